This is an optimization exercise on Yosys and OpenROAD, whose aim is small area, a short achievable clock period and few clock cycles, not a production implementation.
Only simulation tests tie the RTL to the original design; equivalence was not proved.
Runs are listed by start time; runs that overlapped did not see each other's results, and the first one shown may already differ from the original design.
The series may have gaps, and a smaller design here may also do less where the tests do not look.

==> flow/design.v <==
module alu (
    input logic [2:0] ALUOp,
    input logic [31:0] a,b,
    output logic [31:0] out,
    output logic zero
);
logic [31:0] res;
always_comb begin : ALU
    case (ALUOp)
        3'b000 : res = a & b;
        3'b001 : res = a | b;
        3'b010 : res = a + b;
        3'b110 : res = a - b;
        3'b111 : res = (a < b) ? 32'h0000_0001 : 32'h0000_0000;
        default: res = 32'h0000_0000;
    endcase
end
always_comb begin
    zero = (res == '0) ? 1'b1 : 1'b0;
    out = res;
end
endmodule
module ALUcontrol (
    input   logic [5:0] func,
    input   logic [1:0] ALUCtrl,
    output  logic [2:0] ALUOp
);
always_comb begin : FunctionControl
    case (ALUCtrl)
        2'b00 : begin 
				case (func)
					6'b100000: ALUOp = 3'b010;  
                    6'b100010: ALUOp = 3'b110;  
                    6'b100100: ALUOp = 3'b000;  
                    6'b100101: ALUOp = 3'b001;  
                    6'b101010: ALUOp = 3'b111;  
					default : ALUOp = 3'b000;
				endcase
				end
        2'b01 : ALUOp = 3'b010;  
        2'b10 : ALUOp = 3'b110;  
        2'b11 : ALUOp = 3'b000;  
        default : ALUOp = 3'b000;
    endcase
end
endmodule
module pc (
	input logic clk, rst, PCSrc, Branch,
    input logic [31:0] pc_offset,pc_jmp,
	output logic [31:0] pc
);
logic [31:0] pc_d,pc_inc;
logic [9:0] pc_q;  
logic [31:0] offshift;
always_comb begin : PCoffset
    offshift = pc_offset;  
end
always_comb begin : ADD
    pc_inc  = {22'b0, pc_q} + 1;  
end
always_comb begin : mux
    case ({PCSrc,Branch})
        2'b00: pc_d = pc_inc;
        2'b01: pc_d = offshift + pc_inc;
        2'b10: pc_d = pc_jmp;
        default: pc_d = pc_inc;
    endcase
end
always_ff @( posedge clk ) begin : PC
    if (rst) begin
        pc_q <= 0;
    end else begin
        pc_q <= pc_d[9:0];
    end
end
always_comb pc = {22'b0, pc_q};
endmodule
module instmem (
   input logic clk,rst,
   input logic [31:0] read_addr,
   input logic [31:0] mem_data,
   output logic [31:0] inst
);
   always_ff @(posedge clk ) begin : InstructionMemory
      if (rst) begin
         inst <= 0;
      end 
      else begin
         inst <= mem_data;
      end
   end
endmodule
module regmem 
#(parameter SIZE = 31)  
(
		input  logic 		clk,
		input  logic   		rst,
		input  logic [4:0]  R_reg1,R_reg2,W_reg,
		input  logic 		regWrite,
		input  logic [31:0]	W_data,
		output logic [31:0]	R_data1,R_data2
		);
	logic [32*(SIZE+1)-1:0] mem_array;
	genvar g;
	generate
		for (g = 0; g <= SIZE; g = g+1) begin : regs
			always_ff @(posedge clk) begin : RegMem
				if (rst)
					mem_array[32*g +: 32] <= 0;
				else if (regWrite && (W_reg == g))
					mem_array[32*g +: 32] <= W_data;
			end
		end
	endgenerate
      always_comb begin : RegRead
         if (rst) begin
            R_data1 = 0;
            R_data2 = 0;
         end else begin
            R_data1 = mem_array[32*R_reg1 +: 32];
            R_data2 = mem_array[32*R_reg2 +: 32];
         end
      end
endmodule
module datapath (
    input logic clk,rst,
    input logic RegWrite,RegDst,MemRead,MemWrite,ALUSrc,MemToReg,PCSrc,Branch,
	 input logic [2:0] ALUOp,
	output logic zero,
	output logic [5:0] func, opcode,
    output logic [9:0]  imem_addr,
    input  logic [31:0] imem_data,
    output logic [9:0]  d_addr,
    output logic        d_wr,
    output logic [31:0] d_wdata,
    input  logic [31:0] d_rdata
);
logic [31:0] instruction,sign_extend;
logic [25:0] pc_jmp;
logic [31:0] pc_fetch;
logic [31:0] toW_data,toA,toB,r_data2,alu_out,toMemMux;
logic [4:0] toW_reg;
pc InstructionFetch(
	.clk(clk),
	.rst(rst), 
	.PCSrc(PCSrc),
	.Branch(Branch),
    .pc_offset(sign_extend),
	.pc_jmp(pc_jmp),
	.pc(pc_fetch)
);
instmem InstructionMemory(
	.clk(clk),
	.rst(rst),
	.read_addr(pc_fetch), 
	.mem_data(imem_data),
    .inst(instruction)
); 
always_comb begin : muxW_reg
    toW_reg = (RegDst) ? instruction[15:11] : instruction[20:16];
end
regmem Registers(
		.clk(clk),
		.rst(rst),
		.R_reg1(instruction[25:21]),
        .R_reg2(instruction[20:16]),
        .W_reg(toW_reg),
		.regWrite(RegWrite),  
		.W_data(toW_data),
		.R_data1(toA),
        .R_data2(r_data2)
		);
always_comb begin : signExtend
	sign_extend = (instruction[15]==0) ? {16'h0000,instruction[15:0]} : {16'hFFFF,instruction[15:0]};
end
always_comb begin : muxtoALU
    toB = (ALUSrc) ? sign_extend : r_data2;
end
alu ALU(
    .ALUOp(ALUOp),  
    .a(toA),
    .b(toB),
    .out(alu_out),
	.zero(zero)
);
always_comb begin : DataMemory
    d_addr   = alu_out[9:0];
    d_wr     = MemWrite;
    d_wdata  = r_data2;
    toMemMux = d_rdata;
end
always_comb imem_addr = pc_fetch[9:0];
always_comb begin : muxMemToReg
    toW_data = (MemToReg) ? toMemMux : alu_out;
end
always_comb begin : assignations
	opcode = instruction[31:26];
	func = instruction[5:0];
	pc_jmp = instruction[25:0];
end
endmodule
module controlunit (
    input logic clk,rst,
    input logic [5:0] opcode,
    input logic zero,
    output logic RegDst,
    output logic Branch,
    output logic MemRead,
    output logic MemToReg,
    output logic [1:0]ALUCtrl,
    output logic MemWrite,
    output logic ALUSrc,
    output logic RegWrite,
    output logic PCSrc
);
localparam logic [5:0] RType = 6'h00;
localparam logic [5:0] ADDI  = 6'h08;
localparam logic [5:0] LW    = 6'h23;
localparam logic [5:0] SW    = 6'h2B;
localparam logic [5:0] BEQ   = 6'h04;
localparam logic [5:0] JMP   = 6'h02;
		always_comb begin
		Branch      = '0;  
		RegDst      = '0;
		RegWrite    = '0;
		ALUSrc      = '0;
		ALUCtrl     = 2'b00;
		MemWrite    = '0;
		MemRead     = '0;
		MemToReg    = '0;
		PCSrc       = '0;
			case (opcode)
					RType: begin
                        Branch    = 1'b0;
                        RegDst    = 1'b1;
                        RegWrite  = 1'b1;
                        ALUSrc    = 1'b0;
                        ALUCtrl   = 2'b00;
                        MemWrite  = 1'b0;
                        MemRead   = 1'b0;
                        MemToReg  = 1'b0;
					end
                    ADDI: begin
                        Branch  = 1'b0;
                        RegDst  = 1'b0;
                        RegWrite = 1'b1;
                        ALUSrc = 1'b1;
                        ALUCtrl = 2'b01;
                        MemWrite = 1'b0;
                        MemRead = 1'b0;
                        MemToReg = 1'b0;
                    end
                    LW: begin
                        Branch = 1'b0;
                        RegDst = 1'b0;
                        RegWrite = 1'b1;
                        ALUSrc = 1'b1;
                        ALUCtrl = 2'b01;
                        MemWrite = 1'b0;
                        MemRead = 1'b1;
                        MemToReg = 1'b1;
                    end
                    SW: begin
                        Branch = 1'b0;
                        RegDst = 1'b0;
                        RegWrite = 1'b0;
                        ALUSrc = 1'b1;
                        ALUCtrl = 2'b01;
                        MemWrite = 1'b1;
                        MemRead = 1'b0;
                        MemToReg = 1'b0;
                    end
                    BEQ: begin
                        RegDst = 1'b0;
                        RegWrite = 1'b0;
                        ALUSrc = 1'b0;
                        ALUCtrl = 2'b10;
                        MemWrite = 1'b0;
                        MemRead = 1'b0;
                        MemToReg = 1'b0;
                        PCSrc = 1'b0;
                        Branch = (zero=='1);
                    end
                    JMP: begin
                        PCSrc = 1'b1;
                        RegDst = 1'b0;
                        RegWrite = 1'b0;
                        ALUSrc = 1'b1;
                        ALUCtrl = 2'b10;
                        MemWrite = 1'b0;
                        MemRead = 1'b0;
                        MemToReg = 1'b0;
                    end
                    default: begin
                        Branch = 1'b0;
                        RegDst = 1'b0;
                        RegWrite = 1'b0;
                        ALUSrc = 1'b0;
                        ALUCtrl = 2'b00;
                        MemWrite = 1'b0;
                        MemRead = 1'b0;
                        MemToReg = 1'b0;
                        PCSrc = 1'b0;
                    end
			endcase
		end
endmodule
module mips (
    input  logic        clk,rst,
    output logic [9:0]  imem_addr,
    input  logic [31:0] imem_data,
    output logic [9:0]  d_addr,
    output logic        d_wr,
    output logic [31:0] d_wdata,
    input  logic [31:0] d_rdata
);
logic RegWrite,RegDst,MemRead,MemWrite,ALUSrc,MemToReg,PCSrc,zero,Branch;
logic [2:0] ALUOp;
logic [1:0] ALUCtrl;
logic [5:0] func, opcode;
datapath Datapath(.*);
controlunit ControlUnit(.*);
ALUcontrol ALUControl(.*);
endmodule
==> flow/run.sh <==
#!/bin/bash
# synth_recipe.tcl (not shown) runs the flow's synth.tcl, then flattens the netlist and writes it again
# the make line also repeats each setting of config.mk as NAME=value (left out here)
make -C /OpenROAD-flow-scripts/flow DESIGN_CONFIG=/design/flow/config.mk WORK_HOME=/design/flow/orfs CLKGATE_MAP_FILE= SYNTH_SCRIPT=/design/flow/synth_recipe.tcl finish
==> flow/config.mk <==
export PLATFORM = sky130hd
export DESIGN_NAME = mips
export DESIGN_NICKNAME = mips
export VERILOG_FILES = /design/flow/design.v
export SDC_FILE = /design/flow/constraint.sdc
export NUM_CORES = 4
export LEC_CHECK = 0
export CAP_MARGIN = 20
export CORE_MARGIN = 2
export CORE_UTILIZATION = 40
export PLACE_DENSITY = 0.6
export SLEW_MARGIN = 20
==> flow/constraint.sdc <==
create_clock -name core_clock -period 10.0 [get_ports {clk}]
set_input_delay 2.0000 -clock core_clock [delete_from_list [all_inputs] [get_ports {clk}]]
set_output_delay 2.0000 -clock core_clock [all_outputs]
set_load 0.01 [all_outputs]
==> summary.txt, run 1 <==
detailed-route DRC error count 0; WP data required ~8 ns; Max Clk Rate ~110 MHz; clock latency on the worst-skew pair just under 0.8 ns; Post-CTS Setup Bufs 0; Clock transition at path regs 0.06 ns; Critical R2R Launch Datapath.InstructionMemory.inst[17]; # nets final approximately 6400; met2 Usage GRT 45.31%; crit start category flip-flop; starting density of the core around 40%; CTS tree built; Slew Viols, Final 0; DR WL/cell approximately 27 um; Reg-to-Reg End Datapath.InstructionFetch.pc_q[9]; vias in the first global route a little under 50000; Hold/Removal Path Class reg2reg; gpl congestion ~0.98; dpl ws about 1.6 ns; IO Pins roughly 120; minimum clock period after layout 9.065 ns; worst-case reg-to-reg path depth 25; initial antenna violation count 4; Post-synth EDFFs 0; first-pass GRT wire length 329.0 mm; root buffer cell clkbuf_16; FP Rows 140; syn_nets roughly 6700; final setup margin between 0.9 and 1 ns; critical path launch point Datapath.InstructionMemory.inst[17]; most used cell, CP nand2_1; ratio of final minimum period to clock period 90.65%; most used flip-flop cell after synthesis dfxtp_1; Rel. slew slack around a quarter; area delta synth->final 11.94%; gr busiest metal met2; status finished clean; placed instance count 8024; Syn. warnings 8; Seq cells post-synth approximately 1100; met1 GRT Util 39.39%; Tightest Pin Transition ~1.1 ns; Setup Viol. Count Final 0; Num CTS Buffers ~120; CTS resizes 0; TritonRoute pass-1 iters 6; total gr overflow 0; R2R setup slack about 1.7 ns; RSZ-0062 raised after global routing false; htree depth 3; CORE AREA between 100000 and 150000 um2; Worst path slowest cell dfxtp_4; Hold-fix buffers, CTS 0; Synth cell types slightly below 80; crit-path max FO 47; Die W roughly 390 um; Critical Path Max Stage Delay 0.93 ns; vias per cell between 6 and 7; CTS Sinks between 1000 and 1500; Die Y roughly 390 um; CP Capture Type output port; DP HPWL approximately 140 mm; non-filler cells, final ~8200; largest net degree at the start of global routing 97; Worst Path Class, Setup reg2out; # diodes 0; crit path to d_addr[0]; cell count after synthesis 6463; share of cells above drive strength 1 about 18%; syn_area_per_cell a little over 9 um2; GRT Resource Usage Total between 20% and 30%; Fin. Hold Viols 0; setup TNS 0 ns; mapped cell area approximately 59000 um2; Port Buf Inserts around 120; total number of vias between 50000 and 60000; Worst EP arrival 7.07 ns; First DRT Iteration DRCs between 6000 and 7000; Routed Antenna Nets 0; ys async rst share 0%; total die area ~150000 um2; met3 GRT Util approximately 6.7%; Max Buffers Root-to-Sink 3; MaxCap Viol Count 0; Seq/Total Area, Yosys 36.43%; routed wire length between 200 and 250 mm; crit-path cells buf_4, buf_4, mux4_2, mux4_2, nand2_1, a21oi_1, nand2_1, nand2_1, ha_1, nor2b_1, nand2_1, a21oi_1, o31ai_1, a21boi_0, a31oi_1, clkdlybuf4s50_1; setup skew after layout approximately 0.06 ns
[metrics by stage]
| step | hold WS [ns] | utilization (%) | area [um2] |
|---|---|---|---|
| 2_1_floorplan | 0.4385 | - | 58580 |
| 3_3_place_gp | 0.4452 | 42.27 | 61530 |
| 3_5_place_dp | 0.4558 | 42.27 | 61530 |
| 4_1_cts | 0.4628 | 45.04 | 65570 |
| 5_1_grt | 0.4804 | 45.05 | 65570 |
| 6_report | 0.4595 | 45.05 | 65570 |
[cell usage after synthesis (10+ instances only)]
master    instances  area [um2]
nand2_1        1261        4733
dfxtp_1        1066       21340
a21oi_1         882        4414
mux4_2          640       14410
nor2_1          604        2267
clkbuf_1        514        1929
o21ai_0         295        1476
nand3_1         284        1421
ha_1            118        1476
inv_1           115       431.7
buf_1            97       364.1
a211oi_1         80       600.6
nor2b_1          53       331.6
nand2b_1         50       312.8
nor3_1           31       155.2
xnor2_1          27       236.5
mux2i_1          23       230.2
o21ai_1          22       110.1
a21o_1           18       135.1
a221oi_1         18       157.7
buf_2            18       90.09
o211ai_1         18       135.1
o21a_1           15       112.6
o21bai_1         14       105.1
nand4_1          13       81.33
nor4_1           13       81.33
o31ai_1          13       97.59
a211o_1          11       96.34
or2_2            10       62.56
[logic make-up after synthesis]
family	share of synthesized area [%]
AND/OR/NAND/NOR	16.71
AO/OA/AOI/OAI	13.88
flip-flops	36.43
buffers and inverters	4.851
multiplexers	25.04
adder cells (fa/ha/maj)	2.623
XOR/XNOR	0.4635
[layout make-up]
type	count	area, um2
fill	13800	79990
sequential	1066	21370
clock buffer	170	3437
clock inverter	46	601.8
timing repair buffer	275	2490
multi-input combinational	4650	34830
tap	1917	2399
inverter	116	447.9
[critical path: cells and delay by family (launching register included)]
family | cells | cell delay, ns
compound gates | 5 | 1.36
fa+ha+maj | 1 | 0.59
flops | 1 | 0.93
mux | 2 | 0.87
simple gates | 5 | 0.64
buf+inv | 3 | 1.82
[registers in the layout, indices dropped and copies added (netlist names)]
register	cells
Datapath.InstructionMemory.inst	32
Datapath.InstructionFetch.pc_q	10
Datapath.Registers.mem_array	1024
[metal layers]
| metal | part of all wire [%] | wire (um) |
|---|---|---|
| met1 | 40 | 90350 |
| met2 | 45 | 100700 |
| met3 | 11 | 24590 |
| met4 | 4.4 | 9964 |
| met5 | 0.0044 | 10 |
[worst min-delay path by stage]
| stage | cells after the start | slack (ns) | from | endpoint |
|---|---|---|---|---|
| floorplan | 2 | 0.44 | Datapath.Registers.mem_array[207] | Datapath.Registers.mem_array[207] |
| global placement | 2 | 0.45 | Datapath.Registers.mem_array[655] | Datapath.Registers.mem_array[655] |
| detailed placement | 2 | 0.46 | Datapath.Registers.mem_array[463] | Datapath.Registers.mem_array[463] |
| CTS | 2 | 0.46 | Datapath.Registers.mem_array[463] | Datapath.Registers.mem_array[463] |
| global route | 2 | 0.48 | Datapath.Registers.mem_array[209] | Datapath.Registers.mem_array[209] |
| finish | 2 | 0.46 | Datapath.Registers.mem_array[463] | Datapath.Registers.mem_array[463] |
[cells in the final DEF (no fill, tap or decap), types with 117 or more instances in the layout]
cell type        Yosys  layout
nand2_1           1261    1229
dfxtp_1           1066    1057
a21oi_1            882     870
mux4_2             640     640
nor2_1             604     565
o21ai_0            295     294
nand3_1            284     284
buf_4                0     147
ha_1               118     118
clkbuf_16            0     117
clkdlybuf4s50_1      0     117
Testbench counts, summed over its fixed seeds: cycles 101,700.
Power of run 1 is not shown: the default activity estimate is doubtful for this run.
==> run 2, diff against run 1 <==
==> flow/design.v (replaced) <==
module alu (
    input  logic [3:0]  alusel,    
    input  logic        sub,
    input  logic [31:0] a, b,
    output logic [31:0] out,
    output logic        eq
);
logic [32:0] sum;
always_comb begin
    sum = {1'b0, a} + {1'b0, b ^ {32{sub}}} + {32'b0, sub};
    out = ({32{alusel[0]}} & sum[31:0])
        | ({32{alusel[1]}} & (a & b))
        | ({32{alusel[2]}} & (a | b))
        | ({32{alusel[3]}} & {31'b0, ~sum[32]});
    eq  = (a == b);
end
endmodule
module ALUcontrol (
    input  logic [31:0] instr,
    output logic [3:0]  alusel,
    output logic        sub
);
wire [5:0] op = instr[31:26];
wire [5:0] fn = instr[5:0];
always_comb begin
    alusel = 4'b0001;                
    sub    = 1'b0;
    if (op == 6'h00) begin
        case (fn)
            6'h20: alusel = 4'b0001;               
            6'h22: begin alusel = 4'b0001; sub = 1'b1; end  
            6'h25: alusel = 4'b0100;               
            6'h2A: begin alusel = 4'b1000; sub = 1'b1; end  
            default: alusel = 4'b0010;             
        endcase
    end
end
endmodule
module pc (
    input  logic [9:0] F,
    input  logic [9:0] offset,
    output logic [9:0] inc,
    output logic [9:0] tgt
);
always_comb begin
    inc = F + 10'd1;
    tgt = F + 10'd1 + offset;
end
endmodule
module instmem (
    input  logic        clk, rst,
    input  logic        load,       
    input  logic        squash,     
    input  logic [31:0] mem_data,
    output logic [31:0] inst,
    output logic        valid
);
always_ff @(posedge clk) begin
    if (rst)          valid <= 1'b0;
    else if (squash)  valid <= valid & ~load;
    else if (load)    valid <= 1'b1;
end
always_ff @(posedge clk) begin
    if (load) inst <= mem_data;
end
endmodule
module regmem (
    input  logic        clk, rst,
    input  logic [4:0]  R_reg1, R_reg2, W_reg,
    input  logic        regWrite,
    input  logic [31:0] W_data,
    output logic [31:0] R_data1, R_data2
);
logic [32*32-1:0] mem_array;
wire  [31:0] wd = rst ? 32'd0 : W_data;
genvar g;
generate
    for (g = 0; g < 32; g = g + 1) begin : regs
        wire en = rst | (regWrite && (W_reg == g));
        always_ff @(posedge clk) begin : RegMem
            if (en)
                mem_array[32*g +: 32] <= wd;
        end
    end
endgenerate
logic [31:0] sel1, sel2;
always_comb begin : RegRead
    sel1 = (32'd1 << R_reg1);
    sel2 = (32'd1 << R_reg2);
    R_data1 = 32'd0;
    R_data2 = 32'd0;
    for (int i = 0; i < 32; i++) begin
        R_data1 = R_data1 | ({32{sel1[i]}} & mem_array[32*i +: 32]);
        R_data2 = R_data2 | ({32{sel2[i]}} & mem_array[32*i +: 32]);
    end
end
endmodule
module datapath (
    input  logic        clk,rst,
    output logic [9:0]  imem_addr,
    input  logic [31:0] imem_data,
    output logic [9:0]  d_addr,
    output logic        d_wr,
    output logic [31:0] d_wdata,
    input  logic [31:0] d_rdata
);
logic [9:0]  F;
assign imem_addr = F;
logic [31:0] IR;
logic        id_v;
logic        id_we, id_lw, id_sw, id_beq, id_j, id_use_rs, id_use_rt, id_imm_b;
logic [3:0]  id_alusel;
logic        id_sub;
logic [4:0]  id_wa;
controlunit ControlUnit (
    .instr(IR),
    .we(id_we), .lw(id_lw), .sw(id_sw), .beq(id_beq), .j(id_j),
    .use_rs(id_use_rs), .use_rt(id_use_rt), .imm_b(id_imm_b),
    .wa(id_wa)
);
ALUcontrol ALUControl (
    .instr(IR),
    .alusel(id_alusel),
    .sub(id_sub)
);
wire [4:0]  rs = IR[25:21];
wire [4:0]  rt = IR[20:16];
wire [31:0] imm = {{16{IR[15]}}, IR[15:0]};
logic        m_we, m_lw;
logic [4:0]  m_wa;
logic [31:0] m_res;
wire  [31:0] m_wdata = m_lw ? d_rdata : m_res;
logic [31:0] rf_a, rf_b;
regmem Registers (
    .clk(clk), .rst(rst),
    .R_reg1(rs), .R_reg2(rt),
    .W_reg(m_wa), .regWrite(m_we), .W_data(m_wdata),
    .R_data1(rf_a), .R_data2(rf_b)
);
logic        ex_v, ex_we, ex_lw, ex_sw, ex_beq, ex_pred, ex_sub, ex_fa, ex_fb;
logic [3:0]  ex_alusel;
logic [4:0]  ex_wa;
logic [31:0] ex_a, ex_b;
logic [9:0]  ex_imm, ex_alt;
wire ex_wr  = ex_v & ex_we;
wire load_use = id_v & ex_v & ex_lw &
                ((id_use_rs & (ex_wa == rs)) | (id_use_rt & (ex_wa == rt)));
logic redirect;
logic [9:0] redirect_pc;
wire hold_id  = redirect & id_v & (id_beq | id_j);
wire stall    = load_use | hold_id;
wire        pred = id_beq & (IR[15] | (rs == rt));
logic [9:0] f_inc, f_tgt;
pc InstructionFetch (
    .F(F), .offset(IR[9:0]), .inc(f_inc), .tgt(f_tgt)
);
always_ff @(posedge clk) begin
    if (rst) F <= 10'd0;
    else if (redirect) F <= redirect_pc;
    else if (!stall) begin
        if (id_v & id_j)         F <= IR[9:0];
        else if (id_v & pred)    F <= f_tgt;
        else                     F <= f_inc;
    end
end
instmem InstructionMemory (
    .clk(clk), .rst(rst),
    .load(!stall), .squash(redirect),
    .mem_data(imem_data),
    .inst(IR), .valid(id_v)
);
always_ff @(posedge clk) begin
    if (rst) ex_v <= 1'b0;
    else     ex_v <= id_v & ~stall;
end
always_ff @(posedge clk) begin
    begin
        ex_we     <= id_we;
        ex_lw     <= id_lw;
        ex_sw     <= id_sw;
        ex_beq    <= id_beq;
        ex_pred   <= pred;
        ex_sub    <= id_sub;
        ex_alusel <= id_alusel;
        ex_wa     <= id_wa;
        ex_imm    <= IR[9:0];
        ex_alt    <= pred ? f_inc : f_tgt;
        ex_fa     <= ex_wr & (ex_wa == rs);
        ex_fb     <= ex_wr & (ex_wa == rt) & ~id_imm_b;
        ex_a      <= (m_we & (m_wa == rs)) ? m_wdata : rf_a;
        ex_b      <= id_imm_b ? imm : ((m_we & (m_wa == rt)) ? m_wdata : rf_b);
    end
end
wire [31:0] opa = ex_fa ? m_res : ex_a;
wire [31:0] opb = ex_fb ? m_res : ex_b;
logic [31:0] alu_out;
logic        eq;
alu ALU (
    .alusel(ex_alusel), .sub(ex_sub),
    .a(opa), .b(opb),
    .out(alu_out), .eq(eq)
);
always_comb begin
    redirect    = ex_v & ex_beq & (eq ^ ex_pred);
    redirect_pc = ex_alt;
end
always_ff @(posedge clk) begin
    if (rst) begin
        m_we <= 1'b0;
        d_wr <= 1'b0;
    end else begin
        m_we <= ex_v & ex_we;
        d_wr <= ex_v & ex_sw;
    end
end
always_ff @(posedge clk) begin
    m_lw    <= ex_lw;
    m_wa    <= ex_wa;
    m_res   <= alu_out;
    d_addr  <= opa[9:0] + ex_imm;
    d_wdata <= opb;
end
endmodule
module controlunit (
    input  logic [31:0] instr,
    output logic        we,       
    output logic        lw, sw, beq, j,
    output logic        use_rs, use_rt,
    output logic        imm_b,    
    output logic [4:0]  wa
);
localparam logic [5:0] RType = 6'h00;
localparam logic [5:0] ADDI  = 6'h08;
localparam logic [5:0] LW    = 6'h23;
localparam logic [5:0] SW    = 6'h2B;
localparam logic [5:0] BEQ   = 6'h04;
localparam logic [5:0] JMP   = 6'h02;
wire [5:0] op = instr[31:26];
wire rtype = (op == RType);
wire addi  = (op == ADDI);
always_comb begin
    lw     = (op == LW);
    sw     = (op == SW);
    beq    = (op == BEQ);
    j      = (op == JMP);
    we     = rtype | addi | lw;
    use_rs = rtype | addi | lw | sw | beq;
    use_rt = rtype | sw | beq;
    imm_b  = addi;
    wa     = rtype ? instr[15:11] : instr[20:16];
end
endmodule
module mips (
    input  logic        clk,rst,
    output logic [9:0]  imem_addr,
    input  logic [31:0] imem_data,
    output logic [9:0]  d_addr,
    output logic        d_wr,
    output logic [31:0] d_wdata,
    input  logic [31:0] d_rdata
);
datapath Datapath(.*);
endmodule
--- a/flow/config.mk
+++ b/flow/config.mk
@@ -7,2 +7,3 @@
 export LEC_CHECK = 0
+export ABC_CLOCK_PERIOD_IN_PS = 3000
 export CAP_MARGIN = 20
@@ -11,2 +12,3 @@
 export PLACE_DENSITY = 0.6
+export SETUP_SLACK_MARGIN = 5
 export SLEW_MARGIN = 20
==> run 2 against run 1 <==
Final cell count shrank 28%. First-iteration DRC count grew 48%. Die area shrank 6.7%. Core utilization grew 1.6 points. Wire length grew 11%. Fmax grew 110%. Count of clock-buffer cells in the layout shrank 18. Sequential share of layout area grew 24 points. Critical path depth shrank 5.
==> summary.txt, run 2 <==
Clock transition at path regs 0.07 ns (about the same); Port Buf Inserts 118 (unchanged); CP Capture Type flip-flop; CTS Sinks 1251 (+17%); Post-synth EDFFs 1056 (+1056); IO Pins 119 (unchanged); starting density of the core 40.31% (+0.065 points); crit-path max FO 36 (-23%); Die W 373.5 um (-3.4%); MaxCap Viol Count 0 (unchanged); Seq cells post-synth 1251 (+17%); Rel. slew slack 15.03% (-9.2 points); vias in the first global route 41770 (-14%); Fin. Hold Viols 0 (unchanged); setup TNS 0 ns (unchanged); largest net degree at the start of global routing 42 (-57%); commonest non-fill, non-tap cells in the layout 1056 x edfxtp_1, 410 x a22o_1, 410 x a221oi_1; Seq/Total Area, Yosys 65.23% (+29 points); Commonest cells post-synth 1056 x edfxtp_1, 410 x a221oi_1, 410 x a22o_1; syn_nets 4125 (-38%); Worst Path Class, Setup reg2reg; # nets final 4249 (-34%); mapped cell area 54600 um2 (-6.8%); First DRT Iteration DRCs 9679 (+48%); Hold/Removal Path Class reg2reg; detailed-route DRC error count 0 (unchanged); clock latency on the worst-skew pair 0.78 ns (about the same); filler cell count 11860 (-14%); met3 wire length 45.26 mm (+84%); cell count after synthesis 3942 (-39%); htree depth 3 (unchanged); area delta synth->final 15.63%; Top reg by flops Datapath.Registers.mem_array; Setup Viol. Count Final 0 (unchanged); met1 WL 82.34 mm (-8.9%); CTS resizes 0 (unchanged); DP HPWL 133.8 mm (-5.6%); root buffer cell clkbuf_16; RSZ-0062 raised after global routing false; setup skew after layout 0.05147 ns (-0.008813 ns); share of cells above drive strength 1 11.89% (-5.8 points); max reg flops 1024 (unchanged); vias per cell 7.452 (+19%); Max Clk Rate 231.8 MHz (+110%); Routed Antenna Nets 0 (unchanged); TritonRoute pass-1 iters 11 (+5); Sequential Area 35620 um2 (+67%); post-synth top area share 58.08% (+22 points); Syn. warnings 7 (-1); total gr overflow 0 (unchanged); ratio of final minimum period to clock period 43.14% (-48 points); leading area contributor after synthesis edfxtp_1; count leader, synth edfxtp_1; total die area 139500 um2 (-6.7%); Synth cell types 66 (-14%); crit start category flip-flop; routed wire length 250.0 mm (+11%); Slew Viols, Final 0 (unchanged); CTS tree built; Post-CTS Setup Bufs 0 (unchanged); GRT Resource Usage Total 34.62% (+5.4 points); Max Buffers Root-to-Sink 3 (unchanged); CORE AREA 135500 um2 (-6.9%); gpl congestion 0.9536 (-2.3%); initial antenna violation count 7 (+3); total number of vias 44410 (-14%); ys async rst share 0% (unchanged); Die Y 373.5 um (-3.4%); minimum clock period after layout 4.314 ns (-4.751 ns); met2 wire length 100.9 mm (+0.18%); FP Rows 135 (-3.6%); Worst EP arrival 4.76 ns (-2.31 ns); DR top layer met5; area of the multi-input gates 18380 um2 (-47%); DR WL/cell 41.95 um (+53%); Tightest Pin Transition 1.272 ns (+0.1343 ns); first-pass GRT wire length 337.7 mm (+2.6%); most used flip-flop cell after synthesis edfxtp_1; syn_area_per_cell 13.85 um2 (+53%); status finished clean; commonest non-fill, non-tap cell in the layout edfxtp_1; Hold-fix buffers, CTS 0 (unchanged); Synth area leaders edfxtp_1 58%, dfxtp_1 7.1%, a221oi_1 6.6%; Num CTS Buffers 120 (+4.3%); WP data required 10.45 ns (+2.45 ns)
-- run 2: cell type report --
type	count	area share, %
Antenna cell	6	0.02378
Clock buffer	152	5.127
Clock inverter	76	1.358
Inverter	94	0.5589
Multi-Input combinational cell	2314	29.11
Sequential cell	1251	56.42
Tap cell	1781	3.530
Timing Repair Buffer	285	3.880
-- run 2: final timing paths --
| kind | start | endpoint | slack, ns | depth (start not counted) |
|---|---|---|---|---|
| setup / recovery | Datapath.ex_fb | Datapath.InstructionMemory.inst[25] | 5.69 | 11 |
| setup reg to reg | Datapath.ex_fb | Datapath.InstructionMemory.inst[25] | 5.69 | 11 |
| hold reg to reg | Datapath.ex_lw | Datapath.m_lw | 0.36 | 0 |
| hold / removal | Datapath.ex_lw | Datapath.m_lw | 0.36 | 0 |
-- run 2: metrics by stage --
stage	hold WS, ns	utilization [%]	cells	setup slack (ns)	instance area (um2)
floorplan	0.3314	-	3942	5.216	54600
global placement	0.3538	43.50	5724	5.388	58920
detailed placement	0.3500	43.51	5724	5.402	58940
CTS	0.3604	46.53	5952	5.383	63030
global route	0.3664	46.59	5953	5.487	63120
finish	0.3626	46.61	5959	5.686	63140
-- run 2: cell families (layout without fill, tap and decap cells) --
logic type,count (synthesis),count (layout),share of synthesized area [%]
compound gates,1333,1333,19.66
other cells,0,6,0
xor+xnor,110,110,1.764
fa+ha+maj,117,117,2.722
buf+inv,377,607,2.651
flops,1251,1251,65.23
mux,110,110,2.044
simple gates,644,644,5.930
-- run 2: critical path, stage by stage (launching register included) --
cell	delay (ns)
dfxtp_2	0.32
buf_4	0.53
mux2i_1	0.41
ha_1	0.31
nor4_1	0.45
nand4_1	0.31
nor2_1	0.40
xnor2_1	0.18
nor2_1	0.06
buf_4	0.20
a31oi_4	0.54
buf_16	0.23
-- run 2: routing by layer --
metal	vias to the layer above	track usage, %
li1	16640	-
met1	21320	41.74
met2	4926	49.33
met3	1509	17.02
met4	14	21.32
met5	-	1.201
Testbench counts for the RTL of run 2, summed over its fixed seeds: cycles 106,156.
Power of run 2 is not shown: the default activity estimate is doubtful for this run.
==> run 3, diff against run 2 <==
==> flow/flow/run.sh (new file) <==
#!/bin/bash
set -euo pipefail
bash standard.sh SETUP_SLACK_MARGIN=6.5 finish > standard_flow.log 2>&1
==> flow/standard.sh (new file) <==
#!/bin/bash
# synth_recipe.tcl (not shown) runs the flow's synth.tcl, then flattens the netlist and writes it again
# the make line also repeats each setting of config.mk as NAME=value (left out here)
make -C /OpenROAD-flow-scripts/flow DESIGN_CONFIG=/design/flow/config.mk WORK_HOME=/design/flow/orfs CLKGATE_MAP_FILE= SYNTH_SCRIPT=/design/flow/synth_recipe.tcl "${@:-finish}"
--- a/flow/config.mk
+++ b/flow/config.mk
@@ -12,3 +12,2 @@
 export PLACE_DENSITY = 0.6
-export SETUP_SLACK_MARGIN = 5
 export SLEW_MARGIN = 20
removed: flow/run.sh
==> run 3 against run 2 <==
Global-route usage is 1.1 points higher. Flip-flop and latch count unchanged. Wire length is 3.6% higher. Synthesized area stayed put. Critical path depth shrank 4. First-iteration DRC count fell by 3.7%. Setup slack better by 0.59 ns. Synthesized cell count is the same. Critical path type unchanged. Largest cell class unchanged.
==> summary.txt, run 3 <==
status finished clean; total die area 139500 um2 (unchanged); Worst path slowest cell and3_4; MaxCap Viol Count 0 (unchanged); TritonRoute pass-1 iters 11 (unchanged); GRT Resource Usage Total 35.74% (+1.1 points); ratio of final minimum period to clock period 37.19% (-5.9 points); post-synthesis xor/xnor area fraction 1.764% (unchanged); mux cell area share after synthesis 2.044% (unchanged); Synth Area in Compound Gates 19.66% (unchanged); Die W 373.5 um (unchanged); CTS tree built; Clock transition at path regs 0.06 ns (about the same); Synth area leaders edfxtp_1 58%, dfxtp_1 7.1%, a221oi_1 6.6%; ys async rst share 0% (unchanged); Setup Viol. Count Final 0 (unchanged); post-synth top area share 58.08% (unchanged); Num CTS Buffers 131 (+9.2%); gpl congestion 0.9644 (+1.1%); initial antenna violation count 8 (+1); Synth Area in Adders 2.722% (unchanged); DP HPWL 133.7 mm (about the same); Post-synth EDFFs 1056 (unchanged); minimum clock period after layout 3.719 ns (-0.5950 ns); syn_nets 4125 (unchanged); Hold/Removal Path Class reg2reg; First DRT Iteration DRCs 9323 (-3.7%); FP Rows 135 (unchanged); Syn. warnings 7 (unchanged); most used flip-flop cell after synthesis edfxtp_1; largest net degree at the start of global routing 41 (-2.4%); total number of vias 45150 (+1.7%); Worst path top cell family by delay simple AND/OR/NAND/NOR gates; Crit path buffers/inverters 2 (-1); final setup margin 6.281 ns (+0.5950 ns); most used cell, CP buf_4; Synth cell types 66 (unchanged); routed wire length 258.9 mm (+3.6%); RSZ-0062 raised after global routing true; Top reg by flops Datapath.Registers.mem_array; Hold-fix buffers, CTS 0 (unchanged); # nets final 4335 (+2.0%); leading area contributor after synthesis edfxtp_1; Tightest Pin Transition 1.154 ns (-0.1174 ns); clock latency on the worst-skew pair 0.80 ns (+0.02 ns); Synth Area in Simple Gates 5.930% (unchanged); DR WL/cell 42.86 um (+2.2%); Seq cells post-synth 1251 (unchanged); vias per cell 7.473 (+0.28%); commonest non-fill, non-tap cells in the layout 1056 x edfxtp_1, 410 x a22o_1, 410 x a221oi_1; CTS Sinks 1251 (unchanged); WP data required 10.62 ns (+0.17 ns); htree depth 4 (+1); IO Pins 119 (unchanged); Seq/Total Area, Yosys 65.23% (unchanged); Max Buffers Root-to-Sink 3 (unchanged); commonest non-fill, non-tap cell in the layout edfxtp_1; root buffer cell clkbuf_16; crit start category flip-flop; Worst EP arrival 4.34 ns (-0.42 ns); setup TNS 0 ns (unchanged); Die Y 373.5 um (unchanged); Rel. slew slack 20.86% (+5.8 points); area delta synth->final 19.35%; Critical Path Max Stage Delay 0.81 ns (+0.27 ns); placed instance count 5692 (-0.56%); cell count after synthesis 3942 (unchanged); detailed-route DRC error count 0 (unchanged); crit-path max FO 33 (-8.3%); total gr overflow 0 (unchanged); mapped cell area 54600 um2 (unchanged); filler cell count 11640 (-1.9%); Routed Antenna Nets 0 (unchanged); starting density of the core 40.31% (unchanged); max reg flops 1024 (unchanged); count leader, synth edfxtp_1; Fin. Hold Viols 0 (unchanged); vias in the first global route 42060 (+0.70%); CP Capture Type flip-flop; syn_area_per_cell 13.85 um2 (unchanged); dpl ws 5.318 ns (-0.08426 ns); Max Clk Rate 268.9 MHz (+16%); non-filler cells, final 6041 (+1.4%); Port Buf Inserts 118 (unchanged); main combinational cell family by area after synthesis compound AO/OA/AOI/OAI gates; first-pass GRT wire length 347.0 mm (+2.8%); crit-path cells buf_4, xor2_1, nor4_1, and3_4, buf_4, nor3_2, a21oi_1; share of cells above drive strength 1 17.24% (+5.4 points); Commonest cells post-synth 1056 x edfxtp_1, 410 x a221oi_1, 410 x a22o_1; CORE AREA 135500 um2 (unchanged); Worst Path Class, Setup reg2reg; setup skew after layout 0.04180 ns (-0.009669 ns); Slew Viols, Final 0 (unchanged)
[run 3: layer usage]
metal | global-route usage, % | routed length, um | share of wire, %
met4 | 24.64 | 26330 | 10
met1 | 42.87 | 84270 | 33
met3 | 16.52 | 44960 | 17
met5 | 0.3774 | 327 | 0.13
met2 | 50.88 | 103100 | 40
[run 3: path summary, 6_finish.rpt]
path | from | end | slack, ns | cells after the start
worst max-delay path | Datapath.InstructionMemory.inst[23] | Datapath.ex_a[17] | 6.28 | 7
worst min-delay path | Datapath.ex_lw | Datapath.m_lw | 0.37 | 0
worst max register to register | Datapath.InstructionMemory.inst[23] | Datapath.ex_a[17] | 6.28 | 7
worst min register to register | Datapath.ex_lw | Datapath.m_lw | 0.37 | 0
[run 3: logic make-up after synthesis]
group / after synthesis
buffers and inverters: 377
muxes: 110
and+or+nand+nor: 644
AOI/OAI and AO/OA: 1333
xor gates and xnor gates: 110
adders and majority gates: 117
DFF: 1251
[run 3: stage by stage]
step,hold WS [ns],instance area (um2),util (%)
floorplan,0.3314,54750,-
global placement,0.3697,58780,43.39
detailed placement,0.3662,58810,43.41
CTS,0.3691,63910,47.18
global route,0.3698,65160,48.10
finish,0.3654,65170,48.10
[run 3: timing repair]
item	4_1_cts	5_1_grt
resized for setup	150	120
endpoints found under the hold margin	0	0
buffers inserted	46	54
endpoints found under the setup margin	162	216
pin swaps	29	39
cloned	3	1
[run 3: final cells by class]
type / instances / area [um2] / area share [%]
well taps: 1781 / 2228 / 3.420
clock buffers: 162 / 3477 / 5.336
multi-input cells: 2315 / 19400 / 29.77
clock inverters: 76 / 817.0 / 1.254
inverters: 94 / 352.8 / 0.5415
flip-flops and latches: 1251 / 35640 / 54.69
repair buffers: 359 / 3246 / 4.981
diodes: 3 / 7.507 / 0.01152
Power of run 3 is not shown: the default activity estimate is doubtful for this run.
==> run 4, diff against run 3 <==
--- a/flow/design.v
+++ b/flow/design.v
@@ -74,3 +74,5 @@
 logic [32*32-1:0] mem_array;
-wire  [31:0] wd = rst ? 32'd0 : W_data;
+logic rst_q;
+always_ff @(posedge clk) rst_q <= rst;
+wire  [31:0] wd = rst_q ? 32'd0 : W_data;
 genvar g;
@@ -78,3 +80,3 @@
     for (g = 0; g < 32; g = g + 1) begin : regs
-        wire en = rst | (regWrite && (W_reg == g));
+        wire en = rst_q | (regWrite && (W_reg == g));
         always_ff @(posedge clk) begin : RegMem
@@ -148,2 +150,3 @@
 logic redirect;
+logic id_fma, id_fmb;
 logic [9:0] redirect_pc;
@@ -189,5 +192,11 @@
         ex_fb     <= ex_wr & (ex_wa == rt) & ~id_imm_b;
-        ex_a      <= (m_we & (m_wa == rs)) ? m_wdata : rf_a;
-        ex_b      <= id_imm_b ? imm : ((m_we & (m_wa == rt)) ? m_wdata : rf_b);
-    end
+        ex_a      <= id_fma ? m_wdata : rf_a;
+        ex_b      <= id_imm_b ? imm : (id_fmb ? m_wdata : rf_b);
+    end
+end
+wire [4:0] nx_rs = imem_data[25:21];
+wire [4:0] nx_rt = imem_data[20:16];
+always_ff @(posedge clk) begin
+    id_fma <= ex_wr & (stall ? (ex_wa == rs) : (ex_wa == nx_rs));
+    id_fmb <= ex_wr & (stall ? (ex_wa == rt) : (ex_wa == nx_rt));
 end
--- a/flow/config.mk
+++ b/flow/config.mk
@@ -11,2 +11,4 @@
 export CORE_UTILIZATION = 40
+export CTS_CLUSTER_DIAMETER = 100
+export CTS_CLUSTER_SIZE = 20
 export PLACE_DENSITY = 0.6
==> run 4 against run 3 <==
Still clean on timing, DRC and antenna. Count of clock-buffer cells in the layout fell by 66. Final area fell by 4.2%. Flip-flop and latch count grew 3. Die area increased by 0.17%. Worst hold slack worse by 0.014 ns. Fmax increased by 2.9%. Final cell count is 1.3% lower. Largest cell class unchanged.
==> summary.txt, run 4 <==
status finished clean; Reg-to-Reg End Datapath.m_res[31]; routed wire length 250.3 mm (-3.3%); Max Buffers Root-to-Sink 3 (unchanged); area delta synth->final 14.11%; Top reg by flops Datapath.Registers.mem_array; total die area 139700 um2 (+0.17%); Slew Viols, Final 0 (unchanged); First DRT Iteration DRCs 9404 (+0.87%); count leader, synth edfxtp_1; syn_area_per_cell 13.69 um2 (-1.1%); setup TNS 0 ns (unchanged); vias in the first global route 41680 (-0.92%); area of the multi-input gates 19080 um2 (-1.7%); Critical R2R Launch Datapath.ex_fb; ys async rst share 0% (unchanged); Hold/Removal Path Class reg2reg; Commonest cells post-synth 1056 x edfxtp_1, 316 x a221oi_1, 298 x a22oi_1; R2R setup slack 6.39 ns (+0.11 ns); Routed Antenna Nets 0 (unchanged); Worst EP arrival 4.20 ns (-0.14 ns); non-filler cells, final 5962 (-1.3%); WP data required 10.59 ns (-0.03 ns); IO Pins 119 (unchanged); Worst Hold Depth 0 (unchanged); Synth cell types 73 (+11%); first-pass GRT wire length 335.8 mm (-3.2%); crit-path max FO 8 (-76%); most used flip-flop cell after synthesis edfxtp_1; critical path launch point Datapath.ex_fb; CP Capture Type flip-flop; starting density of the core 40.32% (about the same); Synth area leaders edfxtp_1 58%, dfxtp_1 7.2%, a221oi_1 5.1%; largest net degree at the start of global routing 41 (unchanged); commonest non-fill, non-tap cells in the layout 1056 x edfxtp_1, 316 x a221oi_1, 298 x a22oi_1; vias per cell 7.451 (-0.30%); DR WL/cell 41.99 um (-2.0%); Seq/Total Area, Yosys 65.23% (about the same); setup skew after layout 0.03682 ns (-0.004982 ns); # nets final 4325 (-0.23%); met3 wire length 42.53 mm (-5.4%); FP Rows 135 (unchanged); clock latency on the worst-skew pair 0.74 ns (-0.06 ns); Die Y 373.8 um (about the same); CTS tree built; crit-path cells buf_12, buf_16, mux2i_4, xnor2_1, ha_1, and4_4, and2_4, and2_4, a221o_1, o211ai_2, or4b_4, a311oi_4, xor2_1, o221ai_2; Critical Path Max Stage Delay 0.51 ns (-0.30 ns); crit path to Datapath.m_res[31]; TritonRoute pass-1 iters 11 (unchanged); Worst path slowest cell or4b_4; ratio of final minimum period to clock period 36.14% (-1.1 points); placed instance count 5779 (+1.5%); post-synth top area share 57.98% (-0.098 points); syn_nets 4177 (+1.3%); share of cells above drive strength 1 13.20% (-4.0 points); Post-synth EDFFs 1056 (unchanged); DR top layer met5; CTS Sinks 1254 (+0.24%); Worst Path Class, Setup reg2reg; most used cell, CP and2_4; RSZ-0062 raised after global routing true; Hold-fix buffers, CTS 0 (unchanged); htree depth 3 (-1); Rel. slew slack 20.59% (-0.27 points); Fin. Hold Viols 0 (unchanged); cell count after synthesis 3994 (+1.3%); max reg flops 1024 (unchanged); minimum clock period after layout 3.614 ns (-0.1053 ns); mapped cell area 54690 um2 (+0.17%); Num CTS Buffers 72 (-45%); Tightest Pin Transition 1.191 ns (+0.03699 ns); met1 WL 82.52 mm (-2.1%); GRT Resource Usage Total 34.46% (-1.3 points); Sequential Area 35710 um2 (+0.19%); Seq cells post-synth 1254 (+0.24%); total number of vias 44420 (-1.6%); worst-case reg-to-reg path depth 14 (+7); Setup Viol. Count Final 0 (unchanged); Max Clk Rate 276.7 MHz (+2.9%); CORE AREA 135600 um2 (+0.12%); MaxCap Viol Count 0 (unchanged); initial antenna violation count 10 (+2); met2 wire length 102.5 mm (-0.51%); leading area contributor after synthesis edfxtp_1; Die W 373.8 um (about the same); crit start category flip-flop; Port Buf Inserts 118 (unchanged); detailed-route DRC error count 0 (unchanged); commonest non-fill, non-tap cell in the layout edfxtp_1; filler cell count 11900 (+2.3%); Clock transition at path regs 0.09 ns (+0.03 ns); gpl congestion 0.9480 (-1.7%); DP HPWL 132.2 mm (-1.1%); total gr overflow 0 (unchanged); Syn. warnings 7 (unchanged); root buffer cell clkbuf_16
[run 4: worst min-delay path by stage]
stage / startpoint / endpoint / slack (ns)
4_1_cts: Datapath.ex_lw / Datapath.m_lw / 0.35
3_5_place_dp: Datapath.ex_lw / Datapath.m_lw / 0.34
6_report: Datapath.ex_lw / Datapath.m_lw / 0.35
2_1_floorplan: Datapath.ex_wa[1] / Datapath.m_wa[1] / 0.33
3_3_place_gp: Datapath.ex_lw / Datapath.m_lw / 0.34
5_1_grt: Datapath.ex_lw / Datapath.m_lw / 0.38
[run 4: per-stage QoR]
stage	hold slack (ns)	utilization, %	area (um2)	worst slack [ns]
3_5_place_dp	0.3389	43.50	59010	5.352
2_1_floorplan	0.3290	-	54790	6.189
3_3_place_gp	0.3427	43.50	59010	5.359
4_1_cts	0.3517	45.59	61840	6.306
5_1_grt	0.3782	46.00	62390	6.274
6_report	0.3516	46.01	62410	6.386
[run 4: cell families after synthesis]
group	share of synthesized area, %
buffers and inverters	2.539
adder cells (fa/ha/maj)	2.718
AND/OR/NAND/NOR	6.076
flip-flops	65.23
multiplexers	2.720
AO/OA/AOI/OAI	19.06
XOR/XNOR	1.665
[run 4: worst max-delay path: cells and delay by family (launching register included)]
kind            cells  cell delay, ns
simple gates        4            0.98
fa+ha+maj           1            0.35
mux                 1            0.26
buf+inv             2            0.32
flops               1            0.38
compound gates      4            0.90
xor+xnor            2            0.30
[run 4: what timing repair did]
item / 4_1_cts / 5_1_grt
resized for setup: 153 / 70
cloned: 4 / 1
setup endpoints to repair: 159 / 93
pin swaps: 28 / 34
hold endpoints to repair: 0 / 0
setup buffers: 44 / 21
[run 4: final cells by class]
cell class / count / area share [%]
flip-flops and latches: 1254 / 57.21
multi-input cells: 2379 / 30.57
repair buffers: 340 / 4.827
well taps: 1781 / 3.570
clock buffers: 96 / 3.031
inverters: 95 / 0.5774
clock inverters: 9 / 0.1824
diodes: 8 / 0.03208
[run 4: per-layer routing]
metal	track usage (%)	up-vias
li1	-	16660
met1	40.95	21430
met2	49.91	4802
met3	15.71	1524
met4	23.27	12
met5	0	-
Testbench counts for the RTL of run 4, summed over its fixed seeds: cycles 106,156.
Power of run 4 is not shown: the default activity estimate is doubtful for this run.
==> run 5, diff against run 4 <==
--- a/flow/design.v
+++ b/flow/design.v
@@ -3,3 +3,3 @@
     input  logic        sub,
-    input  logic [31:0] a, b,
+    input  logic [31:0] a, b,      
     output logic [31:0] out,
@@ -7,9 +7,9 @@
 );
-logic [32:0] sum;
-always_comb begin
-    sum = {1'b0, a} + {1'b0, b ^ {32{sub}}} + {32'b0, sub};
-    out = ({32{alusel[0]}} & sum[31:0])
+logic [33:0] sum;
+always_comb begin
+    sum = {1'b0, a, 1'b1} + {1'b0, b, sub};
+    out = ({32{alusel[0]}} & sum[32:1])
         | ({32{alusel[1]}} & (a & b))
         | ({32{alusel[2]}} & (a | b))
-        | ({32{alusel[3]}} & {31'b0, ~sum[32]});
+        | ({32{alusel[3]}} & {31'b0, ~sum[33]});
     eq  = (a == b);
@@ -68,3 +68,4 @@
     input  logic        clk, rst,
-    input  logic [4:0]  R_reg1, R_reg2, W_reg,
+    input  logic [31:0] R_sel1, R_sel2,    
+    input  logic [4:0]  W_reg,
     input  logic        regWrite,
@@ -87,6 +88,3 @@
 endgenerate
-logic [31:0] sel1, sel2;
 always_comb begin : RegRead
-    sel1 = (32'd1 << R_reg1);
-    sel2 = (32'd1 << R_reg2);
     R_data1 = 32'd0;
@@ -94,4 +92,4 @@
     for (int i = 0; i < 32; i++) begin
-        R_data1 = R_data1 | ({32{sel1[i]}} & mem_array[32*i +: 32]);
-        R_data2 = R_data2 | ({32{sel2[i]}} & mem_array[32*i +: 32]);
+        R_data1 = R_data1 | ({32{R_sel1[i]}} & mem_array[32*i +: 32]);
+        R_data2 = R_data2 | ({32{R_sel2[i]}} & mem_array[32*i +: 32]);
     end
@@ -109,3 +107,4 @@
 logic [9:0]  F;
-assign imem_addr = F;
+logic [9:0]  F_n;
+assign imem_addr = ~F_n;
 logic [31:0] IR;
@@ -135,5 +134,6 @@
 logic [31:0] rf_a, rf_b;
+logic [31:0] rsel_a, rsel_b;    
 regmem Registers (
     .clk(clk), .rst(rst),
-    .R_reg1(rs), .R_reg2(rt),
+    .R_sel1(rsel_a), .R_sel2(rsel_b),
     .W_reg(m_wa), .regWrite(m_we), .W_data(m_wdata),
@@ -141,3 +141,4 @@
 );
-logic        ex_v, ex_we, ex_lw, ex_sw, ex_beq, ex_pred, ex_sub, ex_fa, ex_fb;
+logic        ex_v, ex_we, ex_lw, ex_sw, ex_beq, ex_pred, ex_sub;
+logic [31:0] alu_out;
 logic [3:0]  ex_alusel;
@@ -146,12 +147,12 @@
 logic [9:0]  ex_imm, ex_alt;
-wire ex_wr  = ex_v & ex_we;
-wire load_use = id_v & ex_v & ex_lw &
-                ((id_use_rs & (ex_wa == rs)) | (id_use_rt & (ex_wa == rt)));
-logic redirect;
+wire ex_wr = ex_v & ex_we;
+wire stall = id_v & ex_v & ex_lw &
+             ((id_use_rs & (ex_wa == rs)) | (id_use_rt & (ex_wa == rt)));
+wire fwd_ex_a = ex_wr & ~ex_lw & (ex_wa == rs);
+wire fwd_ex_b = ex_wr & ~ex_lw & (ex_wa == rt);
 logic id_fma, id_fmb;
-logic [9:0] redirect_pc;
-wire hold_id  = redirect & id_v & (id_beq | id_j);
-wire stall    = load_use | hold_id;
+logic ex_j, ex_lost;
+logic mis, lost_beq, lost_j, eq;
 wire        pred = id_beq & (IR[15] | (rs == rt));
-logic [9:0] f_inc, f_tgt;
+logic [9:0] f_inc, f_tgt, f_tgt_ex;
 pc InstructionFetch (
@@ -159,9 +160,22 @@
 );
-always_ff @(posedge clk) begin
-    if (rst) F <= 10'd0;
-    else if (redirect) F <= redirect_pc;
-    else if (!stall) begin
-        if (id_v & id_j)         F <= IR[9:0];
-        else if (id_v & pred)    F <= f_tgt;
-        else                     F <= f_inc;
+pc LostTarget (
+    .F(F), .offset(ex_imm), .inc(), .tgt(f_tgt_ex)
+);
+logic [9:0] F_d;
+always_comb begin
+    if (mis)           F_d = ex_alt;
+    else if (lost_beq) F_d = eq ? f_tgt_ex : f_inc;
+    else if (lost_j)   F_d = ex_alt;
+    else if (stall)    F_d = F;
+    else if (id_v & id_j)  F_d = IR[9:0];
+    else if (id_v & pred)  F_d = f_tgt;
+    else                   F_d = f_inc;
+end
+always_ff @(posedge clk) begin
+    if (rst) begin
+        F   <= 10'd0;
+        F_n <= 10'h3FF;
+    end else begin
+        F   <= F_d;
+        F_n <= ~F_d;
     end
@@ -170,3 +184,3 @@
     .clk(clk), .rst(rst),
-    .load(!stall), .squash(redirect),
+    .load(!stall), .squash(mis),
     .mem_data(imem_data),
@@ -189,7 +203,7 @@
         ex_imm    <= IR[9:0];
-        ex_alt    <= pred ? f_inc : f_tgt;
-        ex_fa     <= ex_wr & (ex_wa == rs);
-        ex_fb     <= ex_wr & (ex_wa == rt) & ~id_imm_b;
-        ex_a      <= id_fma ? m_wdata : rf_a;
-        ex_b      <= id_imm_b ? imm : (id_fmb ? m_wdata : rf_b);
+        ex_j      <= id_j;
+        ex_lost   <= mis;
+        ex_alt    <= id_j ? IR[9:0] : (pred ? f_inc : f_tgt);
+        ex_a      <= fwd_ex_a ? alu_out : (id_fma ? m_wdata : rf_a);
+        ex_b      <= id_imm_b ? imm : ((fwd_ex_b ? alu_out : (id_fmb ? m_wdata : rf_b)) ^ {32{id_sub}});
     end
@@ -202,9 +216,11 @@
 end
-wire [31:0] opa = ex_fa ? m_res : ex_a;
-wire [31:0] opb = ex_fb ? m_res : ex_b;
-logic [31:0] alu_out;
-logic        eq;
+wire [4:0] sel_rs = stall ? rs : nx_rs;
+wire [4:0] sel_rt = stall ? rt : nx_rt;
+always_ff @(posedge clk) begin
+    rsel_a <= 32'd1 << sel_rs;
+    rsel_b <= 32'd1 << sel_rt;
+end
 alu ALU (
     .alusel(ex_alusel), .sub(ex_sub),
-    .a(opa), .b(opb),
+    .a(ex_a), .b(ex_b),
     .out(alu_out), .eq(eq)
@@ -212,4 +228,5 @@
 always_comb begin
-    redirect    = ex_v & ex_beq & (eq ^ ex_pred);
-    redirect_pc = ex_alt;
+    mis      = ex_v & ex_beq & ~ex_lost & (eq ^ ex_pred);
+    lost_beq = ex_v & ex_beq &  ex_lost;
+    lost_j   = ex_v & ex_j   &  ex_lost;
 end
@@ -228,4 +245,4 @@
     m_res   <= alu_out;
-    d_addr  <= opa[9:0] + ex_imm;
-    d_wdata <= opb;
+    d_addr  <= ex_a[9:0] + ex_imm;
+    d_wdata <= ex_b;
 end
==> flow/flow/run.sh (replaced) <==
#!/bin/bash
set -euo pipefail
bash standard.sh SETUP_SLACK_MARGIN=6.85 "BUFFER_PORTS_ARGS=-buffer_cell sky130_fd_sc_hd__buf_2" finish > standard_flow.log 2>&1
==> run 5 against run 4 <==
Critical path depth down 2. Still clean. First-iteration DRC count rose by 9.1%. Synthesized area increased by 4.0%. Via count grew 6.2%. Register-to-register slack improved by 0.22 ns. Wire length rose by 5.4%. Critical path type unchanged.
==> summary.txt, run 5 <==
Worst Path Class, Setup reg2reg; GRT Resource Usage Total 34.92% (+0.46 points); ys async rst share 0% (unchanged); IO Pins 119 (unchanged); DP HPWL 142.3 mm (+7.6%); WP data required 10.57 ns (-0.02 ns); crit start category flip-flop; Commonest cells post-synth 1056 x edfxtp_1, 322 x a22o_1, 321 x a221oi_1; DR WL/cell 41.85 um (-0.31%); Fin. Hold Viols 0 (unchanged); root buffer cell clkbuf_16; share of cells above drive strength 1 17.58% (+4.4 points); Routed Antenna Nets 0 (unchanged); most used flip-flop cell after synthesis edfxtp_1; area of the multi-input gates 19440 um2 (+1.9%); Setup Viol. Count Final 0 (unchanged); vias per cell 7.485 (+0.45%); CTS Sinks 1328 (+5.9%); CORE AREA 141400 um2 (+4.3%); minimum clock period after layout 3.396 ns (-0.2176 ns); Num CTS Buffers 76 (+5.6%); initial antenna violation count 16 (+6); Seq cells post-synth 1328 (+5.9%); Worst EP arrival 3.97 ns (-0.23 ns); RSZ-0062 raised after global routing true; crit path to Datapath.ex_b[31]; Max Buffers Root-to-Sink 3 (unchanged); Seq/Total Area, Yosys 65.30% (+0.072 points); Reg-to-Reg End Datapath.ex_b[31]; Critical R2R Launch Datapath.ex_a[8]; met2 wire length 108.0 mm (+5.3%); MaxCap Viol Count 0 (unchanged); DR top layer met5; fin util 45.38% (-0.64 points); Max Clk Rate 294.4 MHz (+6.4%); # nets final 4524 (+4.6%); Clock transition at path regs 0.09 ns (about the same); first-pass GRT wire length 354.7 mm (+5.6%); Tightest Pin Transition 1.190 ns (-0.0009161 ns); critical path launch point Datapath.ex_a[8]; max reg flops 1024 (unchanged); commonest non-fill, non-tap cells in the layout 1056 x edfxtp_1, 322 x a22o_1, 319 x a221oi_1; status finished clean; met1 WL 86.81 mm (+5.2%); routed wire length 263.8 mm (+5.4%); Synth area leaders edfxtp_1 56%, dfxtp_1 9.6%, a22o_1 5.0%; htree depth 3 (unchanged); syn_nets 4434 (+6.2%); Sequential Area 37340 um2 (+4.6%); mapped cell area 56900 um2 (+4.0%); worst-case reg-to-reg path depth 12 (-2); Syn. warnings 7 (unchanged); Post-synth EDFFs 1056 (unchanged); Port Buf Inserts 118 (unchanged); First DRT Iteration DRCs 10260 (+9.1%); met3 wire length 45.02 mm (+5.8%); largest net degree at the start of global routing 56 (+37%); post-synth top area share 55.73% (-2.3 points); total number of vias 47170 (+6.2%); CTS tree built; count leader, synth edfxtp_1; R2R setup slack 6.60 ns (+0.22 ns); leading area contributor after synthesis edfxtp_1; detailed-route DRC error count 0 (unchanged); setup TNS 0 ns (unchanged); filler cell count 12510 (+5.2%); starting density of the core 40.24% (-0.086 points); cell count after synthesis 4272 (+7.0%); TritonRoute pass-1 iters 11 (unchanged); FP Rows 138 (+2.2%); Die Y 381.2 um (+2.0%); syn_area_per_cell 13.32 um2 (-2.7%); total die area 145300 um2 (+4.0%); Synth cell types 82 (+12%); vias in the first global route 43540 (+4.5%); ratio of final minimum period to clock period 33.96% (-2.2 points); gpl congestion 0.9361 (-1.3%); commonest non-fill, non-tap cell in the layout edfxtp_1; Rel. slew slack 20.04% (-0.55 points); area delta synth->final 12.77%; crit-path max FO 8 (unchanged); total gr overflow 0 (unchanged); Hold-fix buffers, CTS 0 (unchanged); Hold/Removal Path Class reg2reg; Slew Viols, Final 0 (unchanged); Die W 381.2 um (+2.0%); Top reg by flops Datapath.Registers.mem_array; setup skew after layout 0.03833 ns (+0.001508 ns); clock latency on the worst-skew pair 0.74 ns (about the same); CP Capture Type flip-flop
[run 5: how the worst min path moves through the flow]
stage	start	to	slack (ns)	depth (start not counted)
2_1_floorplan	Datapath.ex_b[10]	Datapath.d_wdata[10]	0.35	0
3_3_place_gp	Datapath.ex_b[24]	Datapath.d_wdata[24]	0.36	0
3_5_place_dp	Datapath.ex_b[19]	Datapath.d_wdata[19]	0.36	0
4_1_cts	Datapath.ex_b[1]	Datapath.d_wdata[1]	0.36	0
5_1_grt	Datapath.ex_b[1]	Datapath.d_wdata[1]	0.37	0
6_report	Datapath.ex_b[19]	Datapath.d_wdata[19]	0.37	0
[run 5: per-stage QoR]
step	cells	hold slack [ns]	instance area, um2	worst slack [ns]
2_1_floorplan	4272	0.3546	56980	6.857
3_3_place_gp	6126	0.3595	60170	6.044
3_5_place_dp	6128	0.3632	60210	5.943
4_1_cts	6263	0.3621	63140	6.582
5_1_grt	6294	0.3652	64150	6.567
6_report	6302	0.3653	64170	6.604
[run 5: timing repair]
| action | in CTS | in global routing |
|---|---|---|
| buffers inserted | 17 | 26 |
| pin swaps | 24 | 42 |
| hold endpoints to repair | 0 | 0 |
| setup endpoints to repair | 221 | 158 |
| resized for setup | 159 | 141 |
[run 5: cell families after synthesis]
| family | count (synthesis) | synth area share, % |
|---|---|---|
| AO/OA/AOI/OAI | 1514 | 20.52 |
| flip-flops | 1328 | 65.30 |
| XOR/XNOR | 88 | 1.355 |
| buffers and inverters | 436 | 2.913 |
| multiplexers | 66 | 1.205 |
| AND/OR/NAND/NOR | 744 | 6.546 |
| adder cells (fa/ha/maj) | 96 | 2.164 |
[run 5: final cells by class]
type | count | area share (%)
Clock inverter | 7 | 0.1404
Sequential cell | 1328 | 58.19
Clock buffer | 111 | 3.235
Inverter | 145 | 0.8560
Multi-Input combinational cell | 2508 | 30.29
Tap cell | 1890 | 3.685
Antenna cell | 10 | 0.03900
Timing Repair Buffer | 303 | 3.560
[run 5: worst max-delay path, cell delays in order, from the launching register on]
cell      delay (ns)
dfxtp_1         0.38
inv_1           0.09
ha_4            0.29
a21oi_4         0.17
o21ai_0         0.13
o211ai_1        0.36
or4b_4          0.57
o211ai_4        0.24
nand3_2         0.11
a2111o_1        0.47
a31oi_4         0.22
o21a_1          0.15
o31ai_2         0.06
[run 5: per-layer routing]
metal / GRT usage (%) / vias up
li1: - / 17570
met1: 42.87 / 22860
met5: 0.9259 / -
met4: 22.50 / 24
met3: 14.49 / 1603
met2: 50.45 / 5107
Testbench counts for the RTL of run 5, summed over its fixed seeds: cycles 106,009.
Power of run 5 is not shown: the default activity estimate is doubtful for this run.
==> run 6, diff against run 5 <==
--- a/flow/design.v
+++ b/flow/design.v
@@ -107,4 +107,3 @@
 logic [9:0]  F;
-logic [9:0]  F_n;
-assign imem_addr = ~F_n;
+assign imem_addr = F;
 logic [31:0] IR;
@@ -163,19 +162,11 @@
 );
-logic [9:0] F_d;
-always_comb begin
-    if (mis)           F_d = ex_alt;
-    else if (lost_beq) F_d = eq ? f_tgt_ex : f_inc;
-    else if (lost_j)   F_d = ex_alt;
-    else if (stall)    F_d = F;
-    else if (id_v & id_j)  F_d = IR[9:0];
-    else if (id_v & pred)  F_d = f_tgt;
-    else                   F_d = f_inc;
-end
-always_ff @(posedge clk) begin
-    if (rst) begin
-        F   <= 10'd0;
-        F_n <= 10'h3FF;
-    end else begin
-        F   <= F_d;
-        F_n <= ~F_d;
+always_ff @(posedge clk) begin
+    if (rst) F <= 10'd0;
+    else if (mis)      F <= ex_alt;
+    else if (lost_beq) F <= eq ? f_tgt_ex : f_inc;
+    else if (lost_j)   F <= ex_alt;
+    else if (!stall) begin
+        if (id_v & id_j)         F <= IR[9:0];
+        else if (id_v & pred)    F <= f_tgt;
+        else                     F <= f_inc;
     end
==> run 6 against run 5 <==
Setup slack better by 0.14 ns. Flip-flop and latch count down 10. Synthesized area down 0.31%. Critical endpoint is now imem_addr[0]. Sequential share of layout area up 0.062 points. Via count up 0.55%. Clock skew down 0.0072 ns. Global-route usage up 0.43 points. Final area down 0.63%. Die area down 0.31%. Fmax up 4.2%. Worst hold slack about the same. Register-to-register slack better by 0.16 ns.
==> summary.txt, run 6 <==
post-synth top area share 55.90% (+0.17 points); crit-path max FO 6 (-2); Hold/Removal Path Class reg2reg; Num CTS Buffers 76 (unchanged); Max Clk Rate 306.9 MHz (+4.2%); Worst Path Class, Setup reg2out; root buffer cell clkbuf_16; CTS tree built; mux cell area share after synthesis 0.8669% (-0.34 points); vias per cell 7.547 (+0.83%); Tightest Pin Transition 1.296 ns (+0.1061 ns); Rel. slew slack 13.58% (-6.5 points); syn_nets 4424 (-0.23%); count leader, synth edfxtp_1; GRT Resource Usage Total 35.36% (+0.43 points); crit start category flip-flop; First DRT Iteration DRCs 10150 (-1.1%); RSZ-0062 raised after global routing true; routed wire length 266.8 mm (+1.2%); Seq cells post-synth 1318 (-0.75%); crit-path cells buf_6; Post-synth EDFFs 1056 (unchanged); Slew Viols, Final 0 (unchanged); vias in the first global route 43970 (+0.99%); first-pass GRT wire length 358.1 mm (+0.98%); max reg flops 1024 (unchanged); most used flip-flop cell after synthesis edfxtp_1; Max Buffers Root-to-Sink 3 (unchanged); total gr overflow 0 (unchanged); critical path launch point Datapath.F[0]; Crit path buffers/inverters 1 (unchanged); Critical Path Max Stage Delay 0.41 ns (-0.16 ns); Worst Hold Launch Datapath.ex_lw; total die area 144800 um2 (-0.31%); Routed Antenna Nets 0 (unchanged); Die W 380.6 um (-0.15%); cell count after synthesis 4262 (-0.23%); Worst EP arrival 1.26 ns (-2.71 ns); minimum clock period after layout 3.259 ns (-0.1375 ns); Critical R2R Launch Datapath.rsel_a[2]; largest net degree at the start of global routing 57 (+1.8%); CTS Sinks 1318 (-0.75%); syn_area_per_cell 13.31 um2 (about the same); dpl ws 5.883 ns (-0.06031 ns); setup skew after layout 0.03112 ns (-0.007206 ns); Hold-fix buffers, CTS 0 (unchanged); gpl congestion 0.9557 (+2.1%); Die Y 380.6 um (-0.15%); Setup Viol. Count Final 0 (unchanged); DR WL/cell 42.45 um (+1.4%); Synth Area in Simple Gates 6.551% (about the same); DP HPWL 148.5 mm (+4.4%); area delta synth->final 12.41%; initial antenna violation count 15 (-1); Synth cell types 86 (+4.9%); starting density of the core 40.16% (-0.077 points); main combinational cell family by area after synthesis compound AO/OA/AOI/OAI gates; ratio of final minimum period to clock period 32.59% (-1.4 points); IO Pins 119 (unchanged); Clock transition at path regs 0.10 ns (about the same); CP Capture Type output port; Worst path slowest cell dfxtp_4; FP Rows 138 (unchanged); WP data required 8.00 ns (-2.57 ns); CORE AREA 141200 um2 (-0.12%); TritonRoute pass-1 iters 15 (+4); fin util 45.15% (-0.23 points); mapped cell area 56720 um2 (-0.31%); Top reg by flops Datapath.Registers.mem_array; Synth Area in Adders 2.170% (+0.0068 points); Worst path top cell family by delay flip-flops; total number of vias 47430 (+0.55%); clock latency on the worst-skew pair 0.75 ns (about the same); htree depth 3 (unchanged); Synth area leaders edfxtp_1 56%, dfxtp_1 9.2%, a221oi_1 5.1%; Port Buf Inserts 118 (unchanged); leading area contributor after synthesis edfxtp_1; detailed-route DRC error count 0 (unchanged); commonest non-fill, non-tap cell in the layout edfxtp_1; setup TNS 0 ns (unchanged); status finished clean; share of cells above drive strength 1 15.94% (-1.6 points); ys async rst share 0% (unchanged); post-synthesis xor/xnor area fraction 1.467% (+0.11 points); final setup margin 6.741 ns (+0.1375 ns); Seq/Total Area, Yosys 65.15% (-0.15 points); Fin. Hold Viols 0 (unchanged); commonest non-fill, non-tap cells in the layout 1056 x edfxtp_1, 330 x a221oi_1, 315 x a22o_1; Synth Area in Compound Gates 20.86% (+0.34 points); Syn. warnings 7 (unchanged); MaxCap Viol Count 0 (unchanged); Commonest cells post-synth 1056 x edfxtp_1, 331 x a221oi_1, 315 x a22o_1; # nets final 4508 (-0.35%)
-- run 6: changes by cell type after synthesis, moves of 15 or more --
cell,change
nand3_1,+30
inv_1,-27
mux2_2,-19
nand4_1,-28
o211ai_1,+15
o21ai_0,+17
a21oi_1,-24
-- run 6: logic make-up (layout without fill, tap and decap cells) --
kind of cell	after synthesis	after routing
buf+inv	414	538
compound gates	1533	1533
fa+ha+maj	96	96
mux	49	49
xor+xnor	95	95
other cells	0	9
simple gates	757	757
flops	1318	1318
-- run 6: cell type report --
class,instances,area [um2]
diodes,9,22.52
clock buffers,112,2101
clock inverters,6,82.58
fillers,12580,77480
inverters,117,441.7
multi-input cells,2530,19320
flip-flops and latches,1318,37140
well taps,1890,2365
repair buffers,303,2291
-- run 6: metrics by stage --
step	cell area (um2)	cells	hold slack [ns]
final	63760	6285	0.3655
after global routing	63740	6277	0.3752
after CTS	62750	6241	0.3681
after detailed placement	59870	6101	0.3621
after global placement	59860	6100	0.3595
after floorplan	56850	4262	0.3442
-- run 6: worst paths after layout --
| path | endpoint | slack [ns] | cells after the start |
|---|---|---|---|
| hold reg to reg | Datapath.m_lw | 0.37 | 0 |
| setup / recovery | imem_addr[0] | 6.74 | 1 |
| setup reg to reg | Datapath.ex_a[15] | 6.76 | 7 |
| hold / removal | Datapath.m_lw | 0.37 | 0 |
-- run 6: repair_timing --
action | 4_1_cts | 5_1_grt
pin swaps | 13 | 31
setup buffers | 22 | 29
gates resized for setup | 127 | 132
setup endpoints to repair | 166 | 227
-- run 6: layer usage --
metal  up-vias  track usage, %  share of wire, %
met5         -          0.4960              0.16
met4        29           24.26               9.4
met3      1690           15.81                17
met2      5232           50.71                40
met1     22870           42.43                33
li1      17610               -                 -
Testbench counts for the RTL of run 6, summed over its fixed seeds: cycles 106,009.
Power of run 6 is not shown: the default activity estimate is doubtful for this run.
==> run 7, diff against run 6 <==
--- a/flow/config.mk
+++ b/flow/config.mk
@@ -8,3 +8,3 @@
 export ABC_CLOCK_PERIOD_IN_PS = 3000
-export CAP_MARGIN = 20
+export CAP_MARGIN = 10
 export CORE_MARGIN = 2
@@ -14,2 +14,2 @@
 export PLACE_DENSITY = 0.6
-export SLEW_MARGIN = 20
+export SLEW_MARGIN = 10
==> run 7 against run 6 <==
Still clean. Worst hold slack worse by 0.0011 ns. Setup slack better by 0.023 ns. Synthesized cell count unchanged. First-iteration DRC count down 0.42%. Clock skew up 0.019 ns. Count of clock-buffer cells in the layout down 3. Via count up 0.34%. Wire length up 0.11%. Flip-flop and latch count unchanged. Critical path type is now reg2reg. Critical endpoint is now Datapath.Registers.mem_array[723]. Largest cell class unchanged.
==> summary.txt, run 7 <==
Die Y 380.6 um (unchanged); clock latency on the worst-skew pair 0.75 ns (about the same); detailed-route DRC error count 0 (unchanged); area of the multi-input gates 19250 um2 (-0.36%); syn_nets 4424 (unchanged); root buffer cell clkbuf_16; initial antenna violation count 12 (-3); MaxCap Viol Count 0 (unchanged); share of cells above drive strength 1 15.90% (-0.033 points); CTS tree built; CP Capture Type flip-flop; Num CTS Buffers 76 (unchanged); post-synth top area share 55.90% (unchanged); Worst path top cell family by delay buffers and inverters; R2R setup slack 6.76 ns (about the same); Crit path buffers/inverters 1 (unchanged); # nets final 4495 (-0.29%); total number of vias 47590 (+0.34%); ys async rst share 0% (unchanged); GRT Resource Usage Total 35.45% (+0.098 points); commonest non-fill, non-tap cells in the layout 1056 x edfxtp_1, 328 x a221oi_1, 315 x a22o_1; CORE AREA 141200 um2 (unchanged); Slew Viols, Final 0 (unchanged); Max Clk Rate 309.0 MHz (+0.71%); First DRT Iteration DRCs 10110 (-0.42%); area delta synth->final 12.04%; Fin. Hold Viols 0 (unchanged); WP data required 10.35 ns (+2.35 ns); total gr overflow 0 (unchanged); Setup Viol. Count Final 0 (unchanged); Port Buf Inserts 118 (unchanged); total die area 144800 um2 (unchanged); most used flip-flop cell after synthesis edfxtp_1; Worst EP arrival 3.58 ns (+2.32 ns); Critical Path Max Stage Delay 0.86 ns (+0.45 ns); DP HPWL 148.2 mm (-0.18%); ratio of final minimum period to clock period 32.36% (-0.23 points); Clock transition at path regs 0.10 ns (about the same); Sequential Area 37140 um2 (unchanged); Max Buffers Root-to-Sink 3 (unchanged); mapped cell area 56720 um2 (unchanged); Syn. warnings 7 (unchanged); leading area contributor after synthesis edfxtp_1; syn_area_per_cell 13.31 um2 (unchanged); setup skew after layout 0.05060 ns (+0.01948 ns); Post-synth EDFFs 1056 (unchanged); crit-path cells nor2b_1, nand3_1, o21ai_4, buf_4; TritonRoute pass-1 iters 9 (-6); filler cell count 12600 (+0.095%); Seq cells post-synth 1318 (unchanged); Die W 380.6 um (unchanged); cell count after synthesis 4262 (unchanged); starting density of the core 40.16% (unchanged); count leader, synth edfxtp_1; vias in the first global route 44080 (+0.25%); Worst Path Class, Setup reg2reg; vias per cell 7.593 (+0.61%); largest net degree at the start of global routing 57 (unchanged); Rel. slew slack 9.669% (-3.9 points); crit start category flip-flop; FP Rows 138 (unchanged); DR WL/cell 42.62 um (+0.38%); Worst path slowest cell buf_4; Tightest Pin Transition 1.355 ns (+0.05872 ns); IO Pins 119 (unchanged); Top reg by flops Datapath.Registers.mem_array; Hold/Removal Path Class reg2reg; Seq/Total Area, Yosys 65.15% (unchanged); crit-path max FO 27 (+21); htree depth 3 (unchanged); Synth area leaders edfxtp_1 56%, dfxtp_1 9.2%, a221oi_1 5.1%; RSZ-0062 raised after global routing true; gpl congestion 0.9557 (unchanged); routed wire length 267.1 mm (+0.11%); Commonest cells post-synth 1056 x edfxtp_1, 331 x a221oi_1, 315 x a22o_1; minimum clock period after layout 3.236 ns (-0.02305 ns); Routed Antenna Nets 0 (unchanged); final setup margin 6.764 ns (+0.02305 ns); dpl ws 5.852 ns (-0.03026 ns); first-pass GRT wire length 359.4 mm (+0.35%); Synth cell types 86 (unchanged); status finished clean; Hold-fix buffers, CTS 0 (unchanged); max reg flops 1024 (unchanged); commonest non-fill, non-tap cell in the layout edfxtp_1; setup TNS 0 ns (unchanged); CTS Sinks 1318 (unchanged)
run 7: stage by stage:
step | std cells | hold WS [ns] | cell area (um2) | util (%)
finish | 6268 | 0.3643 | 63550 | 45.00
global route | 6261 | 0.3771 | 63530 | 44.98
CTS | 6242 | 0.3653 | 62780 | 44.45
detailed placement | 6100 | 0.3611 | 59860 | 42.38
global placement | 6100 | 0.3595 | 59860 | 42.38
floorplan | 4262 | 0.3442 | 56850 | -
run 7: layout make-up:
type | count | share of cell area, %
diodes | 8 | 0.03150
clock buffers | 109 | 3.254
clock inverters | 6 | 0.1299
inverters | 117 | 0.6950
multi-input cells | 2530 | 30.29
flip-flops and latches | 1318 | 58.45
well taps | 1890 | 3.721
repair buffers | 290 | 3.434
run 7: logic make-up after synthesis:
logic type               Yosys count  synth area share, %
adder cells (fa/ha/maj)           96                2.170
buffers and inverters            414                2.936
flip-flops                      1318                65.15
XOR/XNOR                          95                1.467
AO/OA/AOI/OAI                   1533                20.86
multiplexers                      49               0.8669
AND/OR/NAND/NOR                  757                6.551
run 7: layer usage:
metal	vias to the layer above	share of wire, %	track usage [%]
li1	17580	-	-
met1	23000	33	42.84
met2	5347	40	50.79
met3	1646	17	15.57
met4	18	9.3	24.01
met5	-	0.15	1.422
run 7: worst reg2reg max path, cell delays in order, from the launching register on:
cell,delay (ns)
dfxtp_1,0.62
nor2b_1,0.39
nand3_1,0.38
o21ai_4,0.54
buf_4,0.86
run 7: worst paths after layout:
check	startpoint	endpoint	cells past startpoint
worst max-delay path	Datapath.m_wa[1]	Datapath.Registers.mem_array[723]	4
worst min-delay path	Datapath.ex_b[31]	Datapath.d_wdata[31]	0
worst max register to register	Datapath.m_wa[1]	Datapath.Registers.mem_array[723]	4
worst min register to register	Datapath.ex_b[31]	Datapath.d_wdata[31]	0
run 7: repair_timing:
item / CTS / global route
pin swaps: 13 / 21
endpoints found under the setup margin: 196 / 219
gates resized for setup: 131 / 136
buffers inserted: 27 / 17
Power of run 7 is not shown: the default activity estimate is doubtful for this run.
==> run 8, diff against run 7 <==
==> flow/flow/run.sh (replaced) <==
#!/bin/bash
set -euo pipefail
bash standard.sh SETUP_SLACK_MARGIN=7 "BUFFER_PORTS_ARGS=-buffer_cell sky130_fd_sc_hd__buf_2" finish > standard_flow.log 2>&1
==> run 8 against run 7 <==
Worst hold slack gained 0.0027 ns. Sequential share of layout area shrank 0.55 points. Highest routed layer unchanged. Flip-flop and latch count is the same. Register-to-register slack gained 0.04 ns. Still clean on timing, DRC and antenna. Non-clock buffer count grew 22. Count of clock-buffer cells in the layout grew 4.
==> summary.txt, run 8 <==
status finished clean; Die Y 380.6 um (unchanged); WP data required 8.00 ns (-2.35 ns); clock latency on the worst-skew pair 0.75 ns (about the same); worst-case reg-to-reg path depth 4 (unchanged); Setup Viol. Count Final 0 (unchanged); Worst Path Class, Setup reg2out; RSZ-0062 raised after global routing true; leading area contributor after synthesis edfxtp_1; Top reg by flops Datapath.Registers.mem_array; Port Buf Inserts 118 (unchanged); Synth area leaders edfxtp_1 56%, dfxtp_1 9.2%, a221oi_1 5.1%; CTS Sinks 1318 (unchanged); Hold WS 0.3670 ns (+0.002691 ns); Rel. slew slack 17.73% (+8.1 points); critical path launch point Datapath.d_wdata[23]; Worst path depth 1 (-3); crit path to d_wdata[23]; R2R setup slack 6.80 ns (+0.04 ns); commonest non-fill, non-tap cell in the layout edfxtp_1; gpl congestion 0.9546 (-0.12%); CP Capture Type output port; area of the multi-input gates 19690 um2 (+2.3%); Crit path buffers/inverters 1 (unchanged); root buffer cell clkbuf_16; detailed-route DRC error count 0 (unchanged); Slew Viols, Final 0 (unchanged); minimum clock period after layout 3.220 ns (-0.01601 ns); MaxCap Viol Count 0 (unchanged); ratio of final minimum period to clock period 32.20% (-0.16 points); Post-synth EDFFs 1056 (unchanged); Seq cells post-synth 1318 (unchanged); crit-path cells buf_6; Fin. Hold Viols 0 (unchanged); most used flip-flop cell after synthesis edfxtp_1; met1 GRT Util 43.12% (+0.28 points); vias per cell 7.498 (-1.2%); Worst EP arrival 1.22 ns (-2.36 ns); filler cell count 12550 (-0.38%); vias in the first global route 43720 (-0.81%); Critical R2R Launch Datapath.Registers.rst_q; Max Clk Rate 310.6 MHz (+0.50%); CTS tree built; share of cells above drive strength 1 17.42% (+1.5 points); setup skew after layout 0.04724 ns (-0.003358 ns); Clock transition at path regs 0.10 ns (about the same); IO Pins 119 (unchanged); fin util 45.46% (+0.46 points); crit start category flip-flop; Sequential Area 37180 um2 (about the same); mapped cell area 56720 um2 (unchanged); First DRT Iteration DRCs 10380 (+2.7%); DP HPWL 149.8 mm (+1.1%); DR WL/cell 42.59 um (about the same); gr busiest metal met2; max reg flops 1024 (unchanged); total number of vias 47160 (-0.90%); setup TNS 0 ns (unchanged); Num CTS Buffers 75 (-1.3%); total die area 144800 um2 (unchanged); area delta synth->final 13.19%; met3 GRT Util 16.65% (+1.1 points); post-synth top area share 55.90% (unchanged); starting density of the core 40.16% (unchanged); FP Rows 138 (unchanged); final setup margin 6.780 ns (+0.01601 ns); Critical Path Max Stage Delay 0.37 ns (-0.49 ns); Reg-to-Reg End Datapath.Registers.mem_array[466]; # nets final 4516 (+0.47%); largest net degree at the start of global routing 57 (unchanged); TritonRoute pass-1 iters 13 (+4); ys async rst share 0% (unchanged); syn_area_per_cell 13.31 um2 (unchanged); Syn. warnings 7 (unchanged); crit-path max FO 1 (-96%); htree depth 3 (unchanged); Synth cell types 86 (unchanged); Worst path top cell family by delay flip-flops; Routed Antenna Nets 0 (unchanged); dpl ws 5.804 ns (-0.04817 ns); Max Buffers Root-to-Sink 3 (unchanged); Tightest Pin Transition 1.234 ns (-0.1210 ns); Hold-fix buffers, CTS 0 (unchanged); routed wire length 267.9 mm (+0.28%); commonest non-fill, non-tap cells in the layout 1056 x edfxtp_1, 327 x a221oi_1, 315 x a22o_1; Worst path slowest cell dfxtp_2; initial antenna violation count 15 (+3); syn_nets 4424 (unchanged); CORE AREA 141200 um2 (unchanged); total gr overflow 0 (unchanged); Commonest cells post-synth 1056 x edfxtp_1, 331 x a221oi_1, 315 x a22o_1; GRT Resource Usage Total 35.62% (+0.17 points); first-pass GRT wire length 360.2 mm (+0.22%); Hold/Removal Path Class reg2reg; Seq/Total Area, Yosys 65.15% (unchanged); cell count after synthesis 4262 (unchanged); Die W 380.6 um (unchanged); count leader, synth edfxtp_1; met2 Usage GRT 50.46% (-0.33 points)
run 8: cell counts after synthesis:
Identical to the previous run, type by type.
run 8: routing by layer:
metal,part of all wire (%),vias to the layer above
met5,0.15,-
li1,-,17630
met2,40,5156
met3,18,1663
met4,9.1,22
met1,33,22690
run 8: kinds of logic after synthesis:
| family | count (synthesis) | share of synthesized area, % |
|---|---|---|
| xor gates and xnor gates | 95 | 1.467 |
| DFF | 1318 | 65.15 |
| buffers and inverters | 414 | 2.936 |
| muxes | 49 | 0.8669 |
| and+or+nand+nor | 757 | 6.551 |
| adders and majority gates | 96 | 2.170 |
| AOI/OAI and AO/OA | 1533 | 20.86 |
run 8: through the flow:
step,instance area [um2],instances
after global routing,64190,6283
final,64210,6290
after global placement,59890,6101
after floorplan,56870,4262
after CTS,63240,6255
after detailed placement,59910,6102
run 8: layout make-up:
class,count,share of cell area [%]
diodes,8,0.03118
clock buffers,113,3.245
clock inverters,2,0.03118
inverters,117,0.7035
multi-input cells,2530,30.67
flip-flops and latches,1318,57.90
well taps,1890,3.683
repair buffers,312,3.738
run 8: timing repair:
item | in CTS | in global routing
hold endpoints to repair | 0 | 0
pin swaps | 30 | 46
setup buffers | 38 | 26
gates cloned | 0 | 0
resized for setup | 197 | 176
setup endpoints to repair | 949 | 650
run 8: worst min path at each step:
| stage | from | to | slack (ns) | cells after the start |
|---|---|---|---|---|
| 3_3_place_gp | Datapath.ex_b[25] | Datapath.d_wdata[25] | 0.36 | 0 |
| 6_report | Datapath.ex_b[30] | Datapath.d_wdata[30] | 0.37 | 0 |
| 4_1_cts | Datapath.ex_b[6] | Datapath.d_wdata[6] | 0.37 | 0 |
| 5_1_grt | Datapath.ex_b[6] | Datapath.d_wdata[6] | 0.37 | 0 |
| 2_1_floorplan | Datapath.ex_lw | Datapath.m_lw | 0.34 | 0 |
| 3_5_place_dp | Datapath.ex_b[20] | Datapath.d_wdata[20] | 0.36 | 0 |
Power of run 8 is not shown: the default activity estimate is doubtful for this run.
==> run 9, diff against run 8 <==
==> flow/flow/run.sh (replaced) <==
#!/bin/bash
set -euo pipefail
bash standard.sh SETUP_SLACK_MARGIN=6.85 "BUFFER_PORTS_ARGS=-buffer_cell sky130_fd_sc_hd__buf_2" finish > standard_flow.log 2>&1
--- a/flow/config.mk
+++ b/flow/config.mk
@@ -13,3 +13,3 @@
 export CTS_CLUSTER_SIZE = 20
-export PLACE_DENSITY = 0.6
+export PLACE_DENSITY = 0.7
 export SLEW_MARGIN = 10
==> run 9 against run 8 <==
Via count increased by 2.3%. Flip-flop and latch count unchanged. Sequential share of layout area increased by 0.71 points. Non-clock buffer count decreased by 24. Critical path depth increased by 6. Critical path type is now reg2reg. Global-route usage decreased by 2.2 points. First-iteration DRC count increased by 11%. Die area unchanged. Count of clock-buffer cells in the layout decreased by 4. Final cell count decreased by 0.29%.
==> summary.txt, run 9 <==
status finished clean; Worst path slowest cell dfxtp_2; setup skew after layout 0.03602 ns (-0.01122 ns); Die Y 380.6 um (unchanged); Critical Path Max Stage Delay 1.02 ns (+0.65 ns); vias per cell 7.694 (+2.6%); Die W 380.6 um (unchanged); area delta synth->final 11.80%; largest net degree at the start of global routing 58 (+1.8%); setup TNS 0 ns (unchanged); Setup Viol. Count Final 0 (unchanged); WP data required 10.66 ns (+2.66 ns); Max Buffers Root-to-Sink 3 (unchanged); Slew Viols, Final 0 (unchanged); TritonRoute pass-1 iters 14 (+1); minimum clock period after layout 3.374 ns (+0.1540 ns); # nets final 4493 (-0.51%); DP HPWL 132.5 mm (-12%); syn_nets 4424 (unchanged); commonest non-fill, non-tap cell in the layout edfxtp_1; Worst Path Class, Setup reg2reg; main combinational cell family by area after synthesis compound AO/OA/AOI/OAI gates; met1 GRT Util 38.67% (-4.5 points); count leader, synth edfxtp_1; Worst Hold Depth 0 (unchanged); post-synth top area share 55.90% (unchanged); Max Clk Rate 296.4 MHz (-4.6%); Syn. warnings 7 (unchanged); worst-case reg-to-reg path depth 7 (+3); Commonest cells post-synth 1056 x edfxtp_1, 331 x a221oi_1, 315 x a22o_1; MaxCap Viol Count 0 (unchanged); vias in the first global route 43990 (+0.61%); Seq cells post-synth 1318 (unchanged); max reg flops 1024 (unchanged); First DRT Iteration DRCs 11520 (+11%); most used cell, CP a221oi_1; ys async rst share 0% (unchanged); CP Capture Type flip-flop; routed wire length 255.1 mm (-4.8%); Synth cell types 86 (unchanged); detailed-route DRC error count 0 (unchanged); syn_area_per_cell 13.31 um2 (unchanged); most used flip-flop cell after synthesis edfxtp_1; met2 Usage GRT 46.46% (-4.0 points); htree depth 3 (unchanged); total gr overflow 0 (unchanged); FP Rows 138 (unchanged); Worst EP arrival 4.03 ns (+2.81 ns); Crit path buffers/inverters 1 (unchanged); Routed Antenna Nets 0 (unchanged); Synth area leaders edfxtp_1 56%, dfxtp_1 9.2%, a221oi_1 5.1%; starting density of the core 40.16% (unchanged); total die area 144800 um2 (unchanged); gpl congestion 0.9569 (+0.24%); mapped cell area 56720 um2 (unchanged); Hold/Removal Path Class reg2reg; Top reg by flops Datapath.Registers.mem_array; crit-path cells buf_4, a22o_1, a221oi_1, nand4_1, nor3_1, a221oi_1, a21o_1; CTS tree built; post-synthesis xor/xnor area fraction 1.467% (unchanged); first-pass GRT wire length 343.7 mm (-4.6%); GRT Resource Usage Total 33.46% (-2.2 points); Num CTS Buffers 76 (+1.3%); Worst path top cell family by delay compound AO/OA/AOI/OAI gates; Port Buf Inserts 118 (unchanged); Fin. Hold Viols 0 (unchanged); Synth Area in Adders 2.170% (unchanged); crit start category flip-flop; Clock transition at path regs 0.09 ns (about the same); mux cell area share after synthesis 0.8669% (unchanged); gr busiest metal met2; ratio of final minimum period to clock period 33.74% (+1.5 points); Seq/Total Area, Yosys 65.15% (unchanged); Post-synth EDFFs 1056 (unchanged); Synth Area in Compound Gates 20.86% (unchanged); cell count after synthesis 4262 (unchanged); Rel. slew slack 3.771% (-14 points); share of cells above drive strength 1 15.49% (-1.9 points); Synth Area in Simple Gates 6.551% (unchanged); IO Pins 119 (unchanged); Worst path depth 7 (+6); CORE AREA 141200 um2 (unchanged); RSZ-0062 raised after global routing true; clock latency on the worst-skew pair 0.72 ns (-0.03 ns); initial antenna violation count 15 (unchanged); Tightest Pin Transition 1.432 ns (+0.1984 ns); DR WL/cell 40.67 um (-4.5%); root buffer cell clkbuf_16; crit-path max FO 18 (+17); CTS Sinks 1318 (unchanged); commonest non-fill, non-tap cells in the layout 1056 x edfxtp_1, 330 x a221oi_1, 315 x a22o_1; total number of vias 48260 (+2.3%); leading area contributor after synthesis edfxtp_1; met3 GRT Util 19.10% (+2.5 points)
## run 9: cell counts after synthesis
Identical to the previous run, type by type.
## run 9: cells by family after synthesis
kind of cell               count (synthesis)
DFF                                     1318
buffers and inverters                    414
xor gates and xnor gates                  95
adders and majority gates                 96
AOI/OAI and AO/OA                       1533
and+or+nand+nor                          757
muxes                                     49
## run 9: what timing repair did
action | CTS | global route
hold buffers | 0 | 0
pin swaps | 5 | 38
setup endpoints to repair | 138 | 198
gates resized for setup | 126 | 120
setup buffers | 13 | 44
cloned | 0 | 1
## run 9: final cells by class
cell class,count,area [um2]
fill,12470,77820
sequential,1318,37170
multi-input combinational,2530,19110
tap,1890,2365
timing repair buffer,288,2168
clock buffer,109,2047
inverter,117,439.2
clock inverter,8,90.09
antenna,12,30.03
## run 9: metal layers
metal | part of all wire, % | wire, um
met1 | 31 | 78200
met2 | 39 | 99090
met3 | 20 | 50620
met4 | 10 | 26290
met5 | 0.35 | 882
## run 9: metrics by stage
stage                     instance area (um2)  util (%)  setup WS (ns)  instances  hold slack (ns)
after CTS                               62520     44.26          6.774       6215           0.3670
after floorplan                         56850         -          6.210       4262           0.3442
after detailed placement                59750     42.31          5.917       6085           0.3621
after global placement                  59750     42.31          5.983       6085           0.3574
after global routing                    63390     44.88          6.687       6261           0.3690
final                                   63420     44.90          6.626       6272           0.3649
## run 9: path summary, 6_finish.rpt
kind | slack, ns | from | endpoint
worst max-delay path | 6.63 | Datapath.rsel_a[6] | Datapath.ex_a[18]
worst min-delay path | 0.36 | Datapath.ex_lw | Datapath.m_lw
worst max register to register | 6.63 | Datapath.rsel_a[6] | Datapath.ex_a[18]
worst min register to register | 0.36 | Datapath.ex_lw | Datapath.m_lw
## run 9: worst reg2reg max path: stages, from the launching register on
cell,delay (ns)
dfxtp_2,1.02
buf_4,0.59
a22o_1,0.29
a221oi_1,0.07
nand4_1,0.17
nor3_1,0.09
a221oi_1,0.95
a21o_1,0.16
Power of run 9 is not shown: the default activity estimate is doubtful for this run.

-- port drivers added, routing unchanged --
No port has a modelled driver above. Below, the same layouts with a new extraction and two added sets of constraints. Step 1, drivers: a clkbuf_16 drives clk and a buf_2 each remaining input, both assumed. Step 2 also shifts input and output timing later by t, the mid clock arrival at the registers, as if the neighbouring blocks saw the same clock. Three values: ideal, step 1, step 2; two values: the first two.
run	t, ns	setup slack, ns	slew at the worst register clock pin (ns)	cell pins on the clock port's net
run 1	0.824	0.935 / 0.855 / 1.366	0.07 / 0.07	1
run 2	0.831	5.686 / 5.686 / 5.419	0.07 / 0.07	1
run 3	0.865	6.281 / 6.281 / 5.644	0.07 / 0.07	1
run 4	0.793	6.386 / 6.386 / 6.018	0.10 / 0.10	1
run 5	0.812	6.604 / 6.604 / 6.225	0.10 / 0.10	1
run 6	0.823	6.741 / 6.653 / 6.195	0.10 / 0.10	1
run 7	0.806	6.764 / 6.708 / 6.138	0.10 / 0.10	1
run 8	0.815	6.780 / 6.688 / 6.141	0.10 / 0.10	1
run 9	0.780	6.626 / 6.626 / 6.135	0.10 / 0.10	1
After both steps every run listed still meets setup and hold. The setup slack of run 8, which loses most, moves by -0.092 ns with the drivers and by -0.639 ns with both steps.
